Background: an optimization exercise with open tools, aiming at a short achievable clock period and few clock cycles. Do not read the settings as production practice.
In this exercise RTL edits were held to simulation tests only and were not proved equivalent to the original.
Runs are listed by start time; runs that overlapped did not see each other's results, and the first one shown may already differ from the original design.
The series may have gaps, and a smaller design here may also do less where the tests do not look.
No activity file was given, so power comes from the tool's default toggle rates.

==> flow/design.v <==
`timescale 1ns / 1ps
module ControlUnit (
    input  [31:0] instr,
    output reg        reg_write,
    output reg        alu_b_imm,      
    output reg        mem_write,
    output reg        mem_read,
    output reg        is_jal,
    output reg        is_j,           
    output reg        is_jr,
    output reg        is_beq,
    output reg        is_bne,
    output reg        is_stop,
    output reg  [4:0] ra1,
    output reg  [4:0] ra2,
    output reg  [4:0] wa,
    output reg  [5:0] alu_op,
    output reg [31:0] imm
);
    localparam R_TYPE = 6'b000000, ADDI = 6'b001000, ADDIU = 6'b001001,
               ANDI = 6'b001100, ORI = 6'b001101, XORI = 6'b001110,
               LUI = 6'b001111, SLTI = 6'b001010, SLTIU = 6'b001011,
               BEQ = 6'b000100, BNE = 6'b000101, J = 6'b000010,
               JAL = 6'b000011, LW = 6'b100011, SW = 6'b101011,
               STOP = 6'b111111;
    wire [31:0] zext = {16'b0, instr[15:0]};
    wire [31:0] mag  = {17'b0, instr[14:0]};
    wire [31:0] sext = instr[15] ? (32'd0 - mag) : mag;
    always @(*) begin
        reg_write = 1'b0; alu_b_imm = 1'b1; mem_write = 1'b0; mem_read = 1'b0;
        is_jal = 1'b0; is_j = 1'b0; is_jr = 1'b0; is_beq = 1'b0; is_bne = 1'b0;
        is_stop = 1'b0;
        ra1 = instr[25:21]; ra2 = instr[20:16]; wa = instr[20:16];
        alu_op = 6'b100000; imm = sext;
        case (instr[31:26])
            R_TYPE: begin
                wa = instr[15:11];
                alu_op = instr[5:0];
                if (instr[25:21] != 5'd0) begin
                    alu_b_imm = 1'b0;
                    if (instr[15:11] == 5'd0 && instr[5:0] == 6'b001000)
                        is_jr = 1'b1;
                    else
                        reg_write = 1'b1;
                end else begin
                    reg_write = 1'b1;
                    ra1 = instr[20:16];
                    imm = {27'b0, instr[10:6]};
                end
            end
            ADDI:  begin reg_write = 1'b1; end
            ADDIU: begin reg_write = 1'b1; alu_op = 6'b100001; imm = zext; end
            ANDI:  begin reg_write = 1'b1; alu_op = 6'b100100; imm = zext; end
            ORI:   begin reg_write = 1'b1; alu_op = 6'b100101; imm = zext; end
            XORI:  begin reg_write = 1'b1; alu_op = 6'b100110; imm = zext; end
            LUI:   begin reg_write = 1'b1; alu_op = 6'b001111; imm = zext; end
            SLTI:  begin reg_write = 1'b1; alu_op = 6'b101010; end
            SLTIU: begin reg_write = 1'b1; alu_op = 6'b101011; imm = zext; end
            LW:    begin reg_write = 1'b1; mem_read = 1'b1; end
            SW:    begin mem_write = 1'b1; end
            BEQ:   begin is_beq = 1'b1; alu_b_imm = 1'b0; end
            BNE:   begin is_bne = 1'b1; alu_b_imm = 1'b0; end
            J:     begin is_j = 1'b1; end
            JAL:   begin is_j = 1'b1; is_jal = 1'b1; reg_write = 1'b1; wa = 5'd31; end
            STOP:  begin is_stop = 1'b1; end
            default: ;  
        endcase
    end
endmodule
`timescale 1ns / 1ps
module ALU (
    input      [5:0]  op,
    input      [31:0] a,
    input      [31:0] b,
    output reg [31:0] out
);
    always @(*) begin
        case (op)
            6'b100000, 6'b100001: out = a + b;                        
            6'b100010, 6'b100011: out = a - b;                        
            6'b100100: out = a & b;
            6'b100101: out = a | b;
            6'b100110: out = a ^ b;
            6'b100111: out = ~(a | b);
            6'b101010: out = {31'b0, $signed(a) < $signed(b)};        
            6'b101011: out = {31'b0, a < b};                          
            6'b000000: out = a << b[4:0];                             
            6'b000010: out = a >> b[4:0];                             
            6'b000011: out = $unsigned($signed(a) >>> b[4:0]);        
            6'b000100: out = b << a[4:0];                             
            6'b000110: out = b >> a[4:0];                             
            6'b000111: out = $unsigned($signed(b) >>> a[4:0]);        
            6'b001111: out = b << 16;                                 
            default:   out = 32'hffffffff;
        endcase
    end
endmodule
`timescale 1ns / 1ps
module RegFile (
    input         clk,
    input         rst,
    input  [4:0]  ra1,
    input  [4:0]  ra2,
    input         we,
    input  [4:0]  wa,
    input  [31:0] wd,
    output [31:0] rd1,
    output [31:0] rd2
);
    reg [31:0] regs [1:31];
    integer i;
    always @(posedge clk) begin
        if (rst) begin
            for (i = 1; i < 32; i = i + 1) regs[i] <= 32'd0;
        end else if (we && wa != 5'd0) begin
            regs[wa] <= wd;
        end
    end
    assign rd1 = (ra1 == 5'd0) ? 32'd0 : (we && wa == ra1) ? wd : regs[ra1];
    assign rd2 = (ra2 == 5'd0) ? 32'd0 : (we && wa == ra2) ? wd : regs[ra2];
endmodule
`timescale 1ns / 1ps
module cpu_stream (
    input             clk,
    input             rst,
    output     [31:0] imem_addr,
    input      [31:0] imem_rdata,
    output     [31:0] dmem_addr,
    output     [31:0] dmem_wdata,
    output            dmem_we,
    input      [31:0] dmem_rdata,
    output reg        halted
);
    reg  [31:0] pc;
    wire [31:0] pc4_if = pc + 32'd4;
    assign imem_addr = pc;
    reg         id_valid;
    reg  [31:0] id_instr, id_pc4;
    wire        c_reg_write, c_b_imm, c_mem_write, c_mem_read, c_jal, c_j, c_jr;
    wire        c_beq, c_bne, c_stop;
    wire [4:0]  c_ra1, c_ra2, c_wa;
    wire [5:0]  c_op;
    wire [31:0] c_imm;
    ControlUnit cu (
        .instr(id_instr), .reg_write(c_reg_write), .alu_b_imm(c_b_imm),
        .mem_write(c_mem_write), .mem_read(c_mem_read), .is_jal(c_jal),
        .is_j(c_j), .is_jr(c_jr), .is_beq(c_beq), .is_bne(c_bne),
        .is_stop(c_stop), .ra1(c_ra1), .ra2(c_ra2), .wa(c_wa),
        .alu_op(c_op), .imm(c_imm)
    );
    reg         wb_valid, wb_reg_write;
    reg  [4:0]  wb_wa;
    reg  [31:0] wb_data;
    reg         wb_stop;
    wire [31:0] rf_rd1, rf_rd2;
    RegFile rf (
        .clk(clk), .rst(rst), .ra1(c_ra1), .ra2(c_ra2),
        .we(wb_valid & wb_reg_write), .wa(wb_wa), .wd(wb_data),
        .rd1(rf_rd1), .rd2(rf_rd2)
    );
    wire [31:0] jtarget_id = {id_pc4[31:28], id_instr[25:0], 2'b00};
    reg         ex_valid, ex_reg_write, ex_b_imm, ex_mem_write, ex_mem_read;
    reg         ex_jal, ex_j, ex_jr, ex_beq, ex_bne, ex_stop;
    reg  [4:0]  ex_ra1, ex_ra2, ex_wa;
    reg  [5:0]  ex_op;
    reg  [31:0] ex_imm, ex_rd1, ex_rd2, ex_pc4, ex_jtarget;
    reg         mem_valid, mem_reg_write, mem_mem_write, mem_mem_read, mem_stop;
    reg         mem_taken;
    reg  [4:0]  mem_wa;
    reg  [31:0] mem_result, mem_store, mem_btarget;
    reg         stopping;
    wire fwd_mem1 = mem_valid && mem_reg_write && mem_wa != 5'd0 && mem_wa == ex_ra1;
    wire fwd_wb1  = wb_valid  && wb_reg_write  && wb_wa  != 5'd0 && wb_wa  == ex_ra1;
    wire fwd_mem2 = mem_valid && mem_reg_write && mem_wa != 5'd0 && mem_wa == ex_ra2;
    wire fwd_wb2  = wb_valid  && wb_reg_write  && wb_wa  != 5'd0 && wb_wa  == ex_ra2;
    wire [31:0] opa  = fwd_mem1 ? mem_result : fwd_wb1 ? wb_data : ex_rd1;
    wire [31:0] regb = fwd_mem2 ? mem_result : fwd_wb2 ? wb_data : ex_rd2;
    wire [31:0] opb  = ex_b_imm ? ex_imm : regb;
    wire [31:0] alu_out;
    ALU alu (.op(ex_op), .a(opa), .b(opb), .out(alu_out));
    wire        ex_eq      = (opa == regb);
    wire        ex_taken   = ex_valid && ((ex_beq && ex_eq) || (ex_bne && !ex_eq));
    wire [31:0] ex_btarget = ex_pc4 + {ex_imm[29:0], 2'b00};
    wire        ex_jump    = ex_valid && (ex_j || ex_jr);
    wire [31:0] ex_jdest   = ex_jr ? opa : ex_jtarget;
    wire redirect_mem = mem_valid && mem_taken;
    wire redirect_ex  = ex_jump && !redirect_mem;
    wire load_use = ex_valid && ex_mem_read && ex_wa != 5'd0 &&
                    (ex_wa == c_ra1 || ex_wa == c_ra2);
    wire id_live  = id_valid && !stopping;
    wire stall    = id_live && load_use && !redirect_mem && !redirect_ex;
    assign dmem_addr  = (mem_valid && (mem_mem_read || mem_mem_write)) ? mem_result : 32'd0;
    assign dmem_wdata = mem_store;
    assign dmem_we    = mem_valid && mem_mem_write;
    always @(posedge clk) begin
        if (rst) begin
            pc <= 32'd0;
            id_valid <= 1'b0;
            ex_valid <= 1'b0;
            mem_valid <= 1'b0;
            wb_valid <= 1'b0;
            stopping <= 1'b0;
            halted <= 1'b0;
        end else begin
            if (redirect_mem) begin
                pc <= mem_btarget;
                id_valid <= 1'b0;
                stopping <= 1'b0;
            end else if (redirect_ex) begin
                pc <= ex_jdest;
                id_valid <= 1'b0;
                stopping <= 1'b0;
            end else if (!stall) begin
                pc <= pc4_if;
                id_valid <= 1'b1;
                if (id_live && c_stop) stopping <= 1'b1;
            end
            if (!stall) begin
                id_instr <= imem_rdata;
                id_pc4 <= pc4_if;
            end
            ex_valid <= id_live && !stall && !redirect_mem && !redirect_ex;
            ex_reg_write <= c_reg_write; ex_b_imm <= c_b_imm;
            ex_mem_write <= c_mem_write; ex_mem_read <= c_mem_read;
            ex_jal <= c_jal; ex_j <= c_j; ex_jr <= c_jr;
            ex_beq <= c_beq; ex_bne <= c_bne; ex_stop <= c_stop;
            ex_ra1 <= c_ra1; ex_ra2 <= c_ra2; ex_wa <= c_wa;
            ex_op <= c_op; ex_imm <= c_imm;
            ex_rd1 <= rf_rd1; ex_rd2 <= rf_rd2;
            ex_pc4 <= id_pc4; ex_jtarget <= jtarget_id;
            mem_valid <= ex_valid && !redirect_mem;
            mem_reg_write <= ex_reg_write;
            mem_mem_write <= ex_mem_write;
            mem_mem_read <= ex_mem_read;
            mem_stop <= ex_stop;
            mem_taken <= ex_taken;
            mem_wa <= ex_wa;
            mem_result <= ex_jal ? ex_pc4 : alu_out;
            mem_store <= regb;
            mem_btarget <= ex_btarget;
            wb_valid <= mem_valid;
            wb_reg_write <= mem_reg_write;
            wb_wa <= mem_wa;
            wb_data <= mem_mem_read ? dmem_rdata : mem_result;
            wb_stop <= mem_stop;
            if (wb_valid && wb_stop) halted <= 1'b1;
        end
    end
endmodule
==> flow/run.sh <==
#!/bin/bash
# synth_recipe.tcl (not shown) runs the flow's synth.tcl, then flattens the netlist and writes it again
# the make line also repeats each setting of config.mk as NAME=value (left out here)
make -C /OpenROAD-flow-scripts/flow DESIGN_CONFIG=/design/flow/config.mk WORK_HOME=/design/flow/orfs CLKGATE_MAP_FILE= SYNTH_SCRIPT=/design/flow/synth_recipe.tcl finish
==> flow/config.mk <==
export PLATFORM = sky130hd
export DESIGN_NAME = cpu_stream
export DESIGN_NICKNAME = cpu_stream
export VERILOG_FILES = /design/flow/design.v
export SDC_FILE = /design/flow/constraint.sdc
export NUM_CORES = 4
export LEC_CHECK = 0
export CAP_MARGIN = 20
export CORE_MARGIN = 2
export CORE_UTILIZATION = 40
export SLEW_MARGIN = 20
==> flow/constraint.sdc <==
create_clock -name core_clock -period 7.0 [get_ports {clk}]
set_input_delay 1.4000 -clock core_clock [delete_from_list [all_inputs] [get_ports {clk}]]
set_output_delay 1.4000 -clock core_clock [all_outputs]
set_load 0.01 [all_outputs]
==> results_dict.tcl, run 1 <==
set metrics [dict create \
    cts.sinks 1436 \
    utilization_pct 45.7 \
    initial_core_util_pct 40.3 \
    peakVddDrop_v 0.000251 \
    multi_input_area_mm2 0.0434 \
    vias 74000 \
    drc 0 \
    end_kind "register" \
    r2r_cells 16 \
    powerDensity_mw_per_mm2 237 \
    clk_pin_slew_worst_paths_ps 60 \
    drt_wl_total_um 412000 \
    dieHeight_um 475 \
    critPathMaxFanout 15 \
    yosysSeqAreaShare_pct 48.2 \
    core_mm2 0.220 \
    relSlewSlack_pct 9.05 \
    avgSynthCellArea_um2 10.8 \
    largest_register_ffs 1024 \
    grt_max_degree 153 \
    ys_warn_count 4 \
    wl_per_cell_um 36.4 \
    clock_tree.buffer_depth 3 \
    hold_violations 0 \
    nNetsFinal 8413 \
    worstSetupPathDepth 16 \
    die_area_mm2 0.225 \
    overflow 0 \
    cts_hold_buf 0 \
    grt_antenna_before_repair 65 \
    setup_viol 0 \
    rsz0062_at_grt "false" \
    h-tree-depth 4 \
    via_per_inst 6.53 \
    final_cell_mix "1398 x edfxtp_1, 1039 x and2_1, 951 x nand2_1" \
    dr.pass1.iters 9 \
    hold_class "register to register" \
    grt_pass1_vias 69800 \
    gp_congestion 1.07 \
    clock_latency_ps 880 \
    worst_slew_pin_slew_ps 1350 \
    io-pin-count 164 \
    fillCellCount 20200 \
    path_delay_family "compound AO/OA/AOI/OAI gates" \
    slew_viol_final 0 \
    cts_tree "built" \
    place_hpwl_um 280000 \
    root_buffer "clkbuf_16" \
    final-seq-area_mm2 0.0427 \
    syn_area_mm2 0.0887 \
    top_register "rf.regs" \
    cts_resized 0 \
    finalSetupTns_ps 0 \
    drtIter0Drc 11700 \
    die_w_um 475 \
    crit_chain "or3_1 -> o311a_1 -> nand2_1 -> buf_4 -> mux2i_1 -> a21oi_1 -> ha_1 -> inv_1 -> nand4_1 -> nor3_1 -> nor2_1 -> mux2i_1 -> o21ai_0 -> a211o_1 -> a211oi_1 -> a2bb2oi_1" \
    max_freq_ghz 0.155 \
    path_buf_inv 2 \
    maxCapViolations 0 \
    cts_made_buffers 164 \
    async_flop_share_pct 0 \
    grtUsageTotal_pct 35.9 \
    crit_type "register to register" \
    syn_inst 8211 \
    crit_slowest_cell "a21oi_1" \
    grt_pass1_wl_um 564000 \
    final_common_cell "edfxtp_1" \
    row_count 172 \
    drive_gt1_share_pct 14.2 \
    p_leak_nw 36.7 \
    io_buffers 163 \
    crit_top_cell "mux2i_1" \
    fin_crit_ps 6470 \
    ys_ff_latch 1436 \
    synthDistinctLibCells 97 \
    postRouteAntennaNets 0 \
    post_cts_buffers 0 \
    slowest_delay_ps 840 \
    synth_ff_type "edfxtp_1" \
    synth-edff-count 1398 \
    cp.arrival_ps 7100 \
    holdPathStages 0 \
    fin_skew_ps 72.6 \
    areaGrowthSynthToFinish_pct 13.4 \
    status "timing/DRC/antenna clean" \
    required_ps 7630 \
    fin_crit_sh_pct 92.4 \
    cp-start-kind "register" \
]
## report_power, final
group          switching [mW]  total (mW)  internal, mW
clock                    3.86        8.79          4.94
sequential              0.429        10.3          9.89
combinational            3.21        4.72          1.51
## worst paths after layout
path	from	to	slack, ps
max	wb_wa[4]	mem_result[20]	530
min	id_pc4[18]	ex_pc4[18]	420
max reg2reg	wb_wa[4]	mem_result[20]	530
min reg2reg	id_pc4[18]	ex_pc4[18]	420
## synthesized netlist by cell type, types with 87 or more instances
master,number,area share (%)
a211oi_1,121,1.0
a21oi_1,433,2.4
a311oi_1,93,0.92
a31oi_1,140,0.99
and2_1,1040,7.3
and3_1,87,0.61
buf_1,115,0.49
clkbuf_1,582,2.5
edfxtp_1,1398,47
ha_1,136,1.9
inv_1,133,0.56
mux2i_1,412,4.7
mux4_2,378,9.6
nand2_1,951,4.0
nand3_1,335,1.9
nor2_1,416,1.8
nor3_1,122,0.69
o21ai_0,364,2.1
xnor2_1,132,1.3
## layout make-up
class                   instances  share of cell area [%]
flip-flops and latches       1436                    42.5
multi-input cells            5920                    43.1
well taps                    2958                    3.68
inverters                     146                   0.567
diodes                         24                  0.0597
repair buffers                541                    4.77
clock inverters                94                    1.02
clock buffers                 206                    4.30
## per-layer routing
layer	track usage (%)	share of wire (%)	vias up
met5	0	0.082	-
met4	17.7	5.5	46
met3	11.1	13	989
met2	51.5	42	5260
met1	48.9	39	37200
li1	-	-	30500
## logic make-up after synthesis
logic type      Yosys count  synth area share (%)
simple gates           3111                  17.5
compound gates         1605                  11.7
fa+ha+maj               138                  1.96
xor+xnor                183                  1.81
buf+inv                 886                  3.83
flops                  1436                  48.2
mux                     851                  15.0
other cells               1               0.00423
## stage by stage
step	std cells	power, mW	area [µm²]	setup WS (ps)	hold WS [ps]
2_1_floorplan	8242	12.9	88800	1040	400
3_3_place_gp	11000	15.0	95100	772	401
3_5_place_dp	11000	15.0	95100	736	405
4_1_cts	11300	23.7	100000	750	417
5_1_grt	11300	24.4	101000	384	423
6_report	11300	23.8	101000	530	417
Testbench counts, summed over its fixed seeds: cycles 27,779.
==> inputs of run 2 (changes only) <==
==> flow/design.v (replaced) <==
`timescale 1ns / 1ps
module ControlUnit (
    input  [31:0] instr,
    output reg        a_rs,         
    output reg        a_rt,         
    output reg [31:0] a_const,      
    output reg        b_rt,         
    output reg        b_rs,         
    output reg [31:0] b_const,      
    output reg        b_link,       
    output reg        b_pred,       
    output reg        reg_write,
    output reg  [4:0] wa,
    output reg        is_load,
    output reg        is_store,
    output reg        is_br,
    output reg        is_bne,
    output reg        is_jr,
    output reg        is_jal,
    output reg        is_stop,
    output reg        f_add,
    output reg        f_sub,        
    output reg        f_and,
    output reg        f_or,
    output reg        f_xor,
    output reg        f_nor,
    output reg        f_slt,
    output reg        f_sltu,
    output reg        f_sll,
    output reg        f_srl,        
    output reg        f_arith,      
    output reg        f_lui,        
    output reg        f_passb
);
    wire [5:0]  op = instr[31:26];
    wire [4:0]  rs = instr[25:21];
    wire [4:0]  rt = instr[20:16];
    wire [4:0]  rd = instr[15:11];
    wire [5:0]  fn = instr[5:0];
    wire [31:0] zext = {16'b0, instr[15:0]};
    wire [31:0] mag  = {17'b0, instr[14:0]};
    wire [31:0] sext = instr[15] ? (32'd0 - mag) : mag;
    wire [31:0] shamt = {27'b0, instr[10:6]};
    reg swap;
    always @(*) begin
        a_rs = 1'b0; a_rt = 1'b0; a_const = 32'd0;
        b_rt = 1'b0; b_rs = 1'b0; b_const = 32'd0; b_link = 1'b0; b_pred = 1'b0;
        reg_write = 1'b0; wa = rt;
        is_load = 1'b0; is_store = 1'b0; is_br = 1'b0; is_bne = op[0];
        is_jr = 1'b0; is_jal = 1'b0; is_stop = 1'b0;
        f_add = 1'b0; f_sub = 1'b0; f_and = 1'b0; f_or = 1'b0; f_xor = 1'b0;
        f_nor = 1'b0; f_slt = 1'b0; f_sltu = 1'b0; f_sll = 1'b0; f_srl = 1'b0;
        f_arith = 1'b0; f_lui = 1'b0; f_passb = 1'b0;
        swap = 1'b0;
        case (op)
            6'b000000: begin
                if (rs != 5'd0 && rd == 5'd0 && fn == 6'b001000) begin
                    is_jr = 1'b1; a_rs = 1'b1; b_pred = 1'b1;
                end else begin
                    reg_write = (rd != 5'd0);
                    wa = rd;
                    case (fn)
                        6'b100000, 6'b100001: f_add = 1'b1;
                        6'b100010, 6'b100011: begin f_add = 1'b1; f_sub = 1'b1; end
                        6'b100100: f_and = 1'b1;
                        6'b100101: f_or = 1'b1;
                        6'b100110: f_xor = 1'b1;
                        6'b100111: f_nor = 1'b1;
                        6'b101010: f_slt = 1'b1;
                        6'b101011: f_sltu = 1'b1;
                        6'b000000: f_sll = 1'b1;
                        6'b000010: f_srl = 1'b1;
                        6'b000011: begin f_srl = 1'b1; f_arith = 1'b1; end
                        6'b000100: begin f_sll = 1'b1; swap = 1'b1; end
                        6'b000110: begin f_srl = 1'b1; swap = 1'b1; end
                        6'b000111: begin f_srl = 1'b1; f_arith = 1'b1; swap = 1'b1; end
                        6'b001111: f_lui = 1'b1;
                        default:   f_passb = 1'b1;
                    endcase
                    if (f_passb) begin
                        b_const = 32'hffffffff;        
                    end else if (rs != 5'd0) begin
                        if (swap) begin a_rt = 1'b1; b_rs = 1'b1; end
                        else      begin a_rs = 1'b1; b_rt = 1'b1; end
                    end else begin
                        if (swap) begin a_const = shamt; b_rt = 1'b1; end
                        else      begin a_rt = 1'b1; b_const = shamt; end
                    end
                end
            end
            6'b001000: begin reg_write = 1'b1; a_rs = 1'b1; b_const = sext; f_add = 1'b1; end
            6'b001001: begin reg_write = 1'b1; a_rs = 1'b1; b_const = zext; f_add = 1'b1; end
            6'b001100: begin reg_write = 1'b1; a_rs = 1'b1; b_const = zext; f_and = 1'b1; end
            6'b001101: begin reg_write = 1'b1; a_rs = 1'b1; b_const = zext; f_or = 1'b1; end
            6'b001110: begin reg_write = 1'b1; a_rs = 1'b1; b_const = zext; f_xor = 1'b1; end
            6'b001111: begin reg_write = 1'b1; b_const = {instr[15:0], 16'b0}; f_passb = 1'b1; end
            6'b001010: begin reg_write = 1'b1; a_rs = 1'b1; b_const = sext; f_slt = 1'b1; end
            6'b001011: begin reg_write = 1'b1; a_rs = 1'b1; b_const = zext; f_sltu = 1'b1; end
            6'b100011: begin reg_write = 1'b1; a_rs = 1'b1; b_const = sext; f_add = 1'b1; is_load = 1'b1; end
            6'b101011: begin a_rs = 1'b1; b_const = sext; f_add = 1'b1; is_store = 1'b1; end
            6'b000100, 6'b000101: begin is_br = 1'b1; a_rs = 1'b1; b_rt = 1'b1; end
            6'b000011: begin reg_write = 1'b1; wa = 5'd31; is_jal = 1'b1; b_link = 1'b1; f_passb = 1'b1; end
            6'b111111: is_stop = 1'b1;
            default: ;  
        endcase
        if (wa == 5'd0) reg_write = 1'b0;
    end
endmodule
`timescale 1ns / 1ps
module ALU (
    input  [31:0] a,
    input  [31:0] b,
    input         f_add, f_sub, f_and, f_or, f_xor, f_nor, f_slt, f_sltu,
    input         f_sll, f_srl, f_arith, f_lui, f_passb,
    output [31:0] out
);
    wire [31:0] sum  = a + (b ^ {32{f_sub}}) + {31'b0, f_sub};
    wire        lt   = $signed(a) < $signed(b);
    wire        ltu  = a < b;
    wire [31:0] shl  = a << b[4:0];
    wire [31:0] shr  = $unsigned($signed({f_arith & a[31], a}) >>> b[4:0]);
    wire [31:0] rest = ({32{f_and}}  & (a & b))
                     | ({32{f_or}}   & (a | b))
                     | ({32{f_xor}}  & (a ^ b))
                     | ({32{f_nor}}  & ~(a | b))
                     | ({32{f_sll}}  & shl)
                     | ({32{f_srl}}  & shr)
                     | ({32{f_lui}}  & {b[15:0], 16'b0})
                     | ({32{f_passb}} & b);
    wire        cmp  = (f_slt & lt) | (f_sltu & ltu);
    assign out = ({32{f_add}} & sum) | {rest[31:1], rest[0] | cmp};
endmodule
`timescale 1ns / 1ps
module RegFile (
    input         clk,
    input         rst,
    input  [4:0]  ra1,
    input  [4:0]  ra2,
    input         we,
    input  [4:0]  wa,
    input  [31:0] wd,
    output [31:0] rd1,
    output [31:0] rd2
);
    reg [31:0] regs [1:31];
    integer i;
    always @(posedge clk) begin
        if (rst) begin
            for (i = 1; i < 32; i = i + 1) regs[i] <= 32'd0;
        end else if (we) begin
            regs[wa] <= wd;
        end
    end
    wire [31:0] r1 = (ra1 == 5'd0) ? 32'd0 : regs[ra1];
    wire [31:0] r2 = (ra2 == 5'd0) ? 32'd0 : regs[ra2];
    assign rd1 = (we && wa == ra1) ? wd : r1;
    assign rd2 = (we && wa == ra2) ? wd : r2;
endmodule
`timescale 1ns / 1ps
module cpu_stream (
    input             clk,
    input             rst,
    output     [31:0] imem_addr,
    input      [31:0] imem_rdata,
    output     [31:0] dmem_addr,
    output     [31:0] dmem_wdata,
    output            dmem_we,
    input      [31:0] dmem_rdata,
    output reg        halted
);
    reg  [31:0] pc;                          
    reg         d_valid, d_pred, d_take;
    reg  [31:0] d_instr, d_pc4, d_target;
    reg         e_mis_eq, e_mis_ne;
    reg         e_valid, e_rw, e_load, e_store, e_br, e_bne, e_jr, e_pred, e_stop;
    reg  [4:0]  e_wa;
    reg  [31:0] e_a, e_b, e_s, e_alt;
    reg         e_fa_m, e_fa_w, e_fb_m, e_fb_w, e_fs_m, e_fs_w, e_fs_late;
    reg         e_add, e_sub, e_and, e_or, e_xor, e_nor, e_slt, e_sltu;
    reg         e_sll, e_srl, e_arith, e_lui, e_passb;
    reg         m_valid, m_rw, m_load, m_store, m_sfwd;
    reg  [4:0]  m_wa;
    reg  [31:0] m_result, m_sdata;
    reg         w_rw;
    reg  [4:0]  w_wa;
    reg  [31:0] w_data;
    reg         stopping;                    
    reg  [31:0] ras0, ras1, ras2, ras3;      
    wire [31:0] f_addr = d_take ? d_target : pc;
    assign imem_addr = f_addr;
    wire [31:0] pc_p4  = pc + 32'd4;
    wire [31:0] tgt_p4 = d_target + 32'd4;
    wire [31:0] f_pc4  = d_take ? tgt_p4 : pc_p4;
    wire [31:0] ir    = imem_rdata;
    wire [5:0]  f_op  = ir[31:26];
    wire        f_j   = (f_op == 6'b000010) | (f_op == 6'b000011);
    wire        f_br  = (f_op[5:1] == 5'b00010);
    wire        f_jr  = (f_op == 6'b000000) & (ir[25:21] != 5'd0) &
                        (ir[15:11] == 5'd0) & (ir[5:0] == 6'b001000);
    wire        f_same = (ir[25:21] == ir[20:16]);
    wire        f_back = ir[15] & (ir[14:0] != 15'd0);
    wire        f_brtk = f_same ? ~f_op[0] : (f_op[0] | f_back);
    wire        f_pred = f_j | f_jr | (f_br & f_brtk);
    wire [17:0] lo_p   = {1'b0, f_pc4[16:0]} + {1'b0, ir[14:0], 2'b00};
    wire [17:0] lo_n   = {1'b0, f_pc4[16:0]} - {1'b0, ir[14:0], 2'b00};
    wire [16:0] lo_pos = lo_p[16:0];
    wire [16:0] lo_neg = lo_n[16:0];
    wire        co_pos = lo_p[17];
    wire        co_neg = ~lo_n[17];
    wire [14:0] hi     = f_pc4[31:17];
    wire [14:0] hi_inc = hi + 15'd1;
    wire [14:0] hi_dec = hi - 15'd1;
    wire [31:0] f_bpos = {co_pos ? hi_inc : hi, lo_pos};
    wire [31:0] f_bneg = {co_neg ? hi : hi_dec, lo_neg};
    wire [31:0] f_btgt = ir[15] ? f_bneg : f_bpos;
    wire [31:0] f_jtgt = {f_pc4[31:28], ir[25:0], 2'b00};
    wire        d_is_jal_live;
    wire [31:0] f_ras  = d_is_jal_live ? d_pc4 : ras0;
    wire [31:0] f_target = f_br ? f_btgt : f_jr ? f_ras : f_jtgt;
    wire        c_a_rs, c_a_rt, c_b_rt, c_b_rs, c_b_link, c_b_pred;
    wire [31:0] c_a_const, c_b_const;
    wire        c_rw, c_load, c_store, c_br, c_bne, c_jr, c_jal, c_stop;
    wire [4:0]  c_wa;
    wire        c_add, c_sub, c_and, c_or, c_xor, c_nor, c_slt, c_sltu;
    wire        c_sll, c_srl, c_arith, c_lui, c_passb;
    ControlUnit cu (
        .instr(d_instr),
        .a_rs(c_a_rs), .a_rt(c_a_rt), .a_const(c_a_const),
        .b_rt(c_b_rt), .b_rs(c_b_rs), .b_const(c_b_const),
        .b_link(c_b_link), .b_pred(c_b_pred),
        .reg_write(c_rw), .wa(c_wa), .is_load(c_load), .is_store(c_store),
        .is_br(c_br), .is_bne(c_bne), .is_jr(c_jr), .is_jal(c_jal), .is_stop(c_stop),
        .f_add(c_add), .f_sub(c_sub), .f_and(c_and), .f_or(c_or), .f_xor(c_xor),
        .f_nor(c_nor), .f_slt(c_slt), .f_sltu(c_sltu), .f_sll(c_sll), .f_srl(c_srl),
        .f_arith(c_arith), .f_lui(c_lui), .f_passb(c_passb)
    );
    assign d_is_jal_live = d_valid & c_jal;
    wire [4:0]  d_rs = d_instr[25:21];
    wire [4:0]  d_rt = d_instr[20:16];
    wire [31:0] rf_rs, rf_rt;
    RegFile rf (
        .clk(clk), .rst(rst), .ra1(d_rs), .ra2(d_rt),
        .we(w_rw), .wa(w_wa), .wd(w_data), .rd1(rf_rs), .rd2(rf_rt)
    );
    wire        a_reg = c_a_rs | c_a_rt;
    wire [4:0]  a_idx = c_a_rs ? d_rs : d_rt;
    wire        b_reg = c_b_rs | c_b_rt;
    wire [4:0]  b_idx = c_b_rs ? d_rs : d_rt;
    wire [31:0] d_a = c_a_rs ? rf_rs : c_a_rt ? rf_rt : c_a_const;
    wire [31:0] d_b = c_b_rt ? rf_rt : c_b_rs ? rf_rs :
                      c_b_link ? d_pc4 : c_b_pred ? d_target : c_b_const;
    wire        e_wr = e_valid & e_rw;
    wire        m_wr = m_valid & m_rw;
    wire        fa_m = a_reg & e_wr & (e_wa == a_idx);
    wire        fa_w = a_reg & m_wr & (m_wa == a_idx);
    wire        fb_m = b_reg & e_wr & (e_wa == b_idx);
    wire        fb_w = b_reg & m_wr & (m_wa == b_idx);
    wire        fs_m = e_wr & (e_wa == d_rt);
    wire        fs_w = m_wr & (m_wa == d_rt);
    wire        stall = d_valid & e_valid & e_load & ((fa_m) | (fb_m));
    wire [31:0] opa = ({32{e_fa_m}} & m_result) | ({32{e_fa_w}} & w_data) |
                      ({32{~e_fa_m & ~e_fa_w}} & e_a);
    wire [31:0] opb = ({32{e_fb_m}} & m_result) | ({32{e_fb_w}} & w_data) |
                      ({32{~e_fb_m & ~e_fb_w}} & e_b);
    wire [31:0] ops = ({32{e_fs_m}} & m_result) | ({32{e_fs_w}} & w_data) |
                      ({32{~e_fs_m & ~e_fs_w}} & e_s);
    wire [31:0] alu_out;
    ALU alu (
        .a(opa), .b(opb),
        .f_add(e_add), .f_sub(e_sub), .f_and(e_and), .f_or(e_or), .f_xor(e_xor),
        .f_nor(e_nor), .f_slt(e_slt), .f_sltu(e_sltu), .f_sll(e_sll), .f_srl(e_srl),
        .f_arith(e_arith), .f_lui(e_lui), .f_passb(e_passb), .out(alu_out)
    );
    wire        e_eq    = (opa == opb);
    wire        e_mis   = e_eq ? e_mis_eq : e_mis_ne;
    wire [31:0] e_fix   = e_jr ? opa : e_alt;
    wire        d_go    = d_valid & ~stall & ~e_mis;
    assign dmem_addr  = m_result;
    assign dmem_we    = m_valid & m_store;
    assign dmem_wdata = m_sfwd ? w_data : m_sdata;
    always @(posedge clk) begin
        if (rst) begin
            pc <= 32'd0;
            d_valid <= 1'b0;
            d_take <= 1'b0;
            e_valid <= 1'b0;
            m_valid <= 1'b0;
            m_rw <= 1'b0;
            w_rw <= 1'b0;
            stopping <= 1'b0;
            halted <= 1'b0;
            ras0 <= 32'd0; ras1 <= 32'd0; ras2 <= 32'd0; ras3 <= 32'd0;
        end else begin
            if (e_mis) begin
                pc <= e_fix;
                d_valid <= 1'b0;
                d_take <= 1'b0;
                stopping <= 1'b0;
            end else if (stall) begin
                pc <= f_addr;
            end else begin
                pc <= f_pc4;
                d_valid <= ~(stopping | (d_valid & c_stop));
                d_take <= ~(stopping | (d_valid & c_stop)) & f_pred;
                if (d_valid & c_stop) stopping <= 1'b1;
            end
            if (d_valid & c_jal) begin
                ras0 <= d_pc4; ras1 <= ras0; ras2 <= ras1; ras3 <= ras2;
            end else if (d_valid & ~stall & c_jr) begin
                ras0 <= ras1; ras1 <= ras2; ras2 <= ras3;
            end
            e_valid <= d_go;
            m_valid <= e_valid;
            m_rw <= e_valid & e_rw;
            w_rw <= m_valid & m_rw;
            if (e_valid & e_stop) halted <= 1'b1;
        end
        if (!stall) begin
            d_instr <= ir;
            d_pc4 <= f_pc4;
            d_pred <= f_pred;
            d_target <= f_target;
        end
        e_rw <= c_rw; e_wa <= c_wa;
        e_load <= c_load; e_store <= c_store;
        e_br <= c_br; e_bne <= c_bne; e_jr <= c_jr; e_stop <= c_stop;
        e_pred <= d_pred;
        e_mis_eq <= d_go & c_br & (c_bne ^ ~d_pred);
        e_mis_ne <= d_go & ((c_br & (c_bne ^ d_pred)) | c_jr);
        e_alt <= d_pred ? d_pc4 : d_target;
        e_a <= d_a; e_b <= d_b; e_s <= rf_rt;
        e_fa_m <= fa_m; e_fa_w <= fa_w & ~fa_m;
        e_fb_m <= fb_m; e_fb_w <= fb_w & ~fb_m;
        e_fs_m <= fs_m & ~e_load; e_fs_w <= fs_w & ~fs_m;
        e_fs_late <= fs_m & e_load;
        e_add <= c_add; e_sub <= c_sub; e_and <= c_and; e_or <= c_or;
        e_xor <= c_xor; e_nor <= c_nor; e_slt <= c_slt; e_sltu <= c_sltu;
        e_sll <= c_sll; e_srl <= c_srl; e_arith <= c_arith; e_lui <= c_lui;
        e_passb <= c_passb;
        m_load <= e_load; m_store <= e_store; m_wa <= e_wa;
        m_result <= alu_out;
        m_sdata <= ops;
        m_sfwd <= e_fs_late;
        w_wa <= m_wa;
        w_data <= m_load ? dmem_rdata : m_result;
    end
endmodule
--- a/flow/config.mk
+++ b/flow/config.mk
@@ -5,7 +5,11 @@
 export SDC_FILE = /design/flow/constraint.sdc
 export NUM_CORES = 4
 export LEC_CHECK = 0
-export CAP_MARGIN = 20
+export ABC_AREA = 0
+export ABC_CLOCK_PERIOD_IN_PS = 2500
+export CAP_MARGIN = 30
 export CORE_MARGIN = 2
 export CORE_UTILIZATION = 40
-export SLEW_MARGIN = 20
+export SETUP_SLACK_MARGIN = 4.2
+export SLEW_MARGIN = 30
+export TNS_END_PERCENT = 100
==> results_dict.tcl, run 2 <==
set metrics [dict create \
    peakVddDrop_v 0.000244 \
    grt_pass1_wl_um 543000 \
    die_w_um 476 \
    via_per_inst 6.38 \
    fin_skew_ps 82.4 \
    end_kind "register" \
    async_flop_share_pct 0 \
    status "timing/DRC/antenna clean" \
    root_buffer "clkbuf_16" \
    r2r-start "d_take" \
    wl_per_cell_um 35.1 \
    drive_gt1_share_pct 38.0 \
    cts_made_buffers 180 \
    switching_share_pct 27.5 \
    power_switching_mw 6.61 \
    avgSynthCellArea_um2 12.1 \
    rsz0062_at_grt "true" \
    areaGrowthSynthToFinish_pct 32.3 \
    required_ps 7610 \
    p_leak_nw 45.0 \
    ys_warn_count 3 \
    powerDensity_mw_per_mm2 204 \
    clock_latency_ps 890 \
    setup_viol 0 \
    fillCellCount 18400 \
    fin_crit_ps 3960 \
    worst_slew_pin_slew_ps 1130 \
    crit_type "register to register" \
    clk_pin_slew_worst_paths_ps 70 \
    yosysTopAreaCell "edfxtp_1" \
    synthTopCellsByArea "edfxtp_1 38%, mux4_2 16%, dfxtp_1 10%, and2_1 7.2%, mux2i_1 3.4%" \
    maxCapViolations 0 \
    vias 71800 \
    synth-edff-count 1121 \
    synth_top_area_share_pct 37.9 \
    drc 0 \
    whs_ps 293 \
    syn_area_mm2 0.0889 \
    hold_class "register to register" \
    dieHeight_um 476 \
    cts.sinks 1582 \
    gp_congestion 0.989 \
    io_buffers 163 \
    syn_inst 7341 \
    clock_tree.buffer_depth 3 \
    overflow 0 \
    cp.arrival_ps 4570 \
    p_int_mw 17.4 \
    synthDistinctLibCells 93 \
    io-pin-count 164 \
    cts_tree "built" \
    final_cell_mix "1121 x edfxtp_1, 1027 x and2_1, 640 x mux4_2" \
    nNetsFinal 8342 \
    yosysSeqAreaShare_pct 48.2 \
    initial_core_util_pct 40.1 \
    grt_max_degree 81 \
    dr.pass1.iters 10 \
    ys_ff_latch 1582 \
    clockPowerShare_pct 40.2 \
    hold_path_startpoint "e_fs_late" \
    place_hpwl_um 237000 \
    pwr-share-seq_pct 44.2 \
    top_register "rf.regs" \
    max_freq_ghz 0.253 \
    h-tree-depth 4 \
    drtIter0Drc 10100 \
    core_mm2 0.222 \
    cp-start-kind "register" \
    critPathMaxFanout 7 \
    final_common_cell "edfxtp_1" \
    comb_power_share_pct 15.6 \
    synth_common_cells "1121 x edfxtp_1, 1029 x and2_1, 640 x mux4_2, 550 x clkbuf_1, 497 x nand2_1" \
    startpoint "d_take" \
    die_area_mm2 0.226 \
    synth_ff_type "edfxtp_1" \
    slew_viol_final 0 \
    relSlewSlack_pct 25.0 \
    grt_pass1_vias 69900 \
    grtUsageTotal_pct 34.1 \
    finalSetupTns_ps 0 \
    grt_antenna_before_repair 25 \
    row_count 173 \
    postRouteAntennaNets 0 \
    yosysMostFrequentCell "edfxtp_1" \
    hold_violations 0 \
    largest_register_ffs 1024 \
    fin_crit_sh_pct 56.5 \
    drt_wl_total_um 395000 \
]
-- run 2: area by class of cell --
cell class,instances,area (µm²),share of cell area (%)
inverter,166,738,0.627
sequential,1582,43100,36.6
timing repair inverter,5,71.3,0.0606
tap,2975,3720,3.16
clock buffer,243,4960,4.22
clock inverter,89,963,0.819
multi-input combinational,4927,49300,41.9
timing repair buffer,1248,14800,12.6
antenna,11,27.5,0.0234
-- run 2: power by group through the flow --
| stage | sequential (mW) | combinational, mW | clock (mW) |
|---|---|---|---|
| 5_1_grt | 10.6 | 3.84 | 10.0 |
| 2_1_floorplan | 10.6 | 1.71 | 0 |
| 6_report | 10.6 | 3.74 | 9.65 |
| 3_5_place_dp | 10.8 | 2.70 | 0 |
| 3_3_place_gp | 10.8 | 2.68 | 0 |
| 4_1_cts | 10.6 | 3.50 | 9.68 |
-- run 2: timing repair --
action	CTS	global route
hold buffers	0	0
pin swaps	274	267
endpoints found under the setup margin	1833	674
resized for setup	1729	489
cloned	111	7
setup buffers	568	188
-- run 2: kinds of logic after synthesis --
kind of cell	share of synthesized area, %
AO/OA/AOI/OAI	9.00
XOR/XNOR	1.48
adder cells (fa/ha/maj)	2.36
buffers and inverters	3.72
flip-flops	48.2
multiplexers	21.4
AND/OR/NAND/NOR	13.8
-- run 2: through the flow --
step	cells	worst slack (ps)	utilization, %	power [mW]	area (µm²)
final	11200	3040	53.1	24.0	118000
after CTS	11000	3020	51.5	23.8	114000
after global routing	11200	2870	53.1	24.5	118000
after global placement	10000	1640	42.8	13.5	94800
after floorplan	7341	2750	-	12.3	90900
after detailed placement	10000	1660	42.9	13.5	95000
-- run 2: path summary, 6_finish.rpt --
check / to / slack (ps) / cells after the start
hold / removal: m_sfwd / 290 / 0
hold reg to reg: m_sfwd / 290 / 0
setup / recovery: d_target[24] / 3040 / 16
setup reg to reg: d_target[24] / 3040 / 16
-- run 2: worst max-delay path, stage by stage, from the launching register on --
cell,delay [ps]
dfxtp_4,410
mux2i_4,210
inv_2,100
ha_4,160
nand4_1,170
a21oi_4,250
buf_12,150
nand3_4,90
xnor2_4,230
ha_4,270
or3_4,340
o31a_1,370
o21ai_4,240
nand3_4,160
o32ai_4,300
xnor2_1,150
o21ai_1,80
-- run 2: per-layer routing --
| metal | wire [µm] | global-route usage, % | vias to the layer above |
|---|---|---|---|
| met2 | 180000 | 53.4 | 4656 |
| met4 | 28500 | 20.8 | 20 |
| met1 | 142000 | 42.4 | 36600 |
| li1 | - | - | 29300 |
| met3 | 44100 | 8.82 | 1176 |
| met5 | 144 | 0 | - |
Testbench counts for the RTL of run 2, summed over its fixed seeds: cycles 19,213.
==> inputs of run 3 (changes only) <==
--- a/flow/design.v
+++ b/flow/design.v
@@ -30,7 +30,8 @@
     output reg        f_srl,        
     output reg        f_arith,      
     output reg        f_lui,        
-    output reg        f_passb
+    output reg        f_passb,
+    output reg        f_ones        
 );
     wire [5:0]  op = instr[31:26];
     wire [4:0]  rs = instr[25:21];
@@ -50,7 +51,7 @@
         is_jr = 1'b0; is_jal = 1'b0; is_stop = 1'b0;
         f_add = 1'b0; f_sub = 1'b0; f_and = 1'b0; f_or = 1'b0; f_xor = 1'b0;
         f_nor = 1'b0; f_slt = 1'b0; f_sltu = 1'b0; f_sll = 1'b0; f_srl = 1'b0;
-        f_arith = 1'b0; f_lui = 1'b0; f_passb = 1'b0;
+        f_arith = 1'b0; f_lui = 1'b0; f_passb = 1'b0; f_ones = 1'b0;
         swap = 1'b0;
         case (op)
             6'b000000: begin
@@ -75,11 +76,10 @@
                         6'b000110: begin f_srl = 1'b1; swap = 1'b1; end
                         6'b000111: begin f_srl = 1'b1; f_arith = 1'b1; swap = 1'b1; end
                         6'b001111: f_lui = 1'b1;
-                        default:   f_passb = 1'b1;
+                        default:   f_ones = 1'b1;
                     endcase
-                    if (f_passb) begin
-                        b_const = 32'hffffffff;        
-                    end else if (rs != 5'd0) begin
+                    swap = (fn == 6'b000100) | (fn == 6'b000110) | (fn == 6'b000111);
+                    if (rs != 5'd0) begin
                         if (swap) begin a_rt = 1'b1; b_rs = 1'b1; end
                         else      begin a_rs = 1'b1; b_rt = 1'b1; end
                     end else begin
@@ -110,11 +110,14 @@
 module ALU (
     input  [31:0] a,
     input  [31:0] b,
+    input  [31:0] bx,
     input         f_add, f_sub, f_and, f_or, f_xor, f_nor, f_slt, f_sltu,
-    input         f_sll, f_srl, f_arith, f_lui, f_passb,
-    output [31:0] out
+    input         f_sll, f_srl, f_arith, f_lui, f_passb, f_ones,
+    output [31:0] out_s,
+    output        out_c,
+    output [31:0] out_o
 );
-    wire [31:0] sum  = a + (b ^ {32{f_sub}}) + {31'b0, f_sub};
+    wire [31:0] sum  = a + bx + {31'b0, f_sub};
     wire        lt   = $signed(a) < $signed(b);
     wire        ltu  = a < b;
     wire [31:0] shl  = a << b[4:0];
@@ -126,9 +129,11 @@
                      | ({32{f_sll}}  & shl)
                      | ({32{f_srl}}  & shr)
                      | ({32{f_lui}}  & {b[15:0], 16'b0})
-                     | ({32{f_passb}} & b);
-    wire        cmp  = (f_slt & lt) | (f_sltu & ltu);
-    assign out = ({32{f_add}} & sum) | {rest[31:1], rest[0] | cmp};
+                     | ({32{f_passb}} & b)
+                     | {32{f_ones}};
+    assign out_c = (f_slt & lt) | (f_sltu & ltu);
+    assign out_s = sum;
+    assign out_o = rest;
 endmodule
 `timescale 1ns / 1ps
 module RegFile (
@@ -136,8 +141,11 @@
     input         rst,
     input  [4:0]  ra1,
     input  [4:0]  ra2,
+    input  [31:1] rsel1,     
+    input  [31:1] rsel2,     
     input         we,
     input  [4:0]  wa,
+    input  [31:1] wsel,      
     input  [31:0] wd,
     output [31:0] rd1,
     output [31:0] rd2
@@ -147,12 +155,20 @@
     always @(posedge clk) begin
         if (rst) begin
             for (i = 1; i < 32; i = i + 1) regs[i] <= 32'd0;
-        end else if (we) begin
-            regs[wa] <= wd;
+        end else begin
+            for (i = 1; i < 32; i = i + 1)
+                if (wsel[i]) regs[i] <= wd;
+        end
+    end
+    reg  [31:0] r1, r2;
+    integer j;
+    always @(*) begin
+        r1 = 32'd0; r2 = 32'd0;
+        for (j = 1; j < 32; j = j + 1) begin
+            r1 = r1 | (regs[j] & {32{rsel1[j]}});
+            r2 = r2 | (regs[j] & {32{rsel2[j]}});
         end
     end
-    wire [31:0] r1 = (ra1 == 5'd0) ? 32'd0 : regs[ra1];
-    wire [31:0] r2 = (ra2 == 5'd0) ? 32'd0 : regs[ra2];
     assign rd1 = (we && wa == ra1) ? wd : r1;
     assign rd2 = (we && wa == ra2) ? wd : r2;
 endmodule
@@ -171,19 +187,28 @@
     reg  [31:0] pc;                          
     reg         d_valid, d_pred, d_take;
     reg  [31:0] d_instr, d_pc4, d_target;
+    reg  [31:1] d_rs_oh, d_rt_oh;            
     reg         e_mis_eq, e_mis_ne;
     reg         e_valid, e_rw, e_load, e_store, e_br, e_bne, e_jr, e_pred, e_stop;
     reg  [4:0]  e_wa;
     reg  [31:0] e_a, e_b, e_s, e_alt;
-    reg         e_fa_m, e_fa_w, e_fb_m, e_fb_w, e_fs_m, e_fs_w, e_fs_late;
+    reg         e_fs_late;
     reg         e_add, e_sub, e_and, e_or, e_xor, e_nor, e_slt, e_sltu;
-    reg         e_sll, e_srl, e_arith, e_lui, e_passb;
-    reg         m_valid, m_rw, m_load, m_store, m_sfwd;
+    reg         e_sll, e_srl, e_arith, e_lui, e_passb, e_ones;
+    reg         m_valid, m_rw, m_load, m_we;
     reg  [4:0]  m_wa;
-    reg  [31:0] m_result, m_sdata;
+    reg  [31:0] m_sum, m_oth, m_sdata;
+    reg         m_cmp;
+    reg         m_grp_s, m_grp_c;            
+    reg         e_grp_s, e_grp_c;
+    reg         e_fa_s, e_fa_c, e_fa_o, e_fb_s, e_fb_c, e_fb_o, e_fs_s, e_fs_c, e_fs_o;
+    reg         e_bx_sp, e_bx_sn, e_bx_cp, e_bx_cn, e_bx_op, e_bx_on, e_bx_r;
+    reg  [31:0] e_bx;
     reg         w_rw;
     reg  [4:0]  w_wa;
+    reg  [31:1] w_sel;                       
     reg  [31:0] w_data;
+    integer     k;
     reg         stopping;                    
     reg  [31:0] ras0, ras1, ras2, ras3;      
     wire [31:0] f_addr = d_take ? d_target : pc;
@@ -200,19 +225,17 @@
     wire        f_same = (ir[25:21] == ir[20:16]);
     wire        f_back = ir[15] & (ir[14:0] != 15'd0);
     wire        f_brtk = f_same ? ~f_op[0] : (f_op[0] | f_back);
-    wire        f_pred = f_j | f_jr | (f_br & f_brtk);
-    wire [17:0] lo_p   = {1'b0, f_pc4[16:0]} + {1'b0, ir[14:0], 2'b00};
-    wire [17:0] lo_n   = {1'b0, f_pc4[16:0]} - {1'b0, ir[14:0], 2'b00};
-    wire [16:0] lo_pos = lo_p[16:0];
-    wire [16:0] lo_neg = lo_n[16:0];
-    wire        co_pos = lo_p[17];
-    wire        co_neg = ~lo_n[17];
-    wire [14:0] hi     = f_pc4[31:17];
-    wire [14:0] hi_inc = hi + 15'd1;
-    wire [14:0] hi_dec = hi - 15'd1;
-    wire [31:0] f_bpos = {co_pos ? hi_inc : hi, lo_pos};
-    wire [31:0] f_bneg = {co_neg ? hi : hi_dec, lo_neg};
-    wire [31:0] f_btgt = ir[15] ? f_bneg : f_bpos;
+    wire        f_use_rs = ((f_op == 6'b000000) & (ir[25:21] != 5'd0)) |
+                           (f_op[5:3] == 3'b001) | (f_op == 6'b100011) |
+                           (f_op == 6'b101011) | f_br;
+    wire        f_use_rt = (f_op == 6'b000000) | f_br;
+    wire [31:0] bt_pc, bt_tgt;
+    wire        bt_pc_ok, bt_tgt_ok;
+    BranchTarget bt_a (.base(pc),       .imm(ir[15:0]), .target(bt_pc),  .ok(bt_pc_ok));
+    BranchTarget bt_b (.base(d_target), .imm(ir[15:0]), .target(bt_tgt), .ok(bt_tgt_ok));
+    wire        f_bt_ok = d_take ? bt_tgt_ok : bt_pc_ok;
+    wire        f_pred = f_j | f_jr | (f_br & f_brtk & f_bt_ok);
+    wire [31:0] f_btgt = d_take ? bt_tgt : bt_pc;
     wire [31:0] f_jtgt = {f_pc4[31:28], ir[25:0], 2'b00};
     wire        d_is_jal_live;
     wire [31:0] f_ras  = d_is_jal_live ? d_pc4 : ras0;
@@ -222,7 +245,7 @@
     wire        c_rw, c_load, c_store, c_br, c_bne, c_jr, c_jal, c_stop;
     wire [4:0]  c_wa;
     wire        c_add, c_sub, c_and, c_or, c_xor, c_nor, c_slt, c_sltu;
-    wire        c_sll, c_srl, c_arith, c_lui, c_passb;
+    wire        c_sll, c_srl, c_arith, c_lui, c_passb, c_ones;
     ControlUnit cu (
         .instr(d_instr),
         .a_rs(c_a_rs), .a_rt(c_a_rt), .a_const(c_a_const),
@@ -232,65 +255,91 @@
         .is_br(c_br), .is_bne(c_bne), .is_jr(c_jr), .is_jal(c_jal), .is_stop(c_stop),
         .f_add(c_add), .f_sub(c_sub), .f_and(c_and), .f_or(c_or), .f_xor(c_xor),
         .f_nor(c_nor), .f_slt(c_slt), .f_sltu(c_sltu), .f_sll(c_sll), .f_srl(c_srl),
-        .f_arith(c_arith), .f_lui(c_lui), .f_passb(c_passb)
+        .f_arith(c_arith), .f_lui(c_lui), .f_passb(c_passb), .f_ones(c_ones)
     );
     assign d_is_jal_live = d_valid & c_jal;
+    wire [31:0] d_btgt;
+    FullTarget ft (.pc4(d_pc4), .imm(d_instr[15:0]), .target(d_btgt));
     wire [4:0]  d_rs = d_instr[25:21];
     wire [4:0]  d_rt = d_instr[20:16];
     wire [31:0] rf_rs, rf_rt;
     RegFile rf (
-        .clk(clk), .rst(rst), .ra1(d_rs), .ra2(d_rt),
-        .we(w_rw), .wa(w_wa), .wd(w_data), .rd1(rf_rs), .rd2(rf_rt)
+        .clk(clk), .rst(rst), .ra1(d_rs), .ra2(d_rt), .rsel1(d_rs_oh), .rsel2(d_rt_oh),
+        .we(w_rw), .wa(w_wa), .wsel(w_sel), .wd(w_data), .rd1(rf_rs), .rd2(rf_rt)
     );
     wire        a_reg = c_a_rs | c_a_rt;
     wire [4:0]  a_idx = c_a_rs ? d_rs : d_rt;
     wire        b_reg = c_b_rs | c_b_rt;
     wire [4:0]  b_idx = c_b_rs ? d_rs : d_rt;
-    wire [31:0] d_a = c_a_rs ? rf_rs : c_a_rt ? rf_rt : c_a_const;
-    wire [31:0] d_b = c_b_rt ? rf_rt : c_b_rs ? rf_rs :
+    wire [31:0] m_cmp32  = {31'b0, m_cmp};
+    wire [31:0] m_result = m_grp_s ? m_sum : m_grp_c ? m_cmp32 : m_oth;
+    wire [31:0] m_value = m_load ? dmem_rdata : m_result;
+    wire        m_wr    = m_valid & m_rw;
+    wire [31:0] v_rs    = (m_wr & (m_wa == d_rs)) ? m_value : rf_rs;
+    wire [31:0] v_rt    = (m_wr & (m_wa == d_rt)) ? m_value : rf_rt;
+    wire [31:0] d_a = c_a_rs ? v_rs : c_a_rt ? v_rt : c_a_const;
+    wire [31:0] d_b = c_b_rt ? v_rt : c_b_rs ? v_rs :
                       c_b_link ? d_pc4 : c_b_pred ? d_target : c_b_const;
     wire        e_wr = e_valid & e_rw;
-    wire        m_wr = m_valid & m_rw;
     wire        fa_m = a_reg & e_wr & (e_wa == a_idx);
-    wire        fa_w = a_reg & m_wr & (m_wa == a_idx);
     wire        fb_m = b_reg & e_wr & (e_wa == b_idx);
-    wire        fb_w = b_reg & m_wr & (m_wa == b_idx);
     wire        fs_m = e_wr & (e_wa == d_rt);
-    wire        fs_w = m_wr & (m_wa == d_rt);
-    wire        stall = d_valid & e_valid & e_load & ((fa_m) | (fb_m));
-    wire [31:0] opa = ({32{e_fa_m}} & m_result) | ({32{e_fa_w}} & w_data) |
-                      ({32{~e_fa_m & ~e_fa_w}} & e_a);
-    wire [31:0] opb = ({32{e_fb_m}} & m_result) | ({32{e_fb_w}} & w_data) |
-                      ({32{~e_fb_m & ~e_fb_w}} & e_b);
-    wire [31:0] ops = ({32{e_fs_m}} & m_result) | ({32{e_fs_w}} & w_data) |
-                      ({32{~e_fs_m & ~e_fs_w}} & e_s);
-    wire [31:0] alu_out;
+    reg         d_lu;
+    wire        stall = d_valid & d_lu;
+    wire        fa_r = ~e_fa_s & ~e_fa_c & ~e_fa_o;
+    wire        fb_r = ~e_fb_s & ~e_fb_c & ~e_fb_o;
+    wire        fs_r = ~e_fs_s & ~e_fs_c & ~e_fs_o;
+    wire [31:0] opa = ({32{e_fa_s}} & m_sum) | ({32{e_fa_c}} & m_cmp32) |
+                      ({32{e_fa_o}} & m_oth) | ({32{fa_r}} & e_a);
+    wire [31:0] opb = ({32{e_fb_s}} & m_sum) | ({32{e_fb_c}} & m_cmp32) |
+                      ({32{e_fb_o}} & m_oth) | ({32{fb_r}} & e_b);
+    wire [31:0] ops = ({32{e_fs_s}} & m_sum) | ({32{e_fs_c}} & m_cmp32) |
+                      ({32{e_fs_o}} & m_oth) | ({32{fs_r}} & e_s);
+    wire [31:0] opbx = ({32{e_bx_sp}} & m_sum)   | ({32{e_bx_sn}} & ~m_sum) |
+                       ({32{e_bx_cp}} & m_cmp32) | ({32{e_bx_cn}} & ~m_cmp32) |
+                       ({32{e_bx_op}} & m_oth)   | ({32{e_bx_on}} & ~m_oth) |
+                       ({32{e_bx_r}}  & e_bx);
+    wire [31:0] alu_s, alu_o;
+    wire        alu_c;
     ALU alu (
-        .a(opa), .b(opb),
+        .a(opa), .b(opb), .bx(opbx),
         .f_add(e_add), .f_sub(e_sub), .f_and(e_and), .f_or(e_or), .f_xor(e_xor),
         .f_nor(e_nor), .f_slt(e_slt), .f_sltu(e_sltu), .f_sll(e_sll), .f_srl(e_srl),
-        .f_arith(e_arith), .f_lui(e_lui), .f_passb(e_passb), .out(alu_out)
+        .f_arith(e_arith), .f_lui(e_lui), .f_passb(e_passb), .f_ones(e_ones), .out_s(alu_s), .out_c(alu_c), .out_o(alu_o)
     );
-    wire        e_eq    = (opa == opb);
+    wire        eq_ab   = (e_a == e_b);
+    wire        eq_sb   = (m_sum == e_b);
+    wire        eq_cb   = (m_cmp32 == e_b);
+    wire        eq_ob   = (m_oth == e_b);
+    wire        eq_as   = (e_a == m_sum);
+    wire        eq_ac   = (e_a == m_cmp32);
+    wire        eq_ao   = (e_a == m_oth);
+    wire        e_eq    = fa_r ? (fb_r ? eq_ab : e_fb_s ? eq_as : e_fb_c ? eq_ac : eq_ao)
+                               : (fb_r ? (e_fa_s ? eq_sb : e_fa_c ? eq_cb : eq_ob) : 1'b1);
     wire        e_mis   = e_eq ? e_mis_eq : e_mis_ne;
     wire [31:0] e_fix   = e_jr ? opa : e_alt;
     wire        d_go    = d_valid & ~stall & ~e_mis;
-    assign dmem_addr  = m_result;
-    assign dmem_we    = m_valid & m_store;
-    assign dmem_wdata = m_sfwd ? w_data : m_sdata;
+    assign dmem_addr  = m_sum;               
+    assign dmem_we    = m_we;
+    assign dmem_wdata = m_sdata;
     always @(posedge clk) begin
         if (rst) begin
             pc <= 32'd0;
             d_valid <= 1'b0;
             d_take <= 1'b0;
+            d_lu <= 1'b0;
             e_valid <= 1'b0;
             m_valid <= 1'b0;
+            m_we <= 1'b0;
             m_rw <= 1'b0;
             w_rw <= 1'b0;
+            w_sel <= 31'd0;
             stopping <= 1'b0;
             halted <= 1'b0;
             ras0 <= 32'd0; ras1 <= 32'd0; ras2 <= 32'd0; ras3 <= 32'd0;
         end else begin
+            d_lu <= ~stall & d_valid & c_load & c_rw &
+                    ((f_use_rs & (ir[25:21] == c_wa)) | (f_use_rt & (ir[20:16] == c_wa)));
             if (e_mis) begin
                 pc <= e_fix;
                 d_valid <= 1'b0;
@@ -311,12 +360,18 @@
             end
             e_valid <= d_go;
             m_valid <= e_valid;
+            m_we <= e_valid & e_store;
             m_rw <= e_valid & e_rw;
             w_rw <= m_valid & m_rw;
+            for (k = 1; k < 32; k = k + 1) w_sel[k] <= m_valid & m_rw & (m_wa == k);
             if (e_valid & e_stop) halted <= 1'b1;
         end
         if (!stall) begin
             d_instr <= ir;
+            for (k = 1; k < 32; k = k + 1) begin
+                d_rs_oh[k] <= (ir[25:21] == k);
+                d_rt_oh[k] <= (ir[20:16] == k);
+            end
             d_pc4 <= f_pc4;
             d_pred <= f_pred;
             d_target <= f_target;
@@ -325,23 +380,57 @@
         e_load <= c_load; e_store <= c_store;
         e_br <= c_br; e_bne <= c_bne; e_jr <= c_jr; e_stop <= c_stop;
         e_pred <= d_pred;
-        e_mis_eq <= d_go & c_br & (c_bne ^ ~d_pred);
-        e_mis_ne <= d_go & ((c_br & (c_bne ^ d_pred)) | c_jr);
-        e_alt <= d_pred ? d_pc4 : d_target;
-        e_a <= d_a; e_b <= d_b; e_s <= rf_rt;
-        e_fa_m <= fa_m; e_fa_w <= fa_w & ~fa_m;
-        e_fb_m <= fb_m; e_fb_w <= fb_w & ~fb_m;
-        e_fs_m <= fs_m & ~e_load; e_fs_w <= fs_w & ~fs_m;
+        e_mis_eq <= ~rst & d_go & c_br & (c_bne ^ ~d_pred);
+        e_mis_ne <= ~rst & d_go & ((c_br & (c_bne ^ d_pred)) | c_jr);
+        e_alt <= d_pred ? d_pc4 : d_btgt;
+        e_a <= d_a; e_b <= d_b; e_s <= v_rt;
+        e_grp_s <= c_add;
+        e_grp_c <= c_slt | c_sltu;
+        e_fa_s <= fa_m & e_grp_s; e_fa_c <= fa_m & e_grp_c; e_fa_o <= fa_m & ~e_grp_s & ~e_grp_c;
+        e_fb_s <= fb_m & e_grp_s; e_fb_c <= fb_m & e_grp_c; e_fb_o <= fb_m & ~e_grp_s & ~e_grp_c;
+        e_fs_s <= fs_m & ~e_load & e_grp_s; e_fs_c <= fs_m & ~e_load & e_grp_c;
+        e_fs_o <= fs_m & ~e_load & ~e_grp_s & ~e_grp_c;
+        e_bx_sp <= fb_m & e_grp_s & ~c_sub; e_bx_sn <= fb_m & e_grp_s & c_sub;
+        e_bx_cp <= fb_m & e_grp_c & ~c_sub; e_bx_cn <= fb_m & e_grp_c & c_sub;
+        e_bx_op <= fb_m & ~e_grp_s & ~e_grp_c & ~c_sub; e_bx_on <= fb_m & ~e_grp_s & ~e_grp_c & c_sub;
+        e_bx_r  <= ~fb_m;
+        e_bx    <= d_b ^ {32{c_sub}};
         e_fs_late <= fs_m & e_load;
         e_add <= c_add; e_sub <= c_sub; e_and <= c_and; e_or <= c_or;
         e_xor <= c_xor; e_nor <= c_nor; e_slt <= c_slt; e_sltu <= c_sltu;
         e_sll <= c_sll; e_srl <= c_srl; e_arith <= c_arith; e_lui <= c_lui;
-        e_passb <= c_passb;
-        m_load <= e_load; m_store <= e_store; m_wa <= e_wa;
-        m_result <= alu_out;
-        m_sdata <= ops;
-        m_sfwd <= e_fs_late;
+        e_passb <= c_passb; e_ones <= c_ones;
+        m_load <= e_load; m_wa <= e_wa;
+        m_sum <= alu_s; m_cmp <= alu_c; m_oth <= alu_o;
+        m_grp_s <= e_grp_s; m_grp_c <= e_grp_c;
+        m_sdata <= e_fs_late ? dmem_rdata : ops;
         w_wa <= m_wa;
         w_data <= m_load ? dmem_rdata : m_result;
     end
 endmodule
+module BranchTarget (
+    input  [31:0] base,
+    input  [15:0] imm,
+    output [31:0] target,
+    output        ok
+);
+    wire [13:0] off = {2'b0, imm[9:0], 2'b00};
+    wire [13:0] lo  = imm[15] ? ({2'b0, base[11:0]} + 14'd4 - off)
+                              : ({2'b0, base[11:0]} + 14'd4 + off);
+    assign target = {base[31:12], lo[11:0]};
+    assign ok     = (lo[13:12] == 2'b00) & (imm[14:10] == 5'd0);
+endmodule
+module FullTarget (
+    input  [31:0] pc4,
+    input  [15:0] imm,
+    output [31:0] target
+);
+    wire [14:0] hi     = pc4[31:17];
+    wire [14:0] hi_inc = pc4[31:17] + 15'd1;
+    wire [14:0] hi_dec = pc4[31:17] - 15'd1;
+    wire [17:0] lo_p   = {1'b0, pc4[16:0]} + {1'b0, imm[14:0], 2'b00};
+    wire [17:0] lo_n   = {1'b0, pc4[16:0]} - {1'b0, imm[14:0], 2'b00};
+    wire [31:0] t_pos  = {lo_p[17] ? hi_inc : hi, lo_p[16:0]};
+    wire [31:0] t_neg  = {lo_n[17] ? hi_dec : hi, lo_n[16:0]};
+    assign target = imm[15] ? t_neg : t_pos;
+endmodule
--- a/flow/config.mk
+++ b/flow/config.mk
@@ -6,10 +6,12 @@
 export NUM_CORES = 4
 export LEC_CHECK = 0
 export ABC_AREA = 0
-export ABC_CLOCK_PERIOD_IN_PS = 2500
 export CAP_MARGIN = 30
+export CELL_PAD_IN_SITES_DETAIL_PLACEMENT = 1
+export CELL_PAD_IN_SITES_GLOBAL_PLACEMENT = 1
 export CORE_MARGIN = 2
-export CORE_UTILIZATION = 40
-export SETUP_SLACK_MARGIN = 4.2
+export CORE_UTILIZATION = 30
+export PLACE_DENSITY = 0.45
+export SETUP_SLACK_MARGIN = 3.6
 export SLEW_MARGIN = 30
 export TNS_END_PERCENT = 100
==> results_dict.tcl, run 3 <==
set metrics [dict create \
    status "timing/DRC/antenna clean" \
    die_w_um 551 \
    yosysTopAreaCell "dfxtp_1" \
    synthTopCellsByArea "dfxtp_1 35%, mux2i_1 14%, nor2_1 6.2%, edfxtp_1 5.3%, a22oi_1 3.6%" \
    hold_class "register to register" \
    slew_viol_final 0 \
    drtIter0Drc 11800 \
    synth_ff_type "dfxtp_1" \
    io_buffers 163 \
    required_ps 7780 \
    nNetsFinal 10500 \
    clock_tree.buffer_depth 4 \
    maxCapViolations 0 \
    drive_gt1_share_pct 17.1 \
    final_common_cell "nor2_1" \
    final_cell_mix "1463 x nor2_1, 1459 x dfxtp_1, 1274 x mux2i_1" \
    synth-edff-count 159 \
    max_freq_ghz 0.258 \
    synthDistinctLibCells 84 \
    cts.sinks 1711 \
    synth_top_area_share_pct 34.6 \
    grt_pass1_wl_um 754000 \
    dieHeight_um 551 \
    syn_inst 10100 \
    synth_common_cells "1552 x dfxtp_1, 1479 x nor2_1, 1295 x mux2i_1, 789 x clkbuf_1, 516 x nand2_1" \
    grt_pass1_vias 86700 \
    crit_chain "buf_12 -> bufbuf_16 -> a222oi_1 -> buf_4 -> inv_1 -> ha_1 -> inv_1 -> a21oi_1 -> o21bai_1 -> a21oi_1 -> o21bai_1 -> a21oi_1 -> o21ai_0 -> a31oi_1 -> a311o_1" \
    cts_tree "built" \
    peakVddDrop_v 0.000183 \
    syn_area_mm2 0.0898 \
    crit_type "register to register" \
    finalSetupTns_ps 0 \
    powerDensity_mw_per_mm2 212 \
    row_count 200 \
    grt_antenna_before_repair 46 \
    place_hpwl_um 354000 \
    fin_skew_ps 36.0 \
    worst_slew_pin_slew_ps 1170 \
    largest_register_ffs 992 \
    overflow 0 \
    relSlewSlack_pct 21.7 \
    rsz0062_at_grt "true" \
    cp.arrival_ps 4650 \
    slowest_delay_ps 630 \
    avgSynthCellArea_um2 8.89 \
    top_register "rf.regs" \
    drt_wl_total_um 562000 \
    clk_pin_slew_worst_paths_ps 60 \
    core_mm2 0.297 \
    drc 0 \
    fin_crit_ps 3870 \
    fillCellCount 33300 \
    areaGrowthSynthToFinish_pct 23.4 \
    postRouteAntennaNets 0 \
    cp-start-kind "register" \
    critPathMaxFanout 17 \
    cts_made_buffers 214 \
    grtUsageTotal_pct 35.4 \
    crit_top_cell "a21oi_1" \
    hold_violations 0 \
    grt_max_degree 214 \
    initial_core_util_pct 30.2 \
    h-tree-depth 4 \
    via_per_inst 6.24 \
    ys_warn_count 4 \
    dr.pass1.iters 9 \
    setup_viol 0 \
    die_area_mm2 0.304 \
    placed_area_mm2 0.0961 \
    end_kind "register" \
    ys_ff_latch 1711 \
    io-pin-count 164 \
    wl_per_cell_um 39.1 \
    fin_crit_sh_pct 55.3 \
    yosysMostFrequentCell "dfxtp_1" \
    cts_hold_buf 0 \
    yosysSeqAreaShare_pct 39.9 \
    vias 89600 \
    clock_latency_ps 920 \
    p_leak_nw 39.8 \
    fin_area_mm2 0.111 \
    root_buffer "clkbuf_16" \
    async_flop_share_pct 0 \
    gp_congestion 0.930 \
    crit_slowest_cell "a222oi_1" \
]
-- run 3: cell count changes after synthesis, sizes merged, moves of 294 or more --
cell    delta
a22oi    +342
edfxtp   -962
nor2    +1105
a221oi   +294
mux2i    +997
dfxtp   +1091
mux4     -638
and2     -997
-- run 3: cell type report --
cell class | count | area, µm² | share of cell area (%)
well taps | 3939 | 4930 | 4.45
diodes | 11 | 27.5 | 0.0248
clock buffers | 316 | 6260 | 5.65
inverters | 260 | 1120 | 1.01
clock inverters | 62 | 737 | 0.665
multi-input cells | 7149 | 52400 | 47.3
repair inverters | 1 | 8.76 | 0.00790
repair buffers | 917 | 9190 | 8.29
flip-flops and latches | 1711 | 36100 | 32.6
-- run 3: per-layer routing --
metal  track usage (%)  vias up  wire [µm]
li1                  -    37300          -
met1              50.3    46300     252000
met2              51.8     4864     233000
met3              7.52     1163      51500
met4              14.0       14      25700
met5                 0        -        102
-- run 3: timing repair --
action	in CTS	in global routing
endpoints found under the hold margin	0	0
setup endpoints to repair	457	244
pin swaps	79	104
gates cloned	14	10
gates resized for setup	719	343
setup buffers	271	122
-- run 3: final timing paths --
check                           startpoint     end  slack [ps]  cells after the start
worst max-delay path                e_fa_o   m_cmp        3130                     15
worst min-delay path                e_load  m_load         420                      0
worst max register to register      e_fa_o   m_cmp        3130                     15
worst min register to register      e_load  m_load         420                      0
-- run 3: worst max-delay path: cells and delay by family (launching register included) --
kind | cells | cell delay [ps]
AOI/OAI and AO/OA | 9 | 2010
adders and majority gates | 1 | 370
buffers and inverters | 5 | 1010
DFF | 1 | 360
-- run 3: through the flow --
stage / power [mW] / worst slack (ps) / hold WS (ps) / instances / util, %
after CTS: 23.5 / 3320 / 431 / 14200 / 36.3
after global routing: 24.1 / 3130 / 440 / 14400 / 37.3
after detailed placement: 11.9 / 1920 / 414 / 13600 / 32.3
after global placement: 11.9 / 1940 / 412 / 13600 / 32.3
final: 23.5 / 3130 / 417 / 14400 / 37.3
after floorplan: 11.2 / 3390 / 363 / 10100 / -
-- run 3: cell families (layout without fill, tap and decap cells) --
family	Yosys count	in the layout	synth area share, %
flip-flops	1711	1711	39.9
AO/OA/AOI/OAI	2468	2468	20.1
AND/OR/NAND/NOR	2840	2845	13.8
XOR/XNOR	279	279	2.72
adder cells (fa/ha/maj)	215	215	3.06
buffers and inverters	1248	1556	5.36
other	0	11	0
multiplexers	1342	1342	15.0
-- run 3: where the power goes --
part / internal, mW / leakage (nW) / switching [mW]
combinational: 0.596 / 21.9 / 1.25
clock: 6.67 / 3.45 / 4.81
sequential: 9.97 / 14.4 / 0.196
total: 17.2 / 39.8 / 6.26
Testbench counts for the RTL of run 3, summed over its fixed seeds: cycles 19,214.
==> inputs of run 4 (changes only) <==
==> flow/config.mk (replaced) <==
export PLATFORM = sky130hd
export DESIGN_NAME = cpu_stream
export DESIGN_NICKNAME = cpu_stream
export VERILOG_FILES = /design/flow/design.v
export SDC_FILE = /design/flow/constraint.sdc
export NUM_CORES = 4
export LEC_CHECK = 0
export ABC_AREA = 0
export CAP_MARGIN = 30
export CORE_MARGIN = 2
export CORE_UTILIZATION = 35
export PLACE_DENSITY = 0.5
export SETUP_SLACK_MARGIN = 3.6
export SLEW_MARGIN = 30
export TNS_END_PERCENT = 100
==> results_dict.tcl, run 4 <==
set metrics [dict create \
    status "timing/DRC/antenna clean" \
    synth-adder-area-share_pct 3.06 \
    drc 0 \
    switching_share_pct 26.5 \
    comb_power_share_pct 7.3 \
    row_count 185 \
    final_common_cell "nor2_1" \
    vias 89200 \
    clockPowerShare_pct 47.9 \
    overflow 0 \
    fin_area_mm2 0.107 \
    crit_type "register to output port" \
    top_register "rf.regs" \
    synth_top_area_share_pct 34.6 \
    grt_util_met1_pct 47.4 \
    cts_hold_buf 0 \
    syn_inst 10100 \
    yosysMostFrequentCell "dfxtp_1" \
    core_mm2 0.255 \
    grt_max_degree 231 \
    required_ps 5600 \
    ys_warn_count 4 \
    drive_gt1_share_pct 14.7 \
    synth_top_family_by_area "compound AO/OA/AOI/OAI gates" \
    synth-xor-area-share_pct 2.72 \
    rsz0062_at_grt "true" \
    wl_per_cell_um 35.4 \
    clock_latency_ps 920 \
    drt_wl_total_um 483000 \
    hold_class "register to register" \
    largest_register_ffs 992 \
    max_freq_ghz 0.279 \
    utilization_pct 41.9 \
    synth-edff-count 159 \
    p_leak_nw 38.4 \
    grt_antenna_before_repair 24 \
    fin_skew_ps 68.2 \
    async_flop_share_pct 0 \
    busiest_layer "met2" \
    drtIter0Drc 16300 \
    grtUsageTotal_pct 35.0 \
    synth_mux_area_share_pct 15.0 \
    clk_pin_slew_worst_paths_ps 60 \
    final_cell_mix "1468 x nor2_1, 1452 x dfxtp_1, 1280 x mux2i_1" \
    via_per_inst 6.55 \
    io-pin-count 164 \
    nNetsFinal 10300 \
    fin_crit_sh_pct 51.1 \
    peakVddDrop_v 0.000261 \
    cp-start-kind "register" \
    p_int_mw 16.7 \
    end_kind "output port" \
    pwr-share-seq_pct 44.8 \
    use_met2_pct 48.2 \
    cts_tree "built" \
    yosys.area_share.simple_pct 13.8 \
    io_buffers 163 \
    initial_core_util_pct 35.3 \
    avgSynthCellArea_um2 8.89 \
    grt_pass1_wl_um 651000 \
    finalSetupTns_ps 0 \
    placed_area_mm2 0.0950 \
    worst_slew_pin_slew_ps 1150 \
    die_w_um 511 \
    maxCapViolations 0 \
    place_hpwl_um 299000 \
    setup_viol 0 \
    critPathMaxFanout 7 \
    power_switching_mw 6.02 \
    clock_tree.buffer_depth 3 \
    hold_violations 0 \
    postRouteAntennaNets 0 \
    h-tree-depth 4 \
    crit_slowest_cell "dfxtp_4" \
    grt.met3_usage_pct 11.7 \
    gp_congestion 1.01 \
    ys_ff_latch 1711 \
    yosysTopAreaCell "dfxtp_1" \
    crit_chain "clkinvlp_4 -> clkbuf_16 -> nand2_4 -> a21boi_4 -> inv_2 -> buf_6" \
    synth_ff_type "dfxtp_1" \
    grt_pass1_vias 81300 \
    cp.arrival_ps 2180 \
    syn_area_mm2 0.0898 \
    synth_compound_area_share_pct 20.1 \
    root_buffer "clkbuf_16" \
    dieHeight_um 511 \
    synthDistinctLibCells 84 \
    synthTopCellsByArea "dfxtp_1 35%, mux2i_1 14%, nor2_1 6.2%, edfxtp_1 5.3%, a22oi_1 3.6%" \
    fin_crit_ps 3580 \
    synth_common_cells "1552 x dfxtp_1, 1479 x nor2_1, 1295 x mux2i_1, 789 x clkbuf_1, 516 x nand2_1" \
    slowest_delay_ps 450 \
    dr.pass1.iters 22 \
    powerDensity_mw_per_mm2 213 \
    areaGrowthSynthToFinish_pct 18.8 \
    die_area_mm2 0.261 \
    slew_viol_final 0 \
    yosysSeqAreaShare_pct 39.9 \
    cts_made_buffers 196 \
    cts.sinks 1711 \
    relSlewSlack_pct 22.9 \
]
run 4: cell counts after synthesis:
No cell type changed its count.
run 4: worst paths after layout:
kind / cells after the start / to / startpoint / slack (ps)
setup / recovery: 6 / imem_addr[21] / d_take / 3420
hold / removal: 1 / e_nor / register / 430
setup reg to reg: 14 / m_cmp / e_fb_s / 3450
hold reg to reg: 1 / e_nor / register / 430
run 4: power groups by stage:
| stage | combinational (mW) | sequential (mW) | clock (mW) |
|---|---|---|---|
| after detailed placement | 1.41 | 10.4 | 0 |
| after floorplan | 0.893 | 10.3 | 0 |
| after global routing | 1.72 | 10.2 | 11.3 |
| final | 1.66 | 10.2 | 10.9 |
| after global placement | 1.40 | 10.4 | 0 |
| after CTS | 1.51 | 10.2 | 10.9 |
run 4: layout make-up:
type	instances	area, µm²
multi-input combinational	7149	51300
timing repair buffer	749	7190
timing repair inverter	1	8.76
antenna	16	40.0
sequential	1711	36100
fill	25000	148000
clock inverter	101	1160
tap	3366	4210
clock buffer	269	5550
inverter	260	1070
run 4: layer usage:
layer	share of wire, %	wire (µm)
met3	13	64800
met2	40	192000
met4	6.5	31500
met5	0.034	166
met1	40	194000
run 4: stage by stage:
stage                     power [mW]  std cells  worst slack, ps  hold WS, ps
after floorplan                 11.2      10100             3390          363
after global placement          11.8      12900             2160          392
final                           22.7      13600             3420          428
after CTS                       22.6      13500             3280          420
after detailed placement        11.8      12900             2190          407
after global routing            23.2      13600             3370          422
run 4: kinds of logic (layout without fill, tap and decap cells):
group                      Yosys count  count (layout)
AOI/OAI and AO/OA                 2468            2468
xor gates and xnor gates           279             279
adders and majority gates          215             215
buffers and inverters             1248            1380
DFF                               1711            1711
muxes                             1342            1342
other                                0              16
and+or+nand+nor                   2840            2845
run 4: worst max-delay path, delay by kind of cell, from the launching register on:
| kind | cells | cell delay, ps |
|---|---|---|
| compound gates | 1 | 200 |
| simple gates | 1 | 70 |
| buf+inv | 4 | 570 |
| flops | 1 | 450 |
run 4: timing repair:
action / CTS / global route
setup buffers: 160 / 106
pin swaps: 44 / 72
gates cloned: 9 / 12
endpoints found under the setup margin: 371 / 194
gates resized for setup: 496 / 277
==> inputs of run 5 (changes only) <==
==> flow/design.v (replaced) <==
`timescale 1ns / 1ps
module ControlUnit (
    input  [31:0] instr,
    output reg        a_rs,         
    output reg        a_rt,         
    output reg [31:0] a_const,      
    output reg        b_rt,         
    output reg        b_rs,         
    output reg [31:0] b_const,      
    output reg        b_link,       
    output reg        b_pred,       
    output reg        reg_write,
    output reg  [4:0] wa,
    output reg        is_load,
    output reg        is_store,
    output reg        is_br,
    output reg        is_bne,
    output reg        is_jr,
    output reg        is_jal,
    output reg        is_stop,
    output reg        f_add,
    output reg        f_sub,        
    output reg        f_and,
    output reg        f_or,
    output reg        f_xor,
    output reg        f_nor,
    output reg        f_slt,
    output reg        f_sltu,
    output reg        f_sll,
    output reg        f_srl,        
    output reg        f_arith,      
    output reg        f_lui,        
    output reg        f_passb
);
    wire [5:0]  op = instr[31:26];
    wire [4:0]  rs = instr[25:21];
    wire [4:0]  rt = instr[20:16];
    wire [4:0]  rd = instr[15:11];
    wire [5:0]  fn = instr[5:0];
    wire [31:0] zext = {16'b0, instr[15:0]};
    wire [31:0] mag  = {17'b0, instr[14:0]};
    wire [31:0] sext = instr[15] ? (32'd0 - mag) : mag;
    wire [31:0] shamt = {27'b0, instr[10:6]};
    reg swap;
    always @(*) begin
        a_rs = 1'b0; a_rt = 1'b0; a_const = 32'd0;
        b_rt = 1'b0; b_rs = 1'b0; b_const = 32'd0; b_link = 1'b0; b_pred = 1'b0;
        reg_write = 1'b0; wa = rt;
        is_load = 1'b0; is_store = 1'b0; is_br = 1'b0; is_bne = op[0];
        is_jr = 1'b0; is_jal = 1'b0; is_stop = 1'b0;
        f_add = 1'b0; f_sub = 1'b0; f_and = 1'b0; f_or = 1'b0; f_xor = 1'b0;
        f_nor = 1'b0; f_slt = 1'b0; f_sltu = 1'b0; f_sll = 1'b0; f_srl = 1'b0;
        f_arith = 1'b0; f_lui = 1'b0; f_passb = 1'b0;
        swap = 1'b0;
        case (op)
            6'b000000: begin
                if (rs != 5'd0 && rd == 5'd0 && fn == 6'b001000) begin
                    is_jr = 1'b1; a_rs = 1'b1; b_pred = 1'b1;
                end else begin
                    reg_write = (rd != 5'd0);
                    wa = rd;
                    case (fn)
                        6'b100000, 6'b100001: f_add = 1'b1;
                        6'b100010, 6'b100011: begin f_add = 1'b1; f_sub = 1'b1; end
                        6'b100100: f_and = 1'b1;
                        6'b100101: f_or = 1'b1;
                        6'b100110: f_xor = 1'b1;
                        6'b100111: f_nor = 1'b1;
                        6'b101010: f_slt = 1'b1;
                        6'b101011: f_sltu = 1'b1;
                        6'b000000: f_sll = 1'b1;
                        6'b000010: f_srl = 1'b1;
                        6'b000011: begin f_srl = 1'b1; f_arith = 1'b1; end
                        6'b000100: begin f_sll = 1'b1; swap = 1'b1; end
                        6'b000110: begin f_srl = 1'b1; swap = 1'b1; end
                        6'b000111: begin f_srl = 1'b1; f_arith = 1'b1; swap = 1'b1; end
                        6'b001111: f_lui = 1'b1;
                        default:   f_passb = 1'b1;
                    endcase
                    if (f_passb) begin
                        b_const = 32'hffffffff;        
                    end else if (rs != 5'd0) begin
                        if (swap) begin a_rt = 1'b1; b_rs = 1'b1; end
                        else      begin a_rs = 1'b1; b_rt = 1'b1; end
                    end else begin
                        if (swap) begin a_const = shamt; b_rt = 1'b1; end
                        else      begin a_rt = 1'b1; b_const = shamt; end
                    end
                end
            end
            6'b001000: begin reg_write = 1'b1; a_rs = 1'b1; b_const = sext; f_add = 1'b1; end
            6'b001001: begin reg_write = 1'b1; a_rs = 1'b1; b_const = zext; f_add = 1'b1; end
            6'b001100: begin reg_write = 1'b1; a_rs = 1'b1; b_const = zext; f_and = 1'b1; end
            6'b001101: begin reg_write = 1'b1; a_rs = 1'b1; b_const = zext; f_or = 1'b1; end
            6'b001110: begin reg_write = 1'b1; a_rs = 1'b1; b_const = zext; f_xor = 1'b1; end
            6'b001111: begin reg_write = 1'b1; b_const = {instr[15:0], 16'b0}; f_passb = 1'b1; end
            6'b001010: begin reg_write = 1'b1; a_rs = 1'b1; b_const = sext; f_slt = 1'b1; end
            6'b001011: begin reg_write = 1'b1; a_rs = 1'b1; b_const = zext; f_sltu = 1'b1; end
            6'b100011: begin reg_write = 1'b1; a_rs = 1'b1; b_const = sext; f_add = 1'b1; is_load = 1'b1; end
            6'b101011: begin a_rs = 1'b1; b_const = sext; f_add = 1'b1; is_store = 1'b1; end
            6'b000100, 6'b000101: begin is_br = 1'b1; a_rs = 1'b1; b_rt = 1'b1; end
            6'b000011: begin reg_write = 1'b1; wa = 5'd31; is_jal = 1'b1; b_link = 1'b1; f_passb = 1'b1; end
            6'b111111: is_stop = 1'b1;
            default: ;  
        endcase
        if (wa == 5'd0) reg_write = 1'b0;
    end
endmodule
`timescale 1ns / 1ps
module ALU (
    input  [31:0] a,
    input  [31:0] b,
    input         f_add, f_sub, f_and, f_or, f_xor, f_nor, f_slt, f_sltu,
    input         f_sll, f_srl, f_arith, f_lui, f_passb,
    output [31:0] out
);
    wire [31:0] sum  = a + (b ^ {32{f_sub}}) + {31'b0, f_sub};
    wire        lt   = $signed(a) < $signed(b);
    wire        ltu  = a < b;
    wire [31:0] shl  = a << b[4:0];
    wire [31:0] shr  = $unsigned($signed({f_arith & a[31], a}) >>> b[4:0]);
    wire [31:0] rest = ({32{f_and}}  & (a & b))
                     | ({32{f_or}}   & (a | b))
                     | ({32{f_xor}}  & (a ^ b))
                     | ({32{f_nor}}  & ~(a | b))
                     | ({32{f_sll}}  & shl)
                     | ({32{f_srl}}  & shr)
                     | ({32{f_lui}}  & {b[15:0], 16'b0})
                     | ({32{f_passb}} & b);
    wire        cmp  = (f_slt & lt) | (f_sltu & ltu);
    assign out = ({32{f_add}} & sum) | {rest[31:1], rest[0] | cmp};
endmodule
`timescale 1ns / 1ps
module RegFile (
    input         clk,
    input         rst,
    input  [4:0]  ra1,
    input  [4:0]  ra2,
    input         we,
    input  [4:0]  wa,
    input  [31:0] wd,
    output [31:0] rd1,
    output [31:0] rd2
);
    reg [31:0] regs [1:31];
    integer i;
    always @(posedge clk) begin
        if (rst) begin
            for (i = 1; i < 32; i = i + 1) regs[i] <= 32'd0;
        end else if (we) begin
            regs[wa] <= wd;
        end
    end
    wire [31:0] r1 = (ra1 == 5'd0) ? 32'd0 : regs[ra1];
    wire [31:0] r2 = (ra2 == 5'd0) ? 32'd0 : regs[ra2];
    assign rd1 = (we && wa == ra1) ? wd : r1;
    assign rd2 = (we && wa == ra2) ? wd : r2;
endmodule
`timescale 1ns / 1ps
module cpu_stream (
    input             clk,
    input             rst,
    output     [31:0] imem_addr,
    input      [31:0] imem_rdata,
    output     [31:0] dmem_addr,
    output     [31:0] dmem_wdata,
    output            dmem_we,
    input      [31:0] dmem_rdata,
    output reg        halted
);
    reg  [31:0] pc;                          
    reg         d_valid, d_pred, d_take;
    reg  [31:0] d_instr, d_pc4, d_target;
    reg         e_mis_eq, e_mis_ne;
    reg         e_valid, e_rw, e_load, e_store, e_br, e_bne, e_jr, e_pred, e_stop;
    reg  [4:0]  e_wa;
    reg  [31:0] e_a, e_b, e_s, e_alt;
    reg         e_fa_m, e_fa_w, e_fb_m, e_fb_w, e_fs_m, e_fs_w, e_fs_late;
    reg         e_add, e_sub, e_and, e_or, e_xor, e_nor, e_slt, e_sltu;
    reg         e_sll, e_srl, e_arith, e_lui, e_passb;
    reg         m_valid, m_rw, m_load, m_store, m_sfwd;
    reg  [4:0]  m_wa;
    reg  [31:0] m_result, m_sdata;
    reg         w_rw;
    reg  [4:0]  w_wa;
    reg  [31:0] w_data;
    reg         stopping;                    
    reg  [31:0] ras0, ras1, ras2, ras3;      
    wire [31:0] f_addr = d_take ? d_target : pc;
    assign imem_addr = f_addr;
    wire [31:0] pc_p4  = pc + 32'd4;
    wire [31:0] tgt_p4 = d_target + 32'd4;
    wire [31:0] f_pc4  = d_take ? tgt_p4 : pc_p4;
    wire [31:0] ir    = imem_rdata;
    wire [5:0]  f_op  = ir[31:26];
    wire        f_j   = (f_op == 6'b000010) | (f_op == 6'b000011);
    wire        f_br  = (f_op[5:1] == 5'b00010);
    wire        f_jr  = (f_op == 6'b000000) & (ir[25:21] != 5'd0) &
                        (ir[15:11] == 5'd0) & (ir[5:0] == 6'b001000);
    wire        f_same = (ir[25:21] == ir[20:16]);
    wire        f_back = ir[15] & (ir[14:0] != 15'd0);
    wire        f_brtk = f_same ? ~f_op[0] : (f_op[0] | f_back);
    wire        f_pred = f_j | f_jr | (f_br & f_brtk);
    wire [17:0] lo_p   = {1'b0, f_pc4[16:0]} + {1'b0, ir[14:0], 2'b00};
    wire [17:0] lo_n   = {1'b0, f_pc4[16:0]} - {1'b0, ir[14:0], 2'b00};
    wire [16:0] lo_pos = lo_p[16:0];
    wire [16:0] lo_neg = lo_n[16:0];
    wire        co_pos = lo_p[17];
    wire        co_neg = ~lo_n[17];
    wire [14:0] hi     = f_pc4[31:17];
    wire [14:0] hi_inc = hi + 15'd1;
    wire [14:0] hi_dec = hi - 15'd1;
    wire [31:0] f_bpos = {co_pos ? hi_inc : hi, lo_pos};
    wire [31:0] f_bneg = {co_neg ? hi : hi_dec, lo_neg};
    wire [31:0] f_btgt = ir[15] ? f_bneg : f_bpos;
    wire [31:0] f_jtgt = {f_pc4[31:28], ir[25:0], 2'b00};
    wire        d_is_jal_live;
    wire [31:0] f_ras  = d_is_jal_live ? d_pc4 : ras0;
    wire [31:0] f_target = f_br ? f_btgt : f_jr ? f_ras : f_jtgt;
    wire        c_a_rs, c_a_rt, c_b_rt, c_b_rs, c_b_link, c_b_pred;
    wire [31:0] c_a_const, c_b_const;
    wire        c_rw, c_load, c_store, c_br, c_bne, c_jr, c_jal, c_stop;
    wire [4:0]  c_wa;
    wire        c_add, c_sub, c_and, c_or, c_xor, c_nor, c_slt, c_sltu;
    wire        c_sll, c_srl, c_arith, c_lui, c_passb;
    ControlUnit cu (
        .instr(d_instr),
        .a_rs(c_a_rs), .a_rt(c_a_rt), .a_const(c_a_const),
        .b_rt(c_b_rt), .b_rs(c_b_rs), .b_const(c_b_const),
        .b_link(c_b_link), .b_pred(c_b_pred),
        .reg_write(c_rw), .wa(c_wa), .is_load(c_load), .is_store(c_store),
        .is_br(c_br), .is_bne(c_bne), .is_jr(c_jr), .is_jal(c_jal), .is_stop(c_stop),
        .f_add(c_add), .f_sub(c_sub), .f_and(c_and), .f_or(c_or), .f_xor(c_xor),
        .f_nor(c_nor), .f_slt(c_slt), .f_sltu(c_sltu), .f_sll(c_sll), .f_srl(c_srl),
        .f_arith(c_arith), .f_lui(c_lui), .f_passb(c_passb)
    );
    assign d_is_jal_live = d_valid & c_jal;
    wire [4:0]  d_rs = d_instr[25:21];
    wire [4:0]  d_rt = d_instr[20:16];
    wire [31:0] rf_rs, rf_rt;
    RegFile rf (
        .clk(clk), .rst(rst), .ra1(d_rs), .ra2(d_rt),
        .we(w_rw), .wa(w_wa), .wd(w_data), .rd1(rf_rs), .rd2(rf_rt)
    );
    wire        a_reg = c_a_rs | c_a_rt;
    wire [4:0]  a_idx = c_a_rs ? d_rs : d_rt;
    wire        b_reg = c_b_rs | c_b_rt;
    wire [4:0]  b_idx = c_b_rs ? d_rs : d_rt;
    wire [31:0] d_a = c_a_rs ? rf_rs : c_a_rt ? rf_rt : c_a_const;
    wire [31:0] d_b = c_b_rt ? rf_rt : c_b_rs ? rf_rs :
                      c_b_link ? d_pc4 : c_b_pred ? d_target : c_b_const;
    wire        e_wr = e_valid & e_rw;
    wire        m_wr = m_valid & m_rw;
    wire        fa_m = a_reg & e_wr & (e_wa == a_idx);
    wire        fa_w = a_reg & m_wr & (m_wa == a_idx);
    wire        fb_m = b_reg & e_wr & (e_wa == b_idx);
    wire        fb_w = b_reg & m_wr & (m_wa == b_idx);
    wire        fs_m = e_wr & (e_wa == d_rt);
    wire        fs_w = m_wr & (m_wa == d_rt);
    wire        stall = d_valid & e_valid & e_load & ((fa_m) | (fb_m));
    wire [31:0] opa = ({32{e_fa_m}} & m_result) | ({32{e_fa_w}} & w_data) |
                      ({32{~e_fa_m & ~e_fa_w}} & e_a);
    wire [31:0] opb = ({32{e_fb_m}} & m_result) | ({32{e_fb_w}} & w_data) |
                      ({32{~e_fb_m & ~e_fb_w}} & e_b);
    wire [31:0] ops = ({32{e_fs_m}} & m_result) | ({32{e_fs_w}} & w_data) |
                      ({32{~e_fs_m & ~e_fs_w}} & e_s);
    wire [31:0] alu_out;
    ALU alu (
        .a(opa), .b(opb),
        .f_add(e_add), .f_sub(e_sub), .f_and(e_and), .f_or(e_or), .f_xor(e_xor),
        .f_nor(e_nor), .f_slt(e_slt), .f_sltu(e_sltu), .f_sll(e_sll), .f_srl(e_srl),
        .f_arith(e_arith), .f_lui(e_lui), .f_passb(e_passb), .out(alu_out)
    );
    wire        e_eq    = (opa == opb);
    wire        e_mis   = e_eq ? e_mis_eq : e_mis_ne;
    wire [31:0] e_fix   = e_jr ? opa : e_alt;
    wire        d_go    = d_valid & ~stall & ~e_mis;
    assign dmem_addr  = m_result;
    assign dmem_we    = m_valid & m_store;
    assign dmem_wdata = m_sfwd ? w_data : m_sdata;
    always @(posedge clk) begin
        if (rst) begin
            pc <= 32'd0;
            d_valid <= 1'b0;
            d_take <= 1'b0;
            e_valid <= 1'b0;
            m_valid <= 1'b0;
            m_rw <= 1'b0;
            w_rw <= 1'b0;
            stopping <= 1'b0;
            halted <= 1'b0;
            ras0 <= 32'd0; ras1 <= 32'd0; ras2 <= 32'd0; ras3 <= 32'd0;
        end else begin
            if (e_mis) begin
                pc <= e_fix;
                d_valid <= 1'b0;
                d_take <= 1'b0;
                stopping <= 1'b0;
            end else if (stall) begin
                pc <= f_addr;
            end else begin
                pc <= f_pc4;
                d_valid <= ~(stopping | (d_valid & c_stop));
                d_take <= ~(stopping | (d_valid & c_stop)) & f_pred;
                if (d_valid & c_stop) stopping <= 1'b1;
            end
            if (d_valid & c_jal) begin
                ras0 <= d_pc4; ras1 <= ras0; ras2 <= ras1; ras3 <= ras2;
            end else if (d_valid & ~stall & c_jr) begin
                ras0 <= ras1; ras1 <= ras2; ras2 <= ras3;
            end
            e_valid <= d_go;
            m_valid <= e_valid;
            m_rw <= e_valid & e_rw;
            w_rw <= m_valid & m_rw;
            if (e_valid & e_stop) halted <= 1'b1;
        end
        if (!stall) begin
            d_instr <= ir;
            d_pc4 <= f_pc4;
            d_pred <= f_pred;
            d_target <= f_target;
        end
        e_rw <= c_rw; e_wa <= c_wa;
        e_load <= c_load; e_store <= c_store;
        e_br <= c_br; e_bne <= c_bne; e_jr <= c_jr; e_stop <= c_stop;
        e_pred <= d_pred;
        e_mis_eq <= ~rst & d_go & c_br & (c_bne ^ ~d_pred);
        e_mis_ne <= ~rst & d_go & ((c_br & (c_bne ^ d_pred)) | c_jr);
        e_alt <= d_pred ? d_pc4 : d_target;
        e_a <= d_a; e_b <= d_b; e_s <= rf_rt;
        e_fa_m <= fa_m; e_fa_w <= fa_w & ~fa_m;
        e_fb_m <= fb_m; e_fb_w <= fb_w & ~fb_m;
        e_fs_m <= fs_m & ~e_load; e_fs_w <= fs_w & ~fs_m;
        e_fs_late <= fs_m & e_load;
        e_add <= c_add; e_sub <= c_sub; e_and <= c_and; e_or <= c_or;
        e_xor <= c_xor; e_nor <= c_nor; e_slt <= c_slt; e_sltu <= c_sltu;
        e_sll <= c_sll; e_srl <= c_srl; e_arith <= c_arith; e_lui <= c_lui;
        e_passb <= c_passb;
        m_load <= e_load; m_store <= e_store; m_wa <= e_wa;
        m_result <= alu_out;
        m_sdata <= ops;
        m_sfwd <= e_fs_late;
        w_wa <= m_wa;
        w_data <= m_load ? dmem_rdata : m_result;
    end
endmodule
--- a/flow/config.mk
+++ b/flow/config.mk
@@ -6,10 +6,10 @@
 export NUM_CORES = 4
 export LEC_CHECK = 0
 export ABC_AREA = 0
+export ABC_CLOCK_PERIOD_IN_PS = 2500
 export CAP_MARGIN = 30
 export CORE_MARGIN = 2
-export CORE_UTILIZATION = 35
-export PLACE_DENSITY = 0.5
-export SETUP_SLACK_MARGIN = 3.6
+export CORE_UTILIZATION = 40
+export SETUP_SLACK_MARGIN = 4.2
 export SLEW_MARGIN = 30
 export TNS_END_PERCENT = 100
==> results_dict.tcl, run 5 <==
set metrics [dict create \
    path_buf_inv 1 \
    hold_class "register to register" \
    areaGrowthSynthToFinish_pct 33.8 \
    io_buffers 163 \
    holdPathStages 0 \
    synthTopCellsByArea "edfxtp_1 38%, mux4_2 16%, dfxtp_1 10%, and2_1 7.2%, nand2_1 2.7%" \
    reg2reg_slack_ps 2620 \
    final_cell_mix "1121 x edfxtp_1, 1009 x and2_1, 640 x mux4_2" \
    setup_viol 0 \
    ys_warn_count 3 \
    core_mm2 0.220 \
    syn_area_mm2 0.0885 \
    row_count 172 \
    cts_hold_buf 0 \
    peakVddDrop_v 0.000230 \
    wl_per_cell_um 34.3 \
    syn_inst 7405 \
    end_kind "register" \
    drt_wl_total_um 387000 \
    crit_top_cell "ha_4" \
    worst_slew_pin_slew_ps 1070 \
    yosysMostFrequentCell "edfxtp_1" \
    synth_top_area_share_pct 38.0 \
    yosysTopAreaCell "edfxtp_1" \
    via_per_inst 6.39 \
    drtIter0Drc 9429 \
    async_flop_share_pct 0 \
    hold_violations 0 \
    status "timing/DRC/antenna clean" \
    hold_path_startpoint "e_store" \
    path_delay_family "simple AND/OR/NAND/NOR gates" \
    grt_max_degree 90 \
    yosysSeqAreaShare_pct 48.4 \
    clock_latency_ps 860 \
    gp_congestion 0.981 \
    clk_pin_slew_worst_paths_ps 60 \
    utilization_pct 53.9 \
    synth-edff-count 1121 \
    grt_pass1_vias 69400 \
    top_register "rf.regs" \
    final_common_cell "edfxtp_1" \
    cts_made_buffers 179 \
    ys_ff_latch 1582 \
    cts.sinks 1582 \
    synthDistinctLibCells 80 \
    clock_tree.buffer_depth 3 \
    synth_ff_type "edfxtp_1" \
    drive_gt1_share_pct 39.0 \
    synth_common_cells "1121 x edfxtp_1, 1015 x and2_1, 640 x mux4_2, 635 x nand2_1, 557 x clkbuf_1" \
    die_w_um 474 \
    r2r-start "d_take" \
    grtUsageTotal_pct 33.0 \
    rr_endpoint "d_target[29]" \
    overflow 0 \
    fin_skew_ps 51.7 \
    io-pin-count 164 \
    vias 72000 \
    crit_type "register to register" \
    dr.pass1.iters 9 \
    critPathMaxFanout 7 \
    cts_tree "built" \
    relSlewSlack_pct 28.0 \
    crit_slowest_cell "or4_4" \
    rsz0062_at_grt "true" \
    h-tree-depth 4 \
    place_hpwl_um 219000 \
    fin_crit_ps 4380 \
    cp-start-kind "register" \
    avgSynthCellArea_um2 12.0 \
    crit_chain "mux2i_4 -> inv_2 -> ha_4 -> nand4b_1 -> a21oi_4 -> and2_4 -> nand2_4 -> xnor2_4 -> ha_4 -> or4_4 -> nor4_4 -> a21bo_2 -> o21ai_4 -> a211oi_4 -> or3b_4 -> a21oi_2 -> a31oi_1 -> a21boi_1" \
    fin_crit_sh_pct 62.6 \
    drc 0 \
    slowest_delay_ps 530 \
    nNetsFinal 8392 \
    grt_pass1_wl_um 529000 \
    finalSetupTns_ps 0 \
    dp.cells 10000 \
    die_area_mm2 0.225 \
    holdPathEnd "m_store" \
    root_buffer "clkbuf_16" \
    instances_no_fill 11300 \
    p_leak_nw 44.7 \
    powerDensity_mw_per_mm2 201 \
    fillCellCount 18000 \
    largest_register_ffs 1024 \
    cp.arrival_ps 4930 \
    maxCapViolations 0 \
    fin_total_pwr_mw 23.9 \
    grt_antenna_before_repair 22 \
    required_ps 7550 \
    dieHeight_um 474 \
    slew_viol_final 0 \
    postRouteAntennaNets 0 \
    r2r_cells 18 \
    initial_core_util_pct 40.3 \
    max_freq_ghz 0.228 \
]
## run 5: worst max path at each step
stage	from	depth (start not counted)	slack, ps	endpoint
floorplan	d_take	24	2090	d_target[29]
global placement	d_take	15	1520	d_target[31]
detailed placement	d_take	15	1510	d_target[31]
CTS	d_take	18	2610	d_target[31]
global route	d_take	17	2410	d_target[29]
finish	d_take	18	2620	d_target[29]
## run 5: stage by stage
stage	hold WS [ps]	instance area, µm²	setup slack (ps)
3_3_place_gp	313	94200	1520
6_report	328	118000	2620
4_1_cts	328	113000	2610
2_1_floorplan	310	90500	2090
5_1_grt	333	118000	2410
3_5_place_dp	315	94300	1510
## run 5: cell type report
| type | instances | area [µm²] | share of cell area (%) |
|---|---|---|---|
| Clock inverter | 80 | 701 | 0.591 |
| Tap cell | 2958 | 3700 | 3.12 |
| Inverter | 157 | 682 | 0.576 |
| Clock buffer | 245 | 4960 | 4.18 |
| Timing Repair inverter | 4 | 110 | 0.0929 |
| Multi-Input combinational cell | 5008 | 49800 | 42.0 |
| Antenna cell | 7 | 17.5 | 0.0148 |
| Sequential cell | 1582 | 43100 | 36.4 |
| Timing Repair Buffer | 1228 | 15400 | 13.0 |
## run 5: kinds of logic (layout without fill, tap and decap cells)
family	count (synthesis)	in the layout	synth area share [%]
and+or+nand+nor	2448	2482	14.3
DFF	1582	1582	48.4
AOI/OAI and AO/OA	1216	1217	9.25
muxes	980	980	20.3
buffers and inverters	850	1714	3.68
adders and majority gates	166	166	2.37
xor gates and xnor gates	163	163	1.61
other	0	7	0
## run 5: routing by layer
| layer | GRT usage [%] | up-vias | share of wire [%] |
|---|---|---|---|
| met5 | 0 | - | 0.031 |
| li1 | - | 29300 | - |
| met4 | 20.0 | 16 | 7.8 |
| met1 | 41.9 | 36600 | 36 |
| met3 | 7.55 | 1275 | 11 |
| met2 | 51.5 | 4777 | 45 |
## run 5: repair_timing
item | 4_1_cts | 5_1_grt
buffers inserted | 521 | 255
gates resized for setup | 1715 | 625
pin swaps | 201 | 308
endpoints found under the setup margin | 1188 | 794
gates cloned | 120 | 25
## run 5: report_power, final
group	switching, mW	internal (mW)	total (mW)
clock	4.10	5.22	9.32
sequential	0.278	10.3	10.6
combinational	2.18	1.75	3.93
total	6.56	17.3	23.9
Testbench counts for the RTL of run 5, summed over its fixed seeds: cycles 19,213.
==> inputs of run 6 (changes only) <==
==> flow/design.v: back to that of run 3 <==
--- a/flow/config.mk
+++ b/flow/config.mk
@@ -6,10 +6,12 @@
 export NUM_CORES = 4
 export LEC_CHECK = 0
 export ABC_AREA = 0
-export ABC_CLOCK_PERIOD_IN_PS = 2500
 export CAP_MARGIN = 30
+export CELL_PAD_IN_SITES_DETAIL_PLACEMENT = 1
+export CELL_PAD_IN_SITES_GLOBAL_PLACEMENT = 1
 export CORE_MARGIN = 2
-export CORE_UTILIZATION = 40
-export SETUP_SLACK_MARGIN = 4.2
+export CORE_UTILIZATION = 35
+export PLACE_DENSITY = 0.5
+export SETUP_SLACK_MARGIN = 3.8
 export SLEW_MARGIN = 30
 export TNS_END_PERCENT = 100
==> results_dict.tcl, run 6 <==
set metrics [dict create \
    hold_violations 0 \
    drc 0 \
    final-seq-area_mm2 0.0361 \
    cts.sinks 1711 \
    hold_class "register to register" \
    crit_chain "buf_12 -> buf_12 -> buf_16 -> nand2b_4 -> and2_4 -> inv_6 -> buf_6" \
    overflow 0 \
    row_count 185 \
    grt_pass1_vias 87800 \
    status "timing/DRC/antenna clean" \
    yosysTopAreaCell "dfxtp_1" \
    drtIter0Drc 12800 \
    dieHeight_um 511 \
    gp_congestion 0.948 \
    path_buf_inv 5 \
    synth_mux_area_share_pct 15.0 \
    powerDensity_mw_per_mm2 211 \
    pre_cts_slack_ps 1990 \
    dr.pass1.iters 13 \
    h-tree-depth 4 \
    ys_ff_latch 1711 \
    vias 91700 \
    nNetsFinal 10700 \
    synth_common_cells "1552 x dfxtp_1, 1479 x nor2_1, 1295 x mux2i_1, 789 x clkbuf_1, 516 x nand2_1" \
    syn_inst 10100 \
    synthDistinctLibCells 84 \
    drive_gt1_share_pct 20.2 \
    fillCellCount 28300 \
    postRouteAntennaNets 0 \
    clock_latency_ps 900 \
    path_delay_family "buffers and inverters" \
    max_freq_ghz 0.278 \
    reg2reg_slack_ps 3490 \
    finalSetupTns_ps 0 \
    top_register "rf.regs" \
    syn_area_mm2 0.0898 \
    timing.final.ws_setup_ps 3410 \
    place_hpwl_um 337000 \
    synth-edff-count 159 \
    largest_register_ffs 992 \
    clock_tree.buffer_depth 3 \
    maxCapViolations 0 \
    drt_wl_total_um 549000 \
    rsz0062_at_grt "true" \
    grt_antenna_before_repair 45 \
    cts_tree "built" \
    fin_crit_ps 3590 \
    yosysMostFrequentCell "dfxtp_1" \
    yosysSeqAreaShare_pct 39.9 \
    synth_compound_area_share_pct 20.1 \
    peakVddDrop_v 0.000260 \
    crit_slowest_cell "dfxtp_4" \
    areaGrowthSynthToFinish_pct 26.5 \
    wl_per_cell_um 39.3 \
    die_w_um 511 \
    relSlewSlack_pct 16.1 \
    synth_top_area_share_pct 34.6 \
    io_buffers 163 \
    cts_hold_buf 0 \
    core_mm2 0.255 \
    fin_skew_ps 69.7 \
    p_leak_nw 41.3 \
    async_flop_share_pct 0 \
    slew_viol_final 0 \
    initial_core_util_pct 35.3 \
    avgSynthCellArea_um2 8.89 \
    fin_crit_sh_pct 51.3 \
    root_buffer "clkbuf_16" \
    io-pin-count 164 \
    synth_top_family_by_area "compound AO/OA/AOI/OAI gates" \
    ys_warn_count 4 \
    setup_viol 0 \
    via_per_inst 6.57 \
    final_common_cell "dfxtp_1" \
    synthTopCellsByArea "dfxtp_1 35%, mux2i_1 14%, nor2_1 6.2%, edfxtp_1 5.3%, a22oi_1 3.6%" \
    synth-xor-area-share_pct 2.72 \
    final_cell_mix "1458 x dfxtp_1, 1456 x nor2_1, 1252 x mux2i_1" \
    required_ps 5600 \
    grtUsageTotal_pct 39.9 \
    multi_input_area_mm2 0.0538 \
    cts_made_buffers 204 \
    grt_pass1_wl_um 733000 \
    yosys.area_share.simple_pct 13.8 \
    grt_max_degree 191 \
    end_kind "output port" \
    cp-start-kind "register" \
    crit_top_cell "buf_12" \
    critPathMaxFanout 6 \
    cp.arrival_ps 2190 \
    die_area_mm2 0.261 \
    worst_slew_pin_slew_ps 1260 \
    synth_ff_type "dfxtp_1" \
    synth-adder-area-share_pct 3.06 \
    crit_type "register to output port" \
    slowest_delay_ps 400 \
    clk_pin_slew_worst_paths_ps 60 \
]
[run 6: changes by cell type in the layout (fill, tap and decap cells not counted), moves of 128 or more]
cell | previous run | this run
dfxtp_1 | 407 | 1458
buf_6 | 279 | 121
and2_1 | 1009 | 25
a22oi_1 | 78 | 426
a21oi_1 | 178 | 393
edfxtp_1 | 1121 | 159
mux4_2 | 640 | 2
a211oi_1 | 34 | 184
a22o_1 | 80 | 269
mux2i_1 | 95 | 1252
nor2_1 | 300 | 1456
buf_4 | 520 | 648
a221oi_1 | 17 | 302
[run 6: layout make-up]
cell class | count | area share [%]
Antenna cell | 16 | 0.0352
Clock buffer | 284 | 5.10
Clock inverter | 97 | 1.39
Inverter | 260 | 0.995
Multi-Input combinational cell | 7151 | 47.4
Sequential cell | 1711 | 31.8
Tap cell | 3366 | 3.71
Timing Repair Buffer | 1063 | 9.57
Timing Repair inverter | 2 | 0.0154
[run 6: power breakdown]
part,switching (mW),internal [mW]
Combinational,1.31,0.647
Clock,4.87,6.99
Sequential,0.166,9.97
[run 6: path summary, 6_finish.rpt]
path | cells past startpoint | start | to
setup / recovery | 7 | d_take | imem_addr[19]
hold / removal | 0 | e_load | m_load
setup reg to reg | 16 | e_fa_s | pc[30]
hold reg to reg | 0 | e_load | m_load
[run 6: kinds of logic (layout without fill, tap and decap cells)]
| kind of cell | after synthesis | in the layout |
|---|---|---|
| AOI/OAI and AO/OA | 2468 | 2469 |
| xor gates and xnor gates | 279 | 279 |
| adders and majority gates | 215 | 215 |
| buffers and inverters | 1248 | 1706 |
| DFF | 1711 | 1711 |
| muxes | 1342 | 1342 |
| other | 0 | 16 |
| and+or+nand+nor | 2840 | 2846 |
[run 6: what timing repair did]
| action | 4_1_cts | 5_1_grt |
|---|---|---|
| cloned | 26 | 14 |
| setup buffers | 354 | 185 |
| resized for setup | 939 | 526 |
| endpoints found under the setup margin | 509 | 268 |
| pin swaps | 93 | 207 |
[run 6: routing by layer]
layer | global-route usage [%] | part of all wire (%)
met3 | 10.7 | 11
met4 | 18.2 | 5.5
met2 | 57.0 | 41
met1 | 55.7 | 43
met5 | 0 | 0.042
[run 6: stage by stage]
stage	power [mW]	instances	utilization [%]	instance area [µm²]	hold WS, ps
floorplan	11.2	10100	-	90200	363
global placement	11.9	13000	37.4	95100	390
detailed placement	11.9	13000	37.4	95300	409
CTS	23.8	13700	43.0	109000	417
global route	24.5	13900	44.6	114000	435
finish	24.0	14000	44.6	114000	419
Testbench counts for the RTL of run 6, summed over its fixed seeds: cycles 19,214.
==> inputs of run 7 (changes only) <==
--- a/flow/config.mk
+++ b/flow/config.mk
@@ -7,11 +7,9 @@
 export LEC_CHECK = 0
 export ABC_AREA = 0
 export CAP_MARGIN = 30
-export CELL_PAD_IN_SITES_DETAIL_PLACEMENT = 1
-export CELL_PAD_IN_SITES_GLOBAL_PLACEMENT = 1
 export CORE_MARGIN = 2
 export CORE_UTILIZATION = 35
 export PLACE_DENSITY = 0.5
-export SETUP_SLACK_MARGIN = 3.8
+export SETUP_SLACK_MARGIN = 4.0
 export SLEW_MARGIN = 30
 export TNS_END_PERCENT = 100
==> results_dict.tcl, run 7 <==
set metrics [dict create \
    status "timing/DRC/antenna clean" \
    drc 0 \
    maxCapViolations 0 \
    syn_area_mm2 0.0898 \
    hold_path_startpoint "e_load" \
    largest_register_ffs 992 \
    yosysMostFrequentCell "dfxtp_1" \
    r2r_cells 13 \
    vias 92800 \
    peakVddDrop_v 0.000265 \
    pre_cts_slack_ps 2070 \
    synth_common_cells "1552 x dfxtp_1, 1479 x nor2_1, 1295 x mux2i_1, 789 x clkbuf_1, 516 x nand2_1" \
    clk_pin_slew_worst_paths_ps 60 \
    synth_top_area_share_pct 34.6 \
    r2r-start "m_oth[19]" \
    fin_skew_ps 69.8 \
    drt_wl_total_um 506000 \
    powerDensity_mw_per_mm2 197 \
    final_cell_mix "1450 x dfxtp_1, 1432 x nor2_1, 1256 x mux2i_1" \
    io-pin-count 164 \
    ys_warn_count 4 \
    relSlewSlack_pct 20.3 \
    place_hpwl_um 303000 \
    reg2reg_slack_ps 3510 \
    cts_hold_buf 0 \
    worst_slew_pin_slew_ps 1200 \
    cts_tree "built" \
    rr_endpoint "pc[22]" \
    via_per_inst 6.59 \
    cp.arrival_ps 2220 \
    fin_total_pwr_mw 22.9 \
    max_freq_ghz 0.277 \
    final_common_cell "dfxtp_1" \
    cts.sinks 1711 \
    grt_pass1_wl_um 680000 \
    clock_latency_ps 940 \
    drtIter0Drc 15900 \
    crit_type "register to output port" \
    syn_inst 10100 \
    fin_area_mm2 0.116 \
    grt_antenna_before_repair 25 \
    wl_per_cell_um 35.9 \
    clock_tree.buffer_depth 3 \
    die_w_um 511 \
    finalSetupTns_ps 0 \
    hold_class "register to register" \
    avgSynthCellArea_um2 8.89 \
    h-tree-depth 4 \
    areaGrowthSynthToFinish_pct 29.3 \
    slew_viol_final 0 \
    top_register "rf.regs" \
    hold_violations 0 \
    io_buffers 163 \
    critPathMaxFanout 8 \
    holdPathStages 0 \
    grt_pass1_vias 84400 \
    initial_core_util_pct 35.3 \
    yosysTopAreaCell "dfxtp_1" \
    nNetsFinal 10800 \
    holdPathEnd "m_load" \
    p_leak_nw 42.4 \
    async_flop_share_pct 0 \
    setup_viol 0 \
    gp_congestion 0.991 \
    yosysSeqAreaShare_pct 39.9 \
    required_ps 5600 \
    synthTopCellsByArea "dfxtp_1 35%, mux2i_1 14%, nor2_1 6.2%, edfxtp_1 5.3%, a22oi_1 3.6%" \
    rsz0062_at_grt "true" \
    root_buffer "clkbuf_16" \
    postRouteAntennaNets 0 \
    grtUsageTotal_pct 36.7 \
    ys_ff_latch 1711 \
    synthDistinctLibCells 84 \
    end_kind "output port" \
    timing.final.ws_setup_ps 3380 \
    drive_gt1_share_pct 23.4 \
    dr.pass1.iters 17 \
    fin_crit_ps 3620 \
    die_area_mm2 0.261 \
    synth_ff_type "dfxtp_1" \
    fin_crit_sh_pct 51.7 \
    synth-edff-count 159 \
    overflow 0 \
    placed_area_mm2 0.0951 \
    cp-start-kind "register" \
    core_mm2 0.255 \
    row_count 185 \
    cts_made_buffers 193 \
    dieHeight_um 511 \
    whs_ps 412 \
    grt_max_degree 239 \
]
run 7: cells by family after synthesis:
| group | after synthesis | share of synthesized area [%] |
|---|---|---|
| AOI/OAI and AO/OA | 2468 | 20.1 |
| xor gates and xnor gates | 279 | 2.72 |
| adders and majority gates | 215 | 3.06 |
| buffers and inverters | 1248 | 5.36 |
| DFF | 1711 | 39.9 |
| muxes | 1342 | 15.0 |
| and+or+nand+nor | 2840 | 13.8 |
run 7: cell type report:
cell class | instances | area, µm²
multi-input combinational | 7156 | 55400
fill | 24200 | 138000
timing repair inverter | 5 | 53.8
timing repair buffer | 1215 | 12500
antenna | 12 | 30.0
clock inverter | 78 | 945
clock buffer | 280 | 5670
tap | 3366 | 4210
sequential | 1711 | 36100
inverter | 260 | 1170
run 7: worst max-delay path by stage:
stage	startpoint	endpoint	slack (ps)	cells past startpoint
after global routing	d_take	imem_addr[19]	3340	7
after detailed placement	e_fb_o	m_oth[12]	2070	12
after CTS	d_take	imem_addr[19]	3370	7
final	d_take	imem_addr[19]	3380	7
after global placement	e_fb_o	pc[31]	2060	12
after floorplan	imem_rdata[2]	d_take	3430	12
run 7: critical path, cell delays in order (launching register included):
cell and delay [ps]:
dfxtp_4 390, buf_12 140, buf_16 160, buf_6 130, nand2b_4 130, and2_4 180, inv_4 80, buf_6 100
run 7: through the flow:
| step | instances | util [%] |
|---|---|---|
| floorplan | 10100 | - |
| global route | 14100 | 45.6 |
| finish | 14100 | 45.6 |
| CTS | 13800 | 43.5 |
| detailed placement | 13000 | 37.4 |
| global placement | 12900 | 37.3 |
run 7: per-layer routing:
metal | wire length (µm) | up-vias | global-route usage [%] | part of all wire, %
met5 | 338 | - | 0.420 | 0.067
met4 | 34900 | 30 | 20.4 | 6.9
met3 | 74200 | 1802 | 13.8 | 15
met2 | 198000 | 7580 | 50.1 | 39
met1 | 198000 | 45400 | 49.0 | 39
li1 | - | 37900 | - | -
run 7: repair_timing:
| item | CTS | global route |
|---|---|---|
| hold endpoints to repair | 0 | 0 |
| setup endpoints to repair | 505 | 365 |
| setup buffers | 432 | 255 |
| gates cloned | 51 | 17 |
| gates resized for setup | 1364 | 632 |
| pin swaps | 227 | 290 |
run 7: where the power goes:
group / total (mW) / internal (mW) / switching (mW)
Clock: 10.7 / 6.09 / 4.61
Combinational: 2.05 / 0.731 / 1.32
Sequential: 10.1 / 9.97 / 0.179
==> inputs of run 8 (changes only) <==
--- a/flow/config.mk
+++ b/flow/config.mk
@@ -7,6 +7,8 @@
 export LEC_CHECK = 0
 export ABC_AREA = 0
 export CAP_MARGIN = 30
+export CELL_PAD_IN_SITES_DETAIL_PLACEMENT = 1
+export CELL_PAD_IN_SITES_GLOBAL_PLACEMENT = 1
 export CORE_MARGIN = 2
 export CORE_UTILIZATION = 35
 export PLACE_DENSITY = 0.5
==> results_dict.tcl, run 8 <==
set metrics [dict create \
    rsz0062_at_grt "true" \
    cts_made_buffers 203 \
    place_hpwl_um 335000 \
    powerDensity_mw_per_mm2 202 \
    cts.sinks 1711 \
    peakVddDrop_v 0.000289 \
    initial_core_util_pct 35.3 \
    synth_ff_type "dfxtp_1" \
    io_buffers 163 \
    synthTopCellsByArea "dfxtp_1 35%, mux2i_1 14%, nor2_1 6.2%, edfxtp_1 5.3%, a22oi_1 3.6%" \
    h-tree-depth 4 \
    fin_crit_sh_pct 51.0 \
    synthDistinctLibCells 84 \
    required_ps 5600 \
    dr.pass1.iters 7 \
    crit_chain "buf_12 -> buf_6 -> buf_16 -> mux2i_4 -> inv_2 -> buf_6" \
    ys_warn_count 4 \
    status "timing/DRC/antenna clean" \
    root_buffer "clkbuf_16" \
    syn_inst 10100 \
    die_w_um 511 \
    grt_pass1_vias 89500 \
    cp-start-kind "register" \
    synth_top_area_share_pct 34.6 \
    row_count 185 \
    grt_antenna_before_repair 54 \
    async_flop_share_pct 0 \
    postRouteAntennaNets 0 \
    cts_tree "built" \
    yosysSeqAreaShare_pct 39.9 \
    finalSetupTns_ps 0 \
    hold_class "register to register" \
    final_cell_mix "1447 x dfxtp_1, 1436 x nor2_1, 1244 x mux2i_1" \
    die_area_mm2 0.261 \
    overflow 0 \
    clock_tree.buffer_depth 3 \
    nNetsFinal 10900 \
    crit_type "register to output port" \
    r2r_cells 17 \
    largest_register_ffs 992 \
    grt_pass1_wl_um 751000 \
    grt_max_degree 177 \
    dieHeight_um 511 \
    crit_top_cell "buf_6" \
    setup_viol 0 \
    synth-edff-count 159 \
    timing.final.ws_setup_ps 3430 \
    drt_wl_total_um 567000 \
    holdPathStages 0 \
    pre_cts_slack_ps 2050 \
    yosysTopAreaCell "dfxtp_1" \
    max_freq_ghz 0.280 \
    areaGrowthSynthToFinish_pct 31.4 \
    top_register "rf.regs" \
    synth_common_cells "1552 x dfxtp_1, 1479 x nor2_1, 1295 x mux2i_1, 789 x clkbuf_1, 516 x nand2_1" \
    slowest_delay_ps 440 \
    hold_violations 0 \
    final_common_cell "dfxtp_1" \
    gp_congestion 0.957 \
    end_kind "output port" \
    relSlewSlack_pct 24.3 \
    maxCapViolations 0 \
    p_leak_nw 43.4 \
    avgSynthCellArea_um2 8.89 \
    yosysMostFrequentCell "dfxtp_1" \
    ys_ff_latch 1711 \
    fillCellCount 27900 \
    drive_gt1_share_pct 24.1 \
    critPathMaxFanout 6 \
    syn_area_mm2 0.0898 \
    clock_latency_ps 900 \
    drtIter0Drc 13400 \
    fin_total_pwr_mw 23.8 \
    clk_pin_slew_worst_paths_ps 60 \
    fin_crit_ps 3570 \
    vias 93200 \
    fin_skew_ps 57.6 \
    core_mm2 0.255 \
    slew_viol_final 0 \
    grtUsageTotal_pct 41.0 \
    via_per_inst 6.58 \
    worst_slew_pin_slew_ps 1140 \
    cp.arrival_ps 2170 \
    cts_hold_buf 0 \
    io-pin-count 164 \
    crit_slowest_cell "dfxtp_4" \
    wl_per_cell_um 40.0 \
    drc 0 \
]
==> run 8: cell types whose count changed in the layout (fill, tap and decap cells not counted), moves of 13 or more <==
cell / delta
a221oi_2: +15
nor3_1: -13
a211oi_1: +15
a221oi_1: -14
buf_12: +47
nor3_4: +15
==> run 8: worst paths after layout <==
check,from,to,slack (ps)
setup / recovery,d_take,imem_addr[11],3430
hold / removal,e_load,m_load,420
setup reg to reg,e_fa_s,m_sum[29],3490
hold reg to reg,e_load,m_load,420
==> run 8: area by class of cell <==
| class | count | area (µm²) | share of cell area (%) |
|---|---|---|---|
| clock inverter | 95 | 1310 | 1.11 |
| clock buffer | 286 | 5800 | 4.92 |
| timing repair buffer | 1286 | 13700 | 11.6 |
| timing repair inverter | 5 | 58.8 | 0.0498 |
| tap | 3366 | 4210 | 3.57 |
| antenna | 12 | 30.0 | 0.0254 |
| sequential | 1711 | 36100 | 30.6 |
| inverter | 260 | 1170 | 0.990 |
| multi-input combinational | 7151 | 55600 | 47.1 |
==> run 8: worst max-delay path, delay by kind of cell (launching register included) <==
| family | cells | cell delay (ps) |
|---|---|---|
| buf+inv | 5 | 600 |
| mux | 1 | 250 |
| flops | 1 | 440 |
==> run 8: layer usage <==
metal	share of wire, %	up-vias	track usage [%]
met2	41	5940	58.1
met3	12	1409	12.2
li1	-	38100	-
met4	5.5	38	18.6
met5	0.057	-	0
met1	42	47700	56.8
==> run 8: metrics by stage <==
stage	utilization, %	area (µm²)	std cells	hold slack [ps]
global route	46.3	118000	14200	440
finish	46.4	118000	14200	420
CTS	44.4	113000	13900	417
detailed placement	37.5	95500	13000	409
floorplan	-	90400	10100	363
global placement	37.5	95400	13000	402
==> run 8: cells by family after synthesis <==
logic type               share of synthesized area [%]
AND/OR/NAND/NOR                                   13.8
AO/OA/AOI/OAI                                     20.1
flip-flops                                        39.9
multiplexers                                      15.0
buffers and inverters                             5.36
XOR/XNOR                                          2.72
adder cells (fa/ha/maj)                           3.06
==> run 8: power breakdown <==
part	total (mW)	switching [mW]	internal (mW)
Combinational	2.17	1.41	0.755
Clock	11.5	4.89	6.60
Sequential	10.1	0.162	9.97
==> run 8: timing repair <==
item	4_1_cts	5_1_grt
endpoints found under the setup margin	631	362
resized for setup	1428	648
gates cloned	45	21
pin swaps	260	339
setup buffers	519	233

-- separate check: timing with driven ports --
The results above use ideal ports. As a check the final layouts listed here were re-extracted and re-timed, cells and wires unchanged. Step 1, drivers: a clkbuf_16 drives clk and a buf_2 each remaining input, both assumed. Step 2 times the ports against the registers' clock, not the clock port: input delays grow and output delays shrink by t, the midpoint of the rising clock arrivals with the driver on. Three values: ideal, step 1, step 2; two values: the first two.
run | t (ns) | setup WS [ns] | latest minus earliest clock arrival (ns) | worst register clock-pin slew, ns
run 1 | 0.934 | 0.530 / 0.530 / 0.530 | 0.078 / 0.078 | 0.07 / 0.07
run 2 | 0.934 | 3.043 / 3.036 / 2.441 | 0.082 / 0.082 | 0.07 / 0.07
run 3 | 0.989 | 3.126 / 3.126 / 2.668 | 0.055 / 0.056 | 0.07 / 0.07
run 4 | 0.990 | 3.421 / 3.316 / 2.699 | 0.070 / 0.069 | 0.07 / 0.07
run 5 | 0.920 | 2.621 / 2.621 / 1.941 | 0.055 / 0.056 | 0.07 / 0.07
run 6 | 0.954 | 3.409 / 3.315 / 2.812 | 0.071 / 0.071 | 0.07 / 0.07
run 7 | 0.986 | 3.384 / 3.301 / 2.836 | 0.074 / 0.073 | 0.07 / 0.07
run 8 | 0.970 | 3.429 / 3.335 / 2.800 | 0.060 / 0.060 | 0.07 / 0.07
After both steps setup and hold are still met in every run listed. For run 4, which loses most, drivers alone change the setup slack by -0.105 ns; drivers and shift together by -0.722 ns.
